From an optimization exercise on the open Yosys and OpenROAD flow, aimed at small area; shortcuts taken in it are not production practice.
RTL that was checked went through simulation tests only; none was proved equivalent to the original.
Runs are listed by start time; runs that overlapped did not see each other's results, and the first one shown may already differ from the original design.
Some runs may be left out. An edit can pass the tests and still lose a function that they never use.
No functional check of the RTL was part of run 1.
Power is estimated from default activity; no workload was simulated. The flow treats the clock pin as an ideal source, which a real chip does not have.

--- flow/design.v ---
`timescale 1ns / 10ps
module uart_fifo
  #
  (
   parameter FIFO_WRITE_DEPTH = 16,
   parameter WRITE_DATA_WIDTH = 11
   )
  (
   input wire                                 clk,
   input wire                                 rst,    
   input wire                                 wr_en,
   input wire [WRITE_DATA_WIDTH-1:0]          din,
   output wire                                full,
   output wire [$clog2(FIFO_WRITE_DEPTH):0]   wr_data_count,
   input wire                                 rd_en,
   output wire [WRITE_DATA_WIDTH-1:0]         dout,
   output wire                                empty
   );
  localparam AW = $clog2(FIFO_WRITE_DEPTH);
  logic [WRITE_DATA_WIDTH-1:0] mem [0:FIFO_WRITE_DEPTH-1];
  logic [AW-1:0]               wr_ptr;
  logic [AW-1:0]               rd_ptr;
  logic [AW:0]                 count;
  wire do_wr = wr_en & ~full;
  wire do_rd = rd_en & ~empty;
  always @(posedge clk) begin
    if (do_wr) mem[wr_ptr] <= din;
    if (rst) begin
      wr_ptr <= '0;
      rd_ptr <= '0;
      count  <= '0;
    end else begin
      if (do_wr) wr_ptr <= wr_ptr + 1'b1;
      if (do_rd) rd_ptr <= rd_ptr + 1'b1;
      count <= count + {{AW{1'b0}}, do_wr} - {{AW{1'b0}}, do_rd};
    end
  end
  assign full          = count[AW];
  assign empty         = (count == '0);
  assign wr_data_count = count;
  assign dout          = empty ? '0 : mem[rd_ptr];
endmodule
`timescale 1ns / 10ps
module uart_cpu
  (
   input               sys_clk,  
   input               sys_rstn,  
   input               baud_en,  
   output logic        cpu_int,  
   input wire          reg_awvalid,
   output logic        reg_awready,
   input wire [2:0]    reg_awaddr,
   input wire          reg_wvalid,
   output logic        reg_wready,
   input wire [7:0]    reg_wdata,
   input wire          reg_bready,
   output logic        reg_bvalid,
   output logic [1:0]  reg_bresp,
   input wire          reg_arvalid,
   output logic        reg_arready,
   input wire [2:0]    reg_araddr,
   input wire          reg_rready,
   output logic        reg_rvalid,
   output logic [7:0]  reg_rdata,
   output logic [1:0]  reg_rresp,
   output logic [15:0] baud_terminal_count,  
   output logic [2:0]  parity,  
   output logic        force_rts,  
   output logic        autoflow,  
   output logic        loopback,  
   output logic        baud_reset,  
   input               rx_fifo_push,  
   input [7:0]         rx_fifo_din,  
   input               rx_break_det,  
   input               rx_parity_err,  
   input               rx_frame_err,  
   output              rx_fifo_full,  
   input               tx_fifo_pop,  
   input               tx_shift_empty,  
   output              tx_data_avail,  
   output [7:0]        tx_fifo_dout,  
   input               uart_cts  
   );
  typedef enum         bit [2:0]
                       {
                        REG_IDLE,
                        REG_W4ADDR,
                        REG_W4DATA,
                        REG_BRESP,
                        REG_W4RDREADY
                        } reg_cs_t;
  (* mark_debug = "true" *) reg_cs_t reg_cs;
  localparam
    RBR_THR    = 4'h0,  
    IER_IER    = 4'h1,  
    IIR_FCR0   = 4'h2,  
    LCR0       = 4'h3,  
    MCR0       = 4'h4,  
    LSR0       = 4'h5,  
    MSR0       = 4'h6,  
    SCR0       = 4'h7,  
    DLL        = 4'h8,  
    DLM        = 4'h9,  
    IIR_FCR1   = 4'hA,  
    LCR1       = 4'hB,  
    MCR1       = 4'hC,  
    LSR1       = 4'hD,  
    MSR1       = 4'hE,  
    SCR1       = 4'hF;  
  localparam AXI4_OKAY              = 2'b00;
  localparam AXI4_SLVERR            = 2'b10;
  logic [2:0]          reg_addr;
  logic                reg_we;
  logic [7:0]          reg_din;
  logic                dlab;                
  logic                break_en;            
  logic                fifo_enable;         
  logic                reset_rx_fifo;       
  logic                reset_tx_fifo;       
  logic [7:0]          scratch_reg;         
  logic                cts_change;          
  logic                cts_last;            
  (* mark_debug = "true" *) wire [7:0]           rx_fifo_out;         
  (* mark_debug = "true" *) logic                rx_fifo_pop;         
  (* mark_debug = "true" *) wire                 rx_fifo_empty;       
  (* mark_debug = "true" *) wire                 rx_data_avail;       
  logic [3:0]          rx_fifo_count;       
  logic [2:0]          rx_thresh;           
  logic                en_rx_data_avail;    
  logic                en_tx_fifo_empty;   
  logic                en_rx_status_change;
  logic                en_msr_change;
  wire                 tx_fifo_empty;
  logic                rx_status_change;
  logic                msr_change;
  logic                thr_empty, tx_shift_empty_d;
  logic [2:0]          int_status;     
  wire                 char_timeout = 0;  
  wire                 frame_err;      
  logic                tx_fifo_push;   
  logic [7:0]          tx_fifo_din;    
  wire                 break_det;      
  logic                overrun_error;  
  wire                 parity_err;
  wire                 rx_fifo_error;
  always @(posedge sys_clk) begin
    rx_fifo_pop   <= '0;
    reg_we        <= '0;
    reg_bvalid    <= '0;
    baud_reset    <= '0;
    reg_rresp     <= AXI4_OKAY;  
    cts_last <= uart_cts;
    if (baud_en & (cts_last ^ uart_cts)) cts_change <= 1'b1;
    case (reg_cs)
      REG_IDLE: begin
        reg_arready <= '1;
        reg_awready <= '1;
        reg_wready  <= '1;
        reg_rvalid  <= '0;
        if (reg_arvalid) begin
          reg_rvalid  <= '1;
          if (~reg_rready) begin
            reg_arready <= '0;
            reg_cs      <= REG_W4RDREADY;
          end
          case ({dlab, reg_araddr})
            RBR_THR: begin
              reg_rdata     <=  rx_fifo_out[7:0];
              rx_fifo_pop   <= ~rx_fifo_empty;
              if (~reg_rready) begin
                reg_arready <= '0;
                reg_cs      <= REG_W4RDREADY;
              end
            end
            IER_IER: begin
              reg_rdata <= {4'h0,  
                            en_rx_data_avail,
                            en_tx_fifo_empty,
                            en_rx_status_change,
                            en_msr_change};
            end
            IIR_FCR0, IIR_FCR1: begin
              reg_rdata[7:6] <= {2{fifo_enable}};
              reg_rdata[5:4] <= 2'b00;
              reg_rdata[3:0] <= {int_status, cpu_int};
            end
            LCR0, LCR1: begin
              reg_rdata <= {dlab,      
                            break_en,  
                            parity,   
                            1'b0,      
                            2'h0};     
            end  
            MCR0, MCR1: begin
              reg_rdata <= {2'b0,        
                            autoflow,    
                            loopback,    
                            2'b0,        
                            force_rts,   
                            1'b0};       
            end
            LSR0, LSR1: begin
              reg_rdata <= {rx_fifo_error & ~rx_fifo_empty,  
                            tx_shift_empty,   
                            tx_fifo_empty,  
                            break_det & ~rx_fifo_empty,  
                            frame_err & ~rx_fifo_empty,  
                            parity_err & ~rx_fifo_empty,  
                            overrun_error,  
                            ~rx_fifo_empty};    
            end
            MSR0, MSR1: begin
              cts_change <= '0;
              reg_rdata <= {3'h0,         
                            uart_cts,     
                            3'h0,
                            cts_change};  
            end
            SCR0, SCR1: reg_rdata <= scratch_reg;  
            DLL: begin
              reg_rdata  <= baud_terminal_count[7:0];
              baud_reset <= '1;
            end
            DLM: begin
              reg_rdata  <= baud_terminal_count[15:8];
              baud_reset <= '1;
            end
            default: begin
              reg_rdata <= '0;  
              reg_rresp <= AXI4_SLVERR;  
            end
          endcase  
        end else begin  
          case ({reg_awvalid, reg_wvalid})
            2'b11: begin
              reg_addr    <= reg_awaddr;
              reg_we      <= '1;
              reg_din     <= reg_wdata;
              if (reg_bready) begin
                reg_awready <= '1;
                reg_wready  <= '1;
                reg_bvalid  <= '1;
              end else begin
                reg_awready <= '0;
                reg_wready  <= '0;
                reg_cs      <= REG_BRESP;
              end
            end
            2'b10: begin
              reg_awready <= '0;
              reg_addr    <= reg_awaddr;
              reg_cs      <= REG_W4DATA;
            end
            2'b01: begin
              reg_wready <= '0;
              reg_din    <= reg_wdata;
              reg_cs     <= REG_W4ADDR;
            end
          endcase  
        end  
      end  
      REG_W4DATA: begin
        reg_we      <= '1;
        reg_din     <= reg_wdata;
        if (reg_bready) begin
          reg_awready <= '1;
          reg_wready  <= '1;
          reg_bvalid  <= '1;
          reg_cs      <= REG_IDLE;
        end else begin
          reg_awready <= '0;
          reg_wready  <= '0;
          reg_cs      <= REG_BRESP;
        end
      end
      REG_W4ADDR: begin
        reg_addr    <= reg_awaddr;
        reg_we      <= '1;
        if (reg_bready) begin
          reg_awready <= '1;
          reg_wready  <= '1;
          reg_bvalid  <= '1;
          reg_cs      <= REG_IDLE;
        end else begin
          reg_awready <= '0;
          reg_wready  <= '0;
          reg_cs      <= REG_BRESP;
        end
      end
      REG_BRESP: begin
        if (reg_bready) begin
          reg_awready <= '1;
          reg_wready  <= '1;
          reg_bvalid  <= '1;
          reg_cs      <= REG_IDLE;
        end else begin
          reg_awready <= '0;
          reg_wready  <= '0;
          reg_cs      <= REG_BRESP;
        end
      end
      REG_W4RDREADY: begin
        if (reg_rready) begin
          reg_arready <= '1;
          reg_cs      <= REG_IDLE;
        end
      end
    endcase  
    if (~sys_rstn) begin
      rx_fifo_pop         <= '0;
      reg_cs              <= REG_IDLE;
      cts_change          <= 1'b0;
      cts_last            <= 1'b0;
    end
  end  
  always @(posedge sys_clk) begin
    tx_fifo_push  <= '0;
    reset_rx_fifo <= '0;
    reset_tx_fifo <= '0;
    reg_bresp     <= AXI4_OKAY;  
    if (rx_fifo_push & ~rx_fifo_pop & rx_fifo_full) overrun_error <= 1'b1;
    else if (~rx_fifo_full) overrun_error <= 1'b0;
    if (en_rx_status_change && (overrun_error ||
                                parity_err & ~rx_fifo_empty ||
                                break_det & ~rx_fifo_empty ||
                                frame_err & ~rx_fifo_empty))
      {int_status, cpu_int} <= 4'b0110;
    else if (en_rx_data_avail && rx_data_avail)
      {int_status, cpu_int} <= 4'b0100;
    else if (char_timeout)
      {int_status, cpu_int} <= 4'b1100;
    else if (en_tx_fifo_empty && thr_empty)
      {int_status, cpu_int} <= 4'b0010;
    else if (en_msr_change && cts_change)
      {int_status, cpu_int} <= 4'b0000;
    else
      cpu_int <= 1'b1;
    tx_shift_empty_d <= tx_shift_empty;
    if (tx_shift_empty & ~tx_shift_empty_d && tx_fifo_empty) thr_empty <= 1'b1;
    if (reg_we) begin
      case ({dlab, reg_addr})
        RBR_THR: begin
          thr_empty <= 1'b0;
          tx_fifo_push      <= '1;
          tx_fifo_din[7:0]  <= reg_din;
        end
        IER_IER: begin
          {en_rx_data_avail,
           en_tx_fifo_empty,
           en_rx_status_change,
           en_msr_change} <= reg_din[3:0];
        end
        IIR_FCR0, IIR_FCR1: begin
          fifo_enable   <= reg_din[0];
          if (reg_din[1]) begin
            reset_rx_fifo <= '1;
          end
          if (reg_din[2]) begin
            reset_tx_fifo <= '1;
          end
          case (reg_din[7:6])
            2'h0: rx_thresh <= 4'h1;
            2'h1: rx_thresh <= 4'h2;
            2'h2: rx_thresh <= 4'h4;
            2'h3: rx_thresh <= 4'h7;
          endcase  
        end  
        LCR0, LCR1: begin
          dlab     <= reg_din[7];  
          break_en <= reg_din[6];  
          parity   <= reg_din[5:3];   
        end  
        MCR0, MCR1: begin
          autoflow  <= reg_din[5];  
          loopback  <= reg_din[4];  
          force_rts <= reg_din[1];  
        end
        SCR0, SCR1: scratch_reg <= reg_din;  
        DLL:        baud_terminal_count[7:0]  <= reg_din;
        DLM:        baud_terminal_count[15:8] <= reg_din;
        default:    reg_bresp  <= AXI4_SLVERR;  
      endcase  
    end  
    if (reg_cs == REG_IDLE && reg_arvalid &&
        ({dlab, reg_araddr} == IIR_FCR0 || {dlab, reg_araddr} == IIR_FCR1))
      thr_empty <= 1'b0;
    if (~sys_rstn) begin
      thr_empty           <= 1'b0;
      dlab                <= 1'b0;
      break_en            <= 1'b0;
      parity              <= 3'h0;
      autoflow            <= 1'b0;
      loopback            <= 1'b0;
      force_rts           <= 1'b0;
      fifo_enable         <= 1'b1;
      reset_rx_fifo       <= 1'b0;
      reset_tx_fifo       <= 1'b0;
      rx_thresh           <= '0;  
      en_rx_data_avail    <= 1'b0;
      en_tx_fifo_empty    <= 1'b0;
      en_rx_status_change <= 1'b0;
      en_msr_change       <= 1'b0;
      tx_fifo_push        <= 1'b0;
      overrun_error       <= 1'b0;
      baud_terminal_count <= 16'd247;  
      int_status          <= 3'h0;
      cpu_int             <= 1'b1;
      scratch_reg         <= 8'h0;
    end  
  end  
  logic [4:0] wr_data_count;
  wire        data_avail;
  wire        tx_fifo_full;
  assign data_avail = wr_data_count > rx_thresh;
  assign rx_data_avail = data_avail;
  uart_fifo
    #
    (
     .FIFO_WRITE_DEPTH (16),
     .WRITE_DATA_WIDTH (11)
     )
  u_rx
    (
     .rst              (reset_rx_fifo | ~sys_rstn),
     .clk              (sys_clk),
     .wr_en            (rx_fifo_push),
     .din              ({rx_break_det,
                         rx_parity_err,
                         rx_frame_err,
                         rx_fifo_din}),
     .full             (rx_fifo_full),
     .wr_data_count    (wr_data_count),
     .rd_en            (rx_fifo_pop),
     .dout             ({break_det,
                         parity_err,
                         frame_err,
                         rx_fifo_out}),
     .empty            (rx_fifo_empty)
     );
  assign rx_fifo_error = break_det | parity_err | frame_err;
  uart_fifo
    #
    (
     .FIFO_WRITE_DEPTH (16),
     .WRITE_DATA_WIDTH (11)
     )
  u_tx
    (
     .rst              (reset_tx_fifo | ~sys_rstn),
     .clk              (sys_clk),
     .wr_en            (tx_fifo_push),
     .din              (tx_fifo_din),
     .full             (tx_fifo_full),
     .rd_en            (tx_fifo_pop),
     .dout             (tx_fifo_dout),
     .empty            (tx_fifo_empty)
     );
  assign tx_data_avail = ~tx_fifo_empty;
endmodule  
`timescale 1ns / 10ps
module uart
  (
   input wire         sys_clk,  
   input wire         sys_rstn,  
   output logic       cpu_int,  
   input wire         reg_awvalid,
   output logic       reg_awready,
   input wire [2:0]   reg_awaddr,
   input wire         reg_wvalid,
   output logic       reg_wready,
   input wire [7:0]   reg_wdata,
   input wire         reg_bready,
   output logic       reg_bvalid,
   output logic [1:0] reg_bresp,
   input wire         reg_arvalid,
   output logic       reg_arready,
   input wire [2:0]   reg_araddr,
   input wire         reg_rready,
   output logic       reg_rvalid,
   output logic [7:0] reg_rdata,
   output logic [1:0] reg_rresp,
   input              uart_ctsn,  
   input              uart_rx,  
   output             uart_rtsn,  
   output             uart_tx    
   );
  typedef enum bit [1:0]
               {
                TX_IDLE       = 2'h0,
                TX_START      = 2'h1,
                TX_WAIT       = 2'h2,
                TX_TX         = 2'h3} tx_t;
  typedef enum bit [1:0]
               {
                RX_IDLE       = 2'h0,
                RX_START      = 2'h1,
                RX_SHIFT      = 2'h2,
                RX_PUSH       = 2'h3} rx_t;
  (* mark_debug = "true" *)rx_t                 rx_sm;
  tx_t                 tx_sm;
  logic [17:0]         tx_clken_count; 
  (* mark_debug = "true" *)logic [17:0]         rx_clken_count; 
  logic                tx_baudclk_en;  
  (* mark_debug = "true" *)logic                rx_baudclk_en;  
  logic [2:0]          tx_clk_cnt;     
  logic [3:0]          tx_data_cnt;    
  (* mark_debug = "true" *)logic [2:0]          rx_clk_cnt;     
  (* mark_debug = "true" *)logic [4:0]          rx_data_cnt;    
  (* mark_debug = "true" *)logic [6:0]          rx_data_shift;  
  wire                 tx_data_avail;  
  logic                tx_fifo_pop;    
  logic [10:0]         tx_shift;       
  (* mark_debug = "true" *)logic [10:0]         rx_shift;       
  wire [7:0]           tx_fifo_dout;   
  wire [2:0]           parity;         
  wire                 force_rts;     
  wire                 autoflow;       
  wire                 loopback;       
  logic                tx_rtsn;        
  logic [2:0]          din_shift;      
  wire                 rx_fifo_full;   
  (* mark_debug = "true" *) logic [6:0]          uart_rxd;       
  logic                rx_parity_err;  
  logic                rx_frame_err;   
  (* mark_debug = "true" *) logic                rx_fifo_push;   
  (* mark_debug = "true" *) logic [7:0]          rx_fifo_din;    
  logic                vote_bit;       
  logic                voted;          
  (* mark_debug = "true" *)wire [15:0]          baud_terminal_count;
  wire                 baud_reset;     
  logic                tx_shift_empty; 
  logic                enable_tx;      
  wire                 int_rx;
  (* mark_debug = "true" *)logic                rx_baud_reset;  
  wire                 tx_ctsn;        
  always @(posedge sys_clk) begin
    tx_baudclk_en <= '0;
    rx_baudclk_en <= '0;
    if (tx_clken_count == {1'b0, baud_terminal_count[15:1]}) begin
      tx_baudclk_en <= '1;
      tx_clken_count <= '0;
    end else
      tx_clken_count <= tx_clken_count + 1'b1;
    if (rx_clken_count == {2'b0,baud_terminal_count[15:2]}) begin
      rx_baudclk_en <= '1;
      rx_clken_count <= rx_clken_count + 1'b1;
    end else if (rx_clken_count == {1'b0, baud_terminal_count[15:1]}) begin
      rx_clken_count <= 16'h0;
    end else
      rx_clken_count <= rx_clken_count + 1'b1;
    if (~sys_rstn | baud_reset) begin
      tx_clken_count <= '0;
      tx_baudclk_en  <= '0;
    end
    if (~sys_rstn | baud_reset | rx_baud_reset) begin
      rx_clken_count <= '0;
      rx_baudclk_en  <= '0;
    end
  end  
  uart_cpu u_cpu
    (
     .sys_clk             (sys_clk),
     .sys_rstn            (sys_rstn),
     .baud_en             (tx_baudclk_en),
     .cpu_int             (cpu_int),
     .reg_awvalid         (reg_awvalid),
     .reg_awready         (reg_awready),
     .reg_awaddr          (reg_awaddr),
     .reg_wvalid          (reg_wvalid),
     .reg_wready          (reg_wready),
     .reg_wdata           (reg_wdata),
     .reg_bready          (reg_bready),
     .reg_bvalid          (reg_bvalid),
     .reg_bresp           (reg_bresp),
     .reg_arvalid         (reg_arvalid),
     .reg_arready         (reg_arready),
     .reg_araddr          (reg_araddr),
     .reg_rready          (reg_rready),
     .reg_rvalid          (reg_rvalid),
     .reg_rdata           (reg_rdata),
     .reg_rresp           (reg_rresp),
     .baud_terminal_count (baud_terminal_count),
     .baud_reset          (baud_reset),
     .rx_break_det        ('0),  
     .parity              (parity),
     .force_rts           (force_rts),
     .autoflow            (autoflow),
     .loopback            (loopback),
     .rx_fifo_push        (rx_fifo_push),
     .rx_fifo_din         (rx_fifo_din),
     .rx_parity_err       (rx_parity_err),
     .rx_frame_err        (rx_frame_err),
     .rx_fifo_full        (rx_fifo_full),
     .tx_fifo_pop         (tx_fifo_pop),
     .tx_shift_empty      (tx_shift_empty),
     .tx_data_avail       (tx_data_avail),
     .tx_fifo_dout        (tx_fifo_dout),
     .uart_cts            (uart_ctsn)  
     );
  assign uart_rtsn = autoflow ? rx_fifo_full : !force_rts;
  assign tx_ctsn = loopback ? uart_rtsn : uart_ctsn;  
  assign int_rx  = loopback ? uart_tx : uart_rx;
  assign uart_tx = enable_tx ? tx_shift[0] : '1;
  always @* begin
    case (rx_data_shift[4:2])
      3'b000: vote_bit = '0;
      3'b001: vote_bit = '0;
      3'b010: vote_bit = '0;
      3'b011: vote_bit = '1;
      3'b100: vote_bit = '0;
      3'b101: vote_bit = '1;
      3'b110: vote_bit = '1;
      3'b111: vote_bit = '1;
    endcase  
  end  
  always @(posedge sys_clk) begin
    enable_tx   <= '0;
    tx_fifo_pop <= '0;
    case (tx_sm)
      TX_IDLE: begin
        tx_shift_empty <= '1;
        tx_rtsn <= '1;  
        if (tx_data_avail) begin
          tx_sm       <= TX_START;
          tx_fifo_pop <= '1;
        end
      end
      TX_START: begin
        tx_shift_empty <= '0;
        casex (parity)
          3'bxx0: tx_shift <= {2'b11,tx_fifo_dout,1'b0};  
          3'b001: tx_shift <= {1'b1, ~^tx_fifo_dout,
                               tx_fifo_dout,1'b0};  
          3'b011: tx_shift <= {1'b1,  ^tx_fifo_dout,
                               tx_fifo_dout,1'b0};  
          3'b101: tx_shift <= {2'b11,tx_fifo_dout,1'b0};  
          3'b111: tx_shift <= {2'b10,tx_fifo_dout,1'b0};  
        endcase  
        tx_clk_cnt  <= '0;
        tx_data_cnt <= '0;
        tx_rtsn     <= '0;
        tx_sm       <= TX_WAIT;
      end  
      TX_WAIT: begin
        if (tx_baudclk_en && !tx_ctsn) begin
          enable_tx <= '1;
          tx_sm <= TX_TX;
        end
      end
      TX_TX: begin
        enable_tx <= '1;
        if (tx_baudclk_en) begin
          tx_clk_cnt <= tx_clk_cnt + 1'b1;  
          if (tx_clk_cnt == 6) begin
            tx_clk_cnt  <= 3'b0;
            if (( parity[0] && (tx_data_cnt != 10)) ||
                (~parity[0] && (tx_data_cnt != 9))) begin
              tx_data_cnt <= tx_data_cnt + 1'b1;
              tx_shift    <= tx_shift >> 1;
            end else begin
              tx_data_cnt <= 4'b0;
              tx_sm       <= TX_IDLE;
            end
          end  
        end  
      end  
    endcase  
    uart_rxd <= (uart_rxd << 1) | int_rx;  
    rx_fifo_push <= '0;
    rx_baud_reset <= '0;
    case (rx_sm)
      RX_IDLE: begin
        rx_clk_cnt  <= '0;
        rx_data_cnt <= '0;
        if (uart_rxd == 7'b1000000) begin
          rx_baud_reset <= '1;
          rx_data_shift <= (rx_data_shift << 1) | '0;
          rx_sm         <= RX_START;
        end
      end
      RX_START: begin
        if (rx_baudclk_en) begin
          rx_data_shift <= (rx_data_shift << 1) | uart_rxd[6];
          rx_clk_cnt    <= rx_clk_cnt + 1'b1;
          if (rx_clk_cnt == 4) begin
            voted <= ~(&rx_data_shift[4:2] | ~|rx_data_shift[4:2]);
            rx_shift[rx_data_cnt] <= vote_bit;
            if (~vote_bit) begin
              rx_data_cnt <= rx_data_cnt + 1'b1;
              rx_sm <= RX_SHIFT;
            end else begin
              rx_sm <= RX_IDLE;
            end
          end
        end
      end  
      RX_SHIFT: begin
        if (( parity[0] && (rx_data_cnt == 11)) ||
            (~parity[0] && (rx_data_cnt == 10))) begin
          rx_data_shift <= (rx_data_shift << 1) | uart_rxd[6];
          rx_clk_cnt    <= rx_clk_cnt + 1'b1;
          rx_data_cnt   <= 4'b0;
          rx_sm         <= RX_PUSH;
        end
        if (rx_baudclk_en) begin
          rx_data_shift <= (rx_data_shift << 1) | uart_rxd[6];
          rx_clk_cnt    <= rx_clk_cnt + 1'b1;
          if (rx_clk_cnt == 4) begin
            voted <= ~(&rx_data_shift[4:2] | ~|rx_data_shift[4:2]);
            rx_shift[rx_data_cnt] <= vote_bit;
            if (( parity[0] && (rx_data_cnt != 11)) ||
                (~parity[0] && (rx_data_cnt != 10))) begin
              rx_data_cnt <= rx_data_cnt + 1'b1;
            end else begin
              rx_data_cnt <= 4'b0;
              rx_sm       <= RX_PUSH;
            end
          end else if (rx_clk_cnt == 6) begin
            rx_clk_cnt  <= 3'b0;
          end  
        end
      end  
      RX_PUSH: begin
        rx_fifo_din <= rx_shift[8:1];
        if (~parity[0])
          rx_frame_err <= ~rx_shift[9];
        else
          rx_frame_err <= ~rx_shift[10];
        casex (parity)
          3'bxx0: rx_parity_err <= '0;  
          3'b001: rx_parity_err <= ~^rx_shift[9:1];  
          3'b011: rx_parity_err <=  ^rx_shift[9:1];  
          3'b101: rx_parity_err <= ~^rx_shift[9:1];  
          3'b111: rx_parity_err <= ~^rx_shift[9:1];  
          endcase  
        rx_fifo_push <= '1;
        rx_sm        <= RX_IDLE;
      end  
    endcase  
    if (~sys_rstn) begin
      tx_sm        <= TX_IDLE;
      rx_sm        <= RX_IDLE;
      tx_fifo_pop  <= '0;
      enable_tx    <= '0;
      rx_fifo_push <= '0;
      rx_baud_reset<= '0;
      rx_shift     <= '0;
    end
  end
endmodule  
--- flow/run.sh ---
#!/bin/bash
# synth_recipe.tcl (not shown) runs the flow's synth.tcl, then flattens the netlist and writes it again
# the make line also repeats each setting of config.mk as NAME=value (left out here)
make -C /OpenROAD-flow-scripts/flow DESIGN_CONFIG=/design/flow/config.mk WORK_HOME=/design/flow/orfs CLKGATE_MAP_FILE= SYNTH_SCRIPT=/design/flow/synth_recipe.tcl finish
--- flow/config.mk ---
export PLATFORM = sky130hd
export DESIGN_NAME = uart
export DESIGN_NICKNAME = uart
export VERILOG_FILES = /design/flow/design.v
export SDC_FILE = /design/flow/constraint.sdc
export NUM_CORES = 4
export LEC_CHECK = 0
export CAP_MARGIN = 20
export CORE_MARGIN = 2
export CORE_UTILIZATION = 40
export SLEW_MARGIN = 20
--- flow/constraint.sdc ---
create_clock -name core_clock -period 10.0 [get_ports {sys_clk}]
set_input_delay 2.0000 -clock core_clock [delete_from_list [all_inputs] [get_ports {sys_clk}]]
set_output_delay 2.0000 -clock core_clock [all_outputs]
set_load 0.01 [all_outputs]
==> results of run 1 <==
[path summary, 6_finish.rpt]
check                                    to  depth (start not counted)             from  slack, ns
worst max-delay path              uart_rtsn                          2  u_cpu.force_rts       5.90
worst min-delay path            uart_rxd[4]                          0      uart_rxd[3]       0.34
worst max register to register  tx_shift[9]                          9             flop       6.93
worst min register to register  uart_rxd[4]                          0      uart_rxd[3]       0.34
[metal layers]
layer  track usage  part of all wire  up-vias
li1              -                 -     5863
met3        0.0248             0.038       76
met4        0.0532             0.026        0
met5             0                 0        -
met1         0.230              0.46     6333
met2         0.280              0.48      241
[final cells by class]
class / instances / share of cell area
tap: 696 / 0.0351
clock inverter: 32 / 0.0131
timing repair buffer: 59 / 0.0216
inverter: 49 / 0.00741
clock buffer: 70 / 0.0594
sequential: 518 / 0.564
multi-input combinational: 939 / 0.300
[critical path: cells and delay by family (launching register included)]
kind,cells,cell delay (ns)
DFF,1,0.34
buffers and inverters,1,0.66
AOI/OAI and AO/OA,1,0.49
[placed cells by master, fill, tap and decap left out, types with 48 or more instances in the layout]
cell type and n:
ha_1 53, clkbuf_16 56, nor2_1 164, xor2_1 48, nand2_1 116, xnor2_1 70
mux4_2 73, inv_1 49, edfxtp_1 361, dfxtp_1 154
[cell usage after synthesis (20+ instances only)]
library cell	number
xnor2_1	70
ha_1	53
nor2b_1	45
xor2_1	48
o21ai_0	26
dfxtp_1	157
a22oi_1	28
nor2_1	171
nand3_1	28
mux2i_1	33
nand2_1	116
a21oi_1	36
mux4_2	73
and3_1	20
nand4_1	22
clkbuf_1	60
edfxtp_1	361
inv_1	49
[through the flow]
step	setup slack (ns)	total power [W]	instances	utilization
after floorplan	6.11	0.00304	1591	-
after global routing	5.88	0.00544	2363	0.459
final	5.90	0.00521	2363	0.459
after detailed placement	5.83	0.00325	2261	0.426
after CTS	5.89	0.00527	2363	0.459
after global placement	5.88	0.00324	2261	0.426
[logic make-up (layout without fill, tap and decap cells)]
logic type | Yosys count | after routing | synth area share
AO/OA/AOI/OAI | 155 | 155 | 0.0476
XOR/XNOR | 118 | 118 | 0.0470
adder cells (fa/ha/maj) | 56 | 56 | 0.0325
buffers and inverters | 134 | 210 | 0.0269
flip-flops | 518 | 518 | 0.636
multiplexers | 127 | 127 | 0.107
other | 1 | 3 | 0.000171
AND/OR/NAND/NOR | 480 | 480 | 0.103
[report_power, final]
group	internal (W)	total [W]	leakage, nW	switching, W
clock network	0.00117	0.00201	0.876	0.000833
logic	0.000308	0.000658	2.91	0.000350
registers	0.00242	0.00254	4.57	0.000122
==> flow_summary.ini, run 1 <==
[finish]
top_regs = u_cpu.u_rx.mem: 160 flops, u_cpu.u_tx.mem: 128 flops
fin_nets = 1700
ff_latch_area_um2 = 14000
areaGrowthSynthToFinish_pct = 12.9
final_cell_area_um2 = 24800
diodes = 0
nFillCells = 4777
drive_gt1_frac = 0.120
multi_input_area_um2 = 7430
largest_reg_flops = 160
top_register = u_cpu.u_rx.mem

[placed_design]
portBuffers = 39
hpwl_um = 31600
gp_congestion = 0.854
postPlaceCellArea_um2 = 23000

[floorplanning]
io_pins = 43
coreArea_um2 = 54000
die_area_um2 = 56800
fp.dieW_um = 238
start_util = 0.407
rows = 85
die_h_um = 238

[sta]
rsz0062_at_grt = no
hold_ws_ns = 0.344
worst_pin_slew_ns = 1.03
final_hold_viol_count = 0
maxSlewHeadroom = 0.311
maxSlewViolCount = 0
fmax_mhz = 244
fin_crit_sh = 0.410
setup_tns_ns = 0
finClkSkew_ns = 0.0192
setup_viol = 0
min_period_ns = 4.10

[worst_setup_path]
path_cells = o21ai_0 > clkdlybuf4s50_1
cpPeakStageDelay_ns = 0.66
end_kind = output port
arrival_ns = 2.10
cp_max_fo = 3
cp.required_ns = 8.00
crit_path_start_kind = flop
slowest_stage = clkdlybuf4s50_1
worstSetupPathType = flop to output port

[drt]
ant_nets = 0
wl_per_cell_um = 20.0
drt_wl_total_um = 47300
num_vias = 12500
first_iter_violations = 828
drtPass1Iterations = 5
post_drt_via_cell_ratio = 5.30
drc = 0

[power_and_ir_drop]
cellPowerDensity_nw_per_um2 = 210
ir_drop_mv = 0.158
power.leakage_nw = 8.35

[clocking]
cts.path.max_buffers = 3
clk_latency_ns = 0.61
numCtsBuffers = 55
cts_hold_buf = 0
tritoncts = built
cts_sinks = 518
ctsRootBufferMaster = clkbuf_16
cts_setup_buffers = 0
cts.clk_slew.worst_paths_ns = 0.06
htreeDepth = 2
ctsResizeCount = 0

[global_routing]
grtUsageTotal = 0.169
grt_pass1_wl_um = 73900
antenna_found_initial = 0
grt-ovfl-total = 0
grt_pass1_vias = 12600
grt_max_degree = 75

[yosys]
ys.flop_type = edfxtp_1
yosysWarnings = 5
ys_types = 59
synth_largest_area_cell = edfxtp_1
netlist_area_um2 = 22000
synth_seq_cells = 518
yosysSeqAreaShare = 0.636
synth_top_area_share = 0.493
synth_edf_count = 361
async_flop_share = 0
avgSynthCellArea_um2 = 13.8
synthCells = 1589
synth_area_leaders = edfxtp_1, dfxtp_1, mux4_2

[min_path]
min_path_type = flop to flop

[run_status]
status = no timing/DRC/antenna violations

[run]
cap_violations = 0
==> run 2, diff against run 1 <==
--- a/flow/design.v
+++ b/flow/design.v
@@ -2,43 +2,39 @@
 module uart_fifo
   #
   (
-   parameter FIFO_WRITE_DEPTH = 16,
    parameter WRITE_DATA_WIDTH = 11
    )
   (
-   input wire                                 clk,
-   input wire                                 rst,    
-   input wire                                 wr_en,
-   input wire [WRITE_DATA_WIDTH-1:0]          din,
-   output wire                                full,
-   output wire [$clog2(FIFO_WRITE_DEPTH):0]   wr_data_count,
-   input wire                                 rd_en,
-   output wire [WRITE_DATA_WIDTH-1:0]         dout,
-   output wire                                empty
+   input wire                         clk,
+   input wire                         rst,    
+   input wire                         wr_en,
+   input wire [WRITE_DATA_WIDTH-1:0]  din,
+   output wire                        full,
+   output wire [4:0]                  wr_data_count,
+   input wire                         rd_en,
+   output wire [WRITE_DATA_WIDTH-1:0] dout,
+   output wire                        empty
    );
-  localparam AW = $clog2(FIFO_WRITE_DEPTH);
-  logic [WRITE_DATA_WIDTH-1:0] mem [0:FIFO_WRITE_DEPTH-1];
-  logic [AW-1:0]               wr_ptr;
-  logic [AW-1:0]               rd_ptr;
-  logic [AW:0]                 count;
+  localparam W = WRITE_DATA_WIDTH;
+  logic [W-1:0] mem [0:15];
+  logic [4:0]   count;
   wire do_wr = wr_en & ~full;
   wire do_rd = rd_en & ~empty;
   always @(posedge clk) begin
-    if (do_wr) mem[wr_ptr] <= din;
-    if (rst) begin
-      wr_ptr <= '0;
-      rd_ptr <= '0;
-      count  <= '0;
-    end else begin
-      if (do_wr) wr_ptr <= wr_ptr + 1'b1;
-      if (do_rd) rd_ptr <= rd_ptr + 1'b1;
-      count <= count + {{AW{1'b0}}, do_wr} - {{AW{1'b0}}, do_rd};
+    if (do_wr) begin
+      mem[1] <= din;
+      for (int i = 2; i < 16; i++) mem[i] <= mem[i-1];
+      mem[0] <= mem[15];
     end
+    if (rst)
+      count <= '0;
+    else
+      count <= count + {4'b0, do_wr} - {4'b0, do_rd};
   end
-  assign full          = count[AW];
+  assign full          = count[4];
   assign empty         = (count == '0);
   assign wr_data_count = count;
-  assign dout          = empty ? '0 : mem[rd_ptr];
+  assign dout          = empty ? '0 : mem[count[3:0]];
 endmodule
 `timescale 1ns / 10ps
 module uart_cpu
@@ -416,33 +412,30 @@
   uart_fifo
     #
     (
-     .FIFO_WRITE_DEPTH (16),
-     .WRITE_DATA_WIDTH (11)
+     .WRITE_DATA_WIDTH (10)
      )
   u_rx
     (
      .rst              (reset_rx_fifo | ~sys_rstn),
      .clk              (sys_clk),
      .wr_en            (rx_fifo_push),
-     .din              ({rx_break_det,
-                         rx_parity_err,
+     .din              ({rx_parity_err,
                          rx_frame_err,
                          rx_fifo_din}),
      .full             (rx_fifo_full),
      .wr_data_count    (wr_data_count),
      .rd_en            (rx_fifo_pop),
-     .dout             ({break_det,
-                         parity_err,
+     .dout             ({parity_err,
                          frame_err,
                          rx_fifo_out}),
      .empty            (rx_fifo_empty)
      );
+  assign break_det = 1'b0;  
   assign rx_fifo_error = break_det | parity_err | frame_err;
   uart_fifo
     #
     (
-     .FIFO_WRITE_DEPTH (16),
-     .WRITE_DATA_WIDTH (11)
+     .WRITE_DATA_WIDTH (8)
      )
   u_tx
     (
==> run 2 against run 1 <==
Net effect: critical path depth did not move; total power fell by 0.96%; synthesized cell count rose by 5.9%; non-clock buffer count did not move; first-iteration DRC count rose by 67%; global-route usage rose by 0.48 points; critical endpoint unchanged.
==> flow_summary.ini, run 2 <==
[worst_setup_path]
end_kind = output port
arrival_ns = 1.94
r2r_cells = 10
r2r_start = u_cpu.u_tx.count[0]
r2r_end = tx_shift[9]
worstSetupPathType = flop to output port
cp.required_ns = 8.00
r2r_slack_ns = 6.18
crit_start = u_cpu.autoflow
cp-endpoint = uart_rtsn
cp_max_fo = 4
cpPeakStageDelay_ns = 0.62
slowest_stage = clkdlybuf4s50_1
path_cells = o21ai_0 > clkdlybuf4s50_1
crit_path_start_kind = flop

[finish]
top_regs = u_cpu.u_rx.mem: 160 flops, u_cpu.u_tx.mem: 128 flops
drive_gt1_frac = 0.0795
areaGrowthSynthToFinish_pct = 12.5
finalNonFillerCells = 2424
final_cell_mix = edfxtp_1, nor2_1, dfxtp_1
top_register = u_cpu.u_rx.mem
fin_nets = 1769
largest_reg_flops = 160
final_common_cell = edfxtp_1

[sta]
final_hold_viol_count = 0
rsz0062_at_grt = no
finClkSkew_ns = 0.0174
hold_ws_ns = 0.356
maxSlewViolCount = 0
fin_crit_sh = 0.394
fmax_mhz = 254
setup_viol = 0
min_period_ns = 3.94
worst_pin_slew_ns = 0.999
setup_tns_ns = 0
maxSlewHeadroom = 0.334

[drt]
wl_per_cell_um = 19.4
num_vias = 13300
first_iter_violations = 1386
drt_wl_total_um = 47100
drtPass1Iterations = 6
drc = 0
post_drt_via_cell_ratio = 5.50
ant_nets = 0

[floorplanning]
die_area_um2 = 54400
io_pins = 43
fp.dieW_um = 233
rows = 84
die_h_um = 233
coreArea_um2 = 52200
start_util = 0.402

[placed_design]
gp_congestion = 0.804
hpwl_um = 30700
place_inst = 2329
portBuffers = 39

[yosys]
yosysWarnings = 6
synthXorXnorAreaFrac = 0.0427
synth_fa_ha_area_frac = 0.0315
ys_types = 70
netlist_area_um2 = 21000
synth_area_leaders = edfxtp_1, dfxtp_1, ha_1
synth_largest_area_cell = edfxtp_1
async_flop_share = 0
synthCells = 1682
synthMostInstantiatedCell = edfxtp_1
synth_edf_count = 361
avgSynthCellArea_um2 = 12.5
synth_top_area_share = 0.516
muxShareOfSynthArea = 0.0423
yosysSeqAreaShare = 0.642
ys.flop_type = edfxtp_1
synth_compound_area_frac = 0.101
synth_top_family_by_area = simple AND/OR/NAND/NOR gates
ys_top_cells_by_count = edfxtp_1, nor2_1, dfxtp_1, nand2_1, clkbuf_1
synth_seq_cells = 494
synth_simple_gate_area_share = 0.109

[power_and_ir_drop]
power.leakage_nw = 8.06
ir_drop_mv = 0.148
cellPowerDensity_nw_per_um2 = 218

[global_routing]
antenna_found_initial = 1
grt_util_met1 = 0.252
grt_util_met2 = 0.264
grt_pass1_wl_um = 74200
grt.met3_usage = 0.0354
grt_max_degree = 82
grt-busiest-layer = met2
grt-ovfl-total = 0
grt_pass1_vias = 12900
grtUsageTotal = 0.174

[run_status]
status = no timing/DRC/antenna violations

[clocking]
htreeDepth = 2
cts_setup_buffers = 0
cts_hold_buf = 0
cts.path.max_buffers = 3
ctsResizeCount = 0
tritoncts = built
cts_sinks = 494
cts.clk_slew.worst_paths_ns = 0.06
numCtsBuffers = 52
clk_latency_ns = 0.59
ctsRootBufferMaster = clkbuf_16

[min_path]
min_path_type = flop to flop

[run]
cap_violations = 0
## run 2: cell count changes in the layout (fill, tap and decap cells not counted), sizes merged, moves of 16 or more
cell    previous run  this run
mux4              82         5
dfxtp            157       133
a21oi             36        65
nor2b             45        16
a222oi             0        16
a221oi             0        20
o21ai             26        61
nand3             28        61
mux2              12        28
## run 2: cells by family after synthesis
| kind of cell | Yosys count |
|---|---|
| fa+ha+maj | 52 |
| other cells | 1 |
| mux | 79 |
| flops | 494 |
| compound gates | 307 |
| buf+inv | 157 |
| simple gates | 492 |
| xor+xnor | 100 |
## run 2: power breakdown
group	switching [W]	internal (W)	total [W]
Clock	0.000780	0.00108	0.00186
Sequential	0.000107	0.00232	0.00242
Combinational	0.000513	0.000366	0.000879
## run 2: per-stage QoR
stage | setup slack, ns | cell area (um2) | utilization | total power (W)
detailed placement | 5.30 | 22000 | 0.421 | 0.00334
CTS | 5.92 | 23600 | 0.452 | 0.00521
global route | 5.93 | 23600 | 0.453 | 0.00539
floorplan | 5.92 | 21000 | - | 0.00307
finish | 6.06 | 23600 | 0.453 | 0.00516
global placement | 5.48 | 22000 | 0.421 | 0.00332
## run 2: cell type report
type / count / area [um2]
antenna: 1 / 2.50
multi-input combinational: 1033 / 6890
clock inverter: 16 / 133
sequential: 494 / 13500
timing repair buffer: 59 / 544
clock buffer: 78 / 1490
tap: 688 / 861
inverter: 55 / 214
fill: 4676 / 28600
## run 2: how the worst min path moves through the flow
stage	slack (ns)	cells after the start	startpoint	endpoint
3_3_place_gp	0.34	0	uart_rxd[5]	uart_rxd[6]
6_report	0.36	0	uart_rxd[1]	uart_rxd[2]
3_5_place_dp	0.34	0	uart_rxd[3]	uart_rxd[4]
5_1_grt	0.37	0	uart_rxd[5]	uart_rxd[6]
4_1_cts	0.35	0	uart_rxd[1]	uart_rxd[2]
2_1_floorplan	0.33	0	uart_rxd[3]	uart_rxd[4]
## run 2: worst max-delay path, delay by kind of cell, from the launching register on
family          cells  cell delay (ns)
compound gates      1             0.38
buf+inv             1             0.62
flops               1             0.35
## run 2: metal layers
metal | up-vias | routed length (um)
met5 | - | 0
met4 | 0 | 972
met3 | 62 | 3170
met2 | 422 | 21100
met1 | 6608 | 21800
li1 | 6239 | -
==> run 3, diff against run 2 <==
--- a/flow/design.v
+++ b/flow/design.v
@@ -34,7 +34,14 @@
   assign full          = count[4];
   assign empty         = (count == '0);
   assign wr_data_count = count;
-  assign dout          = empty ? '0 : mem[count[3:0]];
+  logic [15:0] sel;
+  logic [W-1:0] mm;
+  always @* begin
+    for (int i = 0; i < 16; i++) sel[i] = (count == 5'(i == 0 ? 16 : i));
+    mm = '0;
+    for (int i = 0; i < 16; i++) mm = mm | ({W{sel[i]}} & mem[i]);
+  end
+  assign dout = mm;
 endmodule
 `timescale 1ns / 10ps
 module uart_cpu
@@ -516,7 +523,7 @@
   logic                rx_parity_err;  
   logic                rx_frame_err;   
   (* mark_debug = "true" *) logic                rx_fifo_push;   
-  (* mark_debug = "true" *) logic [7:0]          rx_fifo_din;    
+  wire [7:0]           rx_fifo_din;    
   logic                vote_bit;       
   logic                voted;          
   (* mark_debug = "true" *)wire [15:0]          baud_terminal_count;
@@ -591,6 +598,7 @@
      .uart_cts            (uart_ctsn)  
      );
   assign uart_rtsn = autoflow ? rx_fifo_full : !force_rts;
+  assign rx_fifo_din = rx_shift[8:1];
   assign tx_ctsn = loopback ? uart_rtsn : uart_ctsn;  
   assign int_rx  = loopback ? uart_tx : uart_rx;
   assign uart_tx = enable_tx ? tx_shift[0] : '1;
@@ -714,22 +722,21 @@
         end
       end  
       RX_PUSH: begin
-        rx_fifo_din <= rx_shift[8:1];
-        if (~parity[0])
-          rx_frame_err <= ~rx_shift[9];
-        else
-          rx_frame_err <= ~rx_shift[10];
-        casex (parity)
-          3'bxx0: rx_parity_err <= '0;  
-          3'b001: rx_parity_err <= ~^rx_shift[9:1];  
-          3'b011: rx_parity_err <=  ^rx_shift[9:1];  
-          3'b101: rx_parity_err <= ~^rx_shift[9:1];  
-          3'b111: rx_parity_err <= ~^rx_shift[9:1];  
-          endcase  
         rx_fifo_push <= '1;
         rx_sm        <= RX_IDLE;
       end  
     endcase  
+    if (~parity[0])
+      rx_frame_err <= ~rx_shift[9];
+    else
+      rx_frame_err <= ~rx_shift[10];
+    casex (parity)
+      3'bxx0: rx_parity_err <= '0;  
+      3'b001: rx_parity_err <= ~^rx_shift[9:1];  
+      3'b011: rx_parity_err <=  ^rx_shift[9:1];  
+      3'b101: rx_parity_err <= ~^rx_shift[9:1];  
+      3'b111: rx_parity_err <= ~^rx_shift[9:1];  
+    endcase  
     if (~sys_rstn) begin
       tx_sm        <= TX_IDLE;
       rx_sm        <= RX_IDLE;
--- a/flow/config.mk
+++ b/flow/config.mk
@@ -8,4 +8,7 @@
 export CAP_MARGIN = 20
 export CORE_MARGIN = 2
 export CORE_UTILIZATION = 40
+export CTS_BUF_LIST = sky130_fd_sc_hd__clkbuf_16
+export CTS_CLUSTER_DIAMETER = 60
+export CTS_CLUSTER_SIZE = 35
 export SLEW_MARGIN = 20
==> run 3 against run 2 <==
Net effect: wire length rose by 0.66%; global-route usage grew 0.33 points; non-clock buffer count shrank 10; sequential power down 2%; critical path depth grew 1; combinational power down 5.3%; critical endpoint unchanged.
==> flow_summary.ini, run 3 <==
[power_and_ir_drop]
p_int_w = 0.00346
finalPower_w = 0.00489
clock_power_share = 0.344
pwr-share-seq = 0.486
cellPowerDensity_nw_per_um2 = 212
ir_drop_mv = 0.125
combPwrFrac = 0.170
p_switching_w = 0.00143
power.leakage_nw = 7.74
power.share.switching = 0.292

[sta]
final_hold_viol_count = 0
rsz0062_at_grt = no
setup_tns_ns = 0
finClkSkew_ns = 0.0368
setup_ws_ns = 5.72
maxSlewHeadroom = 0.208
fmax_mhz = 233
worst_pin_slew_ns = 1.19
hold_ws_ns = 0.356
fin_crit_sh = 0.428
setup_viol = 0
maxSlewViolCount = 0
min_period_ns = 4.28

[finish]
largest_reg_flops = 160
final_common_cell = edfxtp_1
top_regs = u_cpu.u_rx.mem: 160 flops, u_cpu.u_tx.mem: 128 flops
top_register = u_cpu.u_rx.mem
ff_latch_area_um2 = 13200
multi_input_area_um2 = 6880
fin_nets = 1718
areaGrowthSynthToFinish_pct = 11.5
final_cell_mix = edfxtp_1, dfxtp_1, nor2_1
drive_gt1_frac = 0.0741
nFillCells = 4604

[global_routing]
grtUsageTotal = 0.177
grt_pass1_wl_um = 73700
grt_pass1_vias = 12500
grt_max_degree = 87
antenna_found_initial = 2
grt-ovfl-total = 0

[floorplanning]
start_util = 0.404
rows = 83
die_h_um = 231
die_area_um2 = 53500
coreArea_um2 = 51200
fp.dieW_um = 231
io_pins = 43

[clocking]
tritoncts = built
ctsRootBufferMaster = clkbuf_16
numCtsBuffers = 39
ctsResizeCount = 0
cts_setup_buffers = 0
htreeDepth = 2
cts.path.max_buffers = 3
cts.clk_slew.worst_paths_ns = 0.08
clk_latency_ns = 0.58
cts_hold_buf = 0
cts_sinks = 486

[min_path]
holdPathStages = 0
min_from = uart_rxd[5]
min_to = uart_rxd[6]
min_path_type = flop to flop

[worst_setup_path]
cp_max_fo = 16
slowest_stage = dfxtp_1
worstSetupPathType = flop to output port
r2r_end = u_cpu.u_tx.count[4]
crit_path_start_kind = flop
cp.required_ns = 8.00
end_kind = output port
r2r_start = u_cpu.u_tx.count[2]
path_cells = nand2_1 > o21ai_0 > clkdlybuf4s50_1
arrival_ns = 2.28
r2r_slack_ns = 5.94
cpPeakStageDelay_ns = 0.75
r2r_cells = 15

[yosys]
synth_edf_count = 351
synthCells = 1633
yosysWarnings = 6
synth_top_area_share = 0.510
ys_top_cells_by_count = edfxtp_1, dfxtp_1, nor2_1, nand2_1
async_flop_share = 0
synth_largest_area_cell = edfxtp_1
synth_area_leaders = edfxtp_1, dfxtp_1, ha_1
ys_types = 78
ys.flop_type = edfxtp_1
synthMostInstantiatedCell = edfxtp_1
netlist_area_um2 = 20700
yosysSeqAreaShare = 0.640
synth_seq_cells = 486
avgSynthCellArea_um2 = 12.7

[drt]
drt_wl_total_um = 47400
wl_per_cell_um = 20.1
drc = 0
drtPass1Iterations = 8
ant_nets = 0
first_iter_violations = 1510
num_vias = 13000
post_drt_via_cell_ratio = 5.51

[run_status]
status = no timing/DRC/antenna violations

[placed_design]
post-place-ws_ns = 5.53
hpwl_um = 31400
portBuffers = 39
gp_congestion = 0.858

[run]
cap_violations = 0
## run 3: cell types whose count changed in the layout (fill, tap and decap cells not counted), sizes merged, moves of 13 or more
| cell | before | now |
|---|---|---|
| a22oi | 41 | 61 |
| clkbuf | 78 | 41 |
| inv | 56 | 78 |
| nand3 | 61 | 48 |
| nor2 | 161 | 133 |
| nor2b | 16 | 47 |
| o21ai | 61 | 37 |
## run 3: critical path: cells and delay by family, from the launching register on
kind	cells	cell delay (ns)
flip-flops	1	0.75
buffers and inverters	1	0.64
AND/OR/NAND/NOR	1	0.10
AO/OA/AOI/OAI	1	0.24
## run 3: logic make-up (layout without fill, tap and decap cells)
family | count (synthesis) | after routing | synth area share
AOI/OAI and AO/OA | 283 | 283 | 0.0960
xor gates and xnor gates | 100 | 100 | 0.0424
other | 1 | 4 | 0.000181
adders and majority gates | 52 | 52 | 0.0321
DFF | 486 | 486 | 0.640
muxes | 72 | 72 | 0.0391
and+or+nand+nor | 500 | 500 | 0.121
buffers and inverters | 139 | 177 | 0.0289
## run 3: per-stage QoR
stage                     instance area [um2]   util  std cells
after floorplan                         20700      -       1635
after global routing                    23100  0.450       2354
after CTS                               23100  0.450       2353
after detailed placement                21700  0.423       2283
after global placement                  21600  0.423       2283
final                                   23100  0.450       2354
## run 3: cell type report
class | instances | area share
Clock buffer | 41 | 0.0445
Multi-Input combinational cell | 1010 | 0.298
Timing Repair Buffer | 49 | 0.0200
Inverter | 58 | 0.00977
Tap cell | 680 | 0.0369
Clock inverter | 29 | 0.0162
Antenna cell | 1 | 0.000109
Sequential cell | 486 | 0.574
## run 3: worst max path at each step
stage	startpoint	cells past startpoint	endpoint	slack [ns]
final	u_cpu.u_rx.count[4]	3	uart_rtsn	5.72
after global routing	u_cpu.u_tx.count[2]	15	u_cpu.u_tx.count[4]	5.58
after CTS	u_cpu.u_rx.count[4]	3	uart_rtsn	5.65
after detailed placement	reg_araddr[1]	6	u_cpu.reg_rdata[3]	5.53
after global placement	reg_araddr[1]	6	u_cpu.reg_rdata[1]	5.66
after floorplan	u_cpu.u_rx.count[4]	4	u_cpu.u_rx.mem[0][0]	5.69
## run 3: power groups by stage
stage | sequential, W | combinational [W] | clock [W]
finish | 0.00238 | 0.000832 | 0.00168
global route | 0.00239 | 0.000919 | 0.00180
CTS | 0.00238 | 0.000836 | 0.00172
detailed placement | 0.00242 | 0.000830 | 0
global placement | 0.00242 | 0.000816 | 0
floorplan | 0.00237 | 0.000647 | 0
## run 3: metal layers
metal  GRT usage  vias up  wire (um)
met4      0.0702        2       1510
met1       0.252     6407      21500
met3      0.0292       87       2900
met2       0.270      418      21500
met5           0        -         16
li1            -     6063          -
==> run 4, diff against run 3 <==
--- a/flow/config.mk
+++ b/flow/config.mk
@@ -8,7 +8,7 @@
 export CAP_MARGIN = 20
 export CORE_MARGIN = 2
 export CORE_UTILIZATION = 40
-export CTS_BUF_LIST = sky130_fd_sc_hd__clkbuf_16
-export CTS_CLUSTER_DIAMETER = 60
-export CTS_CLUSTER_SIZE = 35
+export CTS_BUF_LIST = sky130_fd_sc_hd__clkbuf_8
+export CTS_CLUSTER_DIAMETER = 50
+export CTS_CLUSTER_SIZE = 16
 export SLEW_MARGIN = 20
==> run 4 against run 3 <==
Net effect: cell count rose by 1.1%; critical path depth did not move; utilization fell by 0.45 points; final area fell by 1.0%; clock power fell by 14%; non-clock buffer count did not move; first-iteration DRC count fell by 7.2%; clock skew rose by 0.017 ns; largest cell class unchanged; largest power group unchanged.
==> flow_summary.ini, run 4 <==
[yosys]
netlist_area_um2 = 20700
synth_top_area_share = 0.510
synth_area_leaders = edfxtp_1, dfxtp_1, ha_1
ys_types = 78
yosysSeqAreaShare = 0.640
avgSynthCellArea_um2 = 12.7
ys_top_cells_by_count = edfxtp_1, dfxtp_1, nor2_1, nand2_1
synthMostInstantiatedCell = edfxtp_1
ys.flop_type = edfxtp_1
synthCells = 1633
synth_edf_count = 351
yosysWarnings = 6
synth_largest_area_cell = edfxtp_1
synth_seq_cells = 486
async_flop_share = 0

[run]
cap_violations = 0

[clocking]
cts_setup_buffers = 0
ctsRootBufferMaster = clkbuf_8
cts_hold_buf = 0
numCtsBuffers = 52
cts.path.max_buffers = 3
htreeDepth = 2
ctsResizeCount = 0
tritoncts = built
cts.clk_slew.worst_paths_ns = 0.09
clk_latency_ns = 0.69
cts_sinks = 486

[sta]
fmax_mhz = 228
finClkSkew_ns = 0.0535
final_hold_viol_count = 0
min_period_ns = 4.39
worst_pin_slew_ns = 1.15
setup_tns_ns = 0
maxSlewHeadroom = 0.232
maxSlewViolCount = 0
rsz0062_at_grt = no
fin_crit_sh = 0.439
setup_viol = 0

[worst_setup_path]
path_cells = nand2_1 > o21ai_0 > clkdlybuf4s50_1
cp.required_ns = 8.00
end_kind = output port
crit_path_start_kind = flop
cp_max_fo = 16
cpPeakStageDelay_ns = 0.75
crit_buf_inv = 1
slowest_stage = dfxtp_1
critPathTopFamily = flip-flops
arrival_ns = 2.39
worstSetupPathType = flop to output port

[power_and_ir_drop]
p_int_w = 0.00325
power.share.switching = 0.301
combPwrFrac = 0.179
ir_drop_mv = 0.103
p_switching_w = 0.00140
power.leakage_nw = 7.67
cellPowerDensity_nw_per_um2 = 204
clock_power_share = 0.310
pwr-share-seq = 0.511
finalPower_w = 0.00465

[global_routing]
grt_max_degree = 87
antenna_found_initial = 2
grt-ovfl-total = 0
grtUsageTotal = 0.179
grt_pass1_vias = 12600
grt_pass1_wl_um = 74300

[drt]
drc = 0
drtPass1Iterations = 8
first_iter_violations = 1402
ant_nets = 0
post_drt_via_cell_ratio = 5.48
wl_per_cell_um = 20.2
num_vias = 13000
drt_wl_total_um = 48000

[finish]
drive_gt1_frac = 0.0848
top_register = u_cpu.u_rx.mem
final_common_cell = edfxtp_1
final_cell_mix = edfxtp_1, dfxtp_1, nor2_1
fin_util = 0.446
nFillCells = 4645
fin_nets = 1731
top_regs = u_cpu.u_rx.mem: 160 flops, u_cpu.u_tx.mem: 128 flops
largest_reg_flops = 160
areaGrowthSynthToFinish_pct = 10.4

[run_status]
status = no timing/DRC/antenna violations

[floorplanning]
rows = 83
fp.dieW_um = 231
io_pins = 43
start_util = 0.404
die_h_um = 231
die_area_um2 = 53500
coreArea_um2 = 51200

[placed_design]
gp_congestion = 0.858
portBuffers = 39
hpwl_um = 31400

[min_path]
min_path_type = flop to flop
## run 4: cell counts after synthesis
No cell type changed its count.
## run 4: area by class of cell
type,instances,area (um2),share of cell area
Antenna cell,1,2.50,0.000110
Timing Repair Buffer,49,460,0.0202
Clock buffer,54,743,0.0326
Inverter,58,225,0.00987
Clock inverter,42,423,0.0185
Tap cell,680,851,0.0373
Sequential cell,486,13200,0.580
Multi-Input combinational cell,1010,6880,0.301
## run 4: worst paths after layout
check | startpoint | endpoint | slack, ns | depth (start not counted)
worst max register to register | u_cpu.u_tx.count[2] | u_cpu.u_tx.count[4] | 5.92 | 15
worst max-delay path | u_cpu.u_rx.count[4] | uart_rtsn | 5.61 | 3
worst min register to register | uart_rxd[5] | uart_rxd[6] | 0.36 | 0
worst min-delay path | uart_rxd[5] | uart_rxd[6] | 0.36 | 0
## run 4: power groups by stage
| stage | clock (W) | sequential, W | combinational (W) |
|---|---|---|---|
| finish | 0.00144 | 0.00237 | 0.000832 |
| global route | 0.00156 | 0.00239 | 0.000919 |
| CTS | 0.00148 | 0.00238 | 0.000835 |
| detailed placement | 0 | 0.00242 | 0.000830 |
| global placement | 0 | 0.00242 | 0.000816 |
| floorplan | 0 | 0.00237 | 0.000647 |
## run 4: worst reg2reg max path, delay by kind of cell, from the launching register on
kind                     cells  cell delay (ns)
AO/OA/AOI/OAI                2             0.30
adder cells (fa/ha/maj)      4             1.39
buffers and inverters        4             0.29
AND/OR/NAND/NOR              5             1.70
flip-flops                   1             0.34
## run 4: metal layers
metal,vias up,routed length (um),global-route usage
li1,6084,-,-
met1,6444,21800,0.252
met2,422,21800,0.275
met3,90,3120,0.0360
met4,2,1260,0.0621
met5,-,16,0
## run 4: cell families after synthesis
group | after synthesis | synth area share
DFF | 486 | 0.640
adders and majority gates | 52 | 0.0321
and+or+nand+nor | 500 | 0.121
buffers and inverters | 139 | 0.0289
other | 1 | 0.000181
xor gates and xnor gates | 100 | 0.0424
muxes | 72 | 0.0391
AOI/OAI and AO/OA | 283 | 0.0960
## run 4: through the flow
stage	hold slack, ns	cells	worst slack [ns]	instance area, um2
after global placement	0.334	2283	5.66	21600
final	0.359	2380	5.61	22800
after detailed placement	0.343	2283	5.53	21700
after global routing	0.365	2380	5.49	22800
after CTS	0.358	2379	5.55	22800
after floorplan	0.332	1635	5.69	20700
==> run 5, diff against run 4 <==
==> flow/flow/run.sh (new file) <==
#!/bin/bash
# Own layout flow: the standard flow, with two changes.
#  1. After the standard synthesis, the combinational logic is mapped again for
#     area by flow/resynth.tcl (the flip-flops are kept: same instances, names
#     and cells). The new netlist replaces 1_2_yosys.v and the flow goes on.
#  2. The clock tree is built from fewer, larger clusters, without dummy loads.
set -euo pipefail
WORK=$(pwd)
R=$WORK/orfs/results/$FLOW_PLATFORM/uart/base
YOSYS=$(command -v yosys || echo "$FLOW_HOME/../tools/install/yosys/bin/yosys")
LIB=$FLOW_HOME/platforms/$FLOW_PLATFORM/lib/sky130_fd_sc_hd__tt_025C_1v80.lib

export CTS_ARGS="-sink_clustering_enable -repair_clock_nets -dont_use_dummy_load -buf_list sky130_fd_sc_hd__clkbuf_16 -sink_clustering_size 28 -sink_clustering_max_diameter 70"

bash standard.sh synth > standard_synth.log 2>&1

cp "$R/1_2_yosys.v" "$WORK/1_2_yosys_standard.v"
RS_LIB=$LIB RS_IN=$WORK/1_2_yosys_standard.v RS_TOP=$FLOW_TOP \
  RS_STAT_BEFORE=$WORK/resynth_stat_before.txt RS_STAT_AFTER=$WORK/resynth_stat_after.txt \
  RS_SCRIPT=$WORK/flow/area.script RS_OUT=$WORK/1_2_yosys_resynth.v \
  "$YOSYS" -c "$WORK/flow/resynth.tcl" > resynth.log 2>&1
cp "$WORK/1_2_yosys_resynth.v" "$R/1_2_yosys.v"
touch "$R/1_2_yosys.v"

bash standard.sh finish > standard_finish.log 2>&1
==> flow/flow/area.script (new file) <==
strash
&get -n
&deepsyn -T 60
&put
dch -f
amap
==> flow/flow/resynth.tcl (new file) <==
# Re-map the combinational logic of the standard synthesis netlist for area.
# The flip-flops are kept as they are (same instances, names and cells).
yosys -import
set lib $::env(RS_LIB)
read_liberty -ignore_miss_func $lib
blackbox sky130_fd_sc_hd__*df* sky130_fd_sc_hd__*dl* sky130_fd_sc_hd__conb*
read_verilog $::env(RS_IN)
hierarchy -top $::env(RS_TOP)
tee -o $::env(RS_STAT_BEFORE) stat -liberty $lib
flatten
opt_clean
abc -script $::env(RS_SCRIPT) -liberty $lib -dont_use sky130_fd_sc_hd__lpflow_* -dont_use sky130_fd_sc_hd__probe*
opt_clean -purge
hilomap -singleton -hicell sky130_fd_sc_hd__conb_1 HI -locell sky130_fd_sc_hd__conb_1 LO
splitnets
opt_clean -purge
tee -o $::env(RS_STAT_AFTER) stat -liberty $lib
write_verilog -noattr -noexpr -nohex -nodec $::env(RS_OUT)
==> flow/standard.sh (new file) <==
#!/bin/bash
# synth_recipe.tcl (not shown) runs the flow's synth.tcl, then flattens the netlist and writes it again
# the make line also repeats each setting of config.mk as NAME=value (left out here)
make -C /OpenROAD-flow-scripts/flow DESIGN_CONFIG=/design/flow/config.mk WORK_HOME=/design/flow/orfs CLKGATE_MAP_FILE= SYNTH_SCRIPT=/design/flow/synth_recipe.tcl "${@:-finish}"
--- a/flow/config.mk
+++ b/flow/config.mk
@@ -8,7 +8,4 @@
 export CAP_MARGIN = 20
 export CORE_MARGIN = 2
 export CORE_UTILIZATION = 40
-export CTS_BUF_LIST = sky130_fd_sc_hd__clkbuf_8
-export CTS_CLUSTER_DIAMETER = 50
-export CTS_CLUSTER_SIZE = 16
 export SLEW_MARGIN = 20
removed: flow/run.sh
==> run 5 against run 4 <==
Net effect: still clean; cell count shrank 9.0%; total power shrank 22%; first-iteration DRC count shrank 5.2%; register-to-register slack lost 0.16 ns; die area shrank 10%; sequential power shrank 3%; setup slack lost 0.099 ns; critical path depth grew 4; maximum frequency shrank 2.2%; via count shrank 4.8%; non-clock buffer count grew 12; largest cell class unchanged.
==> flow_summary.ini, run 5 <==
[run_status]
status = no timing/DRC/antenna violations

[min_path]
min_path_type = flop to flop
min_from = uart_rxd[0]

[sta]
fin_crit_sh = 0.449
worst_pin_slew_ns = 1.09
final_hold_viol_count = 0
min_period_ns = 4.49
finClkSkew_ns = 0.0921
maxSlewViolCount = 0
rsz0062_at_grt = no
setup_tns_ns = 0
setup_viol = 0
fmax_mhz = 223
maxSlewHeadroom = 0.272

[worst_setup_path]
r2r_start = u_cpu.u_tx.count[3]
worstSetupPathType = input port to flop
worst_path_most_repeated_cell = nor2_1
crit_buf_inv = 1
arrival_ns = 4.77
critPathTopFamily = simple AND/OR/NAND/NOR gates
end_kind = flop
crit_start = reg_araddr[2]
slowest_stage = nor2_1
cp.required_ns = 10.28
crit_path_start_kind = input port
cpPeakStageDelay_ns = 0.86
path_cells = clkdlybuf4s50_1 > nor2_1 > nand2_1 > nor2_1 > nand4_1 > a2111oi_0 > a31oi_1
cp_max_fo = 10

[power_and_ir_drop]
power.share.switching = 0.226
p_int_w = 0.00281
clock_power_share = 0.305
combPwrFrac = 0.064
pwr-share-seq = 0.631
p_switching_w = 0.000818
cellPowerDensity_nw_per_um2 = 176
power.leakage_nw = 6.36
finalPower_w = 0.00362
ir_drop_mv = 0.135

[floorplanning]
start_util = 0.407
io_pins = 43
rows = 78
die_area_um2 = 48100
die_h_um = 219
fp.dieW_um = 219
coreArea_um2 = 45600

[drt]
ant_nets = 0
drtPass1Iterations = 7
num_vias = 12400
post_drt_via_cell_ratio = 5.73
first_iter_violations = 1329
drc = 0
drt_wl_total_um = 44800
wl_per_cell_um = 20.7

[yosys]
synthCells = 1474
netlist_area_um2 = 18500
yosysWarnings = 6
avgSynthCellArea_um2 = 12.6

[clocking]
numCtsBuffers = 28
ctsResizeCount = 0
htreeDepth = 1
cts.path.max_buffers = 3
tritoncts = built
cts_sinks = 486
cts_setup_buffers = 0
cts_hold_buf = 0
cts.clk_slew.worst_paths_ns = 0.09
ctsRootBufferMaster = clkbuf_16
clk_latency_ns = 0.60

[finish]
diodes = 0
largest_reg_flops = 160
areaGrowthSynthToFinish_pct = 11.0
fin_nets = 1590
fin_util = 0.452
top_register = u_cpu.u_rx.mem
final_cell_mix = edfxtp_1, nor2_1, clkinv_1
drive_gt1_frac = 0.0345
top_regs = u_cpu.u_rx.mem: 160 flops, u_cpu.u_tx.mem: 128 flops
final_common_cell = edfxtp_1

[global_routing]
grtUsageTotal = 0.186
grt_max_degree = 96
grt_pass1_wl_um = 69400
grt-ovfl-total = 0
antenna_found_initial = 0
grt_pass1_vias = 12000

[placed_design]
hpwl_um = 30700
portBuffers = 39
gp_congestion = 0.934

[run]
cap_violations = 0
-- run 5: path summary, 6_finish.rpt --
kind	endpoint	slack (ns)	depth (start not counted)
max	u_cpu.reg_rdata[2]	5.51	7
min	uart_rxd[1]	0.33	0
max reg2reg	tx_shift[9]	5.76	16
min reg2reg	uart_rxd[1]	0.33	0
-- run 5: power groups by stage --
stage | clock [W] | sequential (W) | combinational (W)
after floorplan | 0 | 0.00232 | 0.000129
after global placement | 0 | 0.00233 | 0.000227
after detailed placement | 0 | 0.00233 | 0.000230
after CTS | 0.00113 | 0.00229 | 0.000231
after global routing | 0.00119 | 0.00230 | 0.000253
final | 0.00111 | 0.00229 | 0.000231
-- run 5: per-stage QoR --
stage,setup WS (ns),cell area (um2),hold slack [ns],std cells
3_3_place_gp,5.18,19900,0.328,2137
4_1_cts,5.62,20600,0.337,2165
3_5_place_dp,5.02,19900,0.334,2137
2_1_floorplan,5.01,18600,0.323,1476
5_1_grt,5.42,20600,0.330,2165
6_report,5.51,20600,0.330,2165
-- run 5: area by class of cell --
cell class              instances  area, um2
flip-flops and latches        486      13200
clock buffers                  28        701
multi-input cells             821       4690
inverters                     169        642
well taps                     600        751
repair buffers                 61        559
fillers                      4100      25000
-- run 5: per-layer routing --
| metal | GRT usage | up-vias | wire [um] |
|---|---|---|---|
| met5 | 0 | - | 0 |
| met1 | 0.259 | 6030 | 19300 |
| met2 | 0.301 | 474 | 20900 |
| met3 | 0.0286 | 84 | 3300 |
| li1 | - | 5822 | - |
| met4 | 0.0597 | 0 | 1260 |
==> run 6, diff against run 5 <==
--- a/flow/design.v
+++ b/flow/design.v
@@ -43,6 +43,55 @@
   end
   assign dout = mm;
 endmodule
+module uart_txfifo
+  #
+  (
+   parameter WRITE_DATA_WIDTH = 8
+   )
+  (
+   input wire                         clk,
+   input wire                         rst,    
+   input wire                         pre_wr,
+   input wire [WRITE_DATA_WIDTH-1:0]  din,
+   input wire                         wr_en,
+   output wire                        full,
+   input wire                         rd_en,
+   output wire [WRITE_DATA_WIDTH-1:0] dout,
+   output wire                        empty
+   );
+  localparam W = WRITE_DATA_WIDTH;
+  logic [W-1:0] mem [0:15];
+  logic [4:0]   count;
+  logic [4:0]   count_next;
+  wire do_wr = wr_en & ~full;
+  wire do_rd = rd_en & ~empty;
+  always @* begin
+    if (rst)
+      count_next = '0;
+    else
+      count_next = count + {4'b0, do_wr} - {4'b0, do_rd};
+  end
+  always @(posedge clk) begin
+    if (pre_wr & ~count_next[4]) begin
+      mem[1] <= din;
+      for (int i = 2; i < 16; i++) mem[i] <= mem[i-1];
+      mem[0] <= mem[15];
+    end
+    count <= count_next;
+  end
+  assign full  = count[4];
+  assign empty = (count == '0);
+  logic [15:0] sel;
+  logic [W-1:0] mm;
+  always @* begin
+    for (int i = 0; i < 16; i++)
+      sel[i] = ~empty & (do_wr ? (count == 5'(i == 0 ? 15 : i - 1))
+                               : (count == 5'(i == 0 ? 16 : i)));
+    mm = '0;
+    for (int i = 0; i < 16; i++) mm = mm | ({W{sel[i]}} & mem[i]);
+  end
+  assign dout = mm;
+endmodule
 `timescale 1ns / 10ps
 module uart_cpu
   (
@@ -141,7 +190,6 @@
   wire                 char_timeout = 0;  
   wire                 frame_err;      
   logic                tx_fifo_push;   
-  logic [7:0]          tx_fifo_din;    
   wire                 break_det;      
   logic                overrun_error;  
   wire                 parity_err;
@@ -345,7 +393,6 @@
         RBR_THR: begin
           thr_empty <= 1'b0;
           tx_fifo_push      <= '1;
-          tx_fifo_din[7:0]  <= reg_din;
         end
         IER_IER: begin
           {en_rx_data_avail,
@@ -439,17 +486,19 @@
      );
   assign break_det = 1'b0;  
   assign rx_fifo_error = break_det | parity_err | frame_err;
-  uart_fifo
+  wire        thr_we = reg_we & ({dlab, reg_addr} == RBR_THR);
+  uart_txfifo
     #
     (
      .WRITE_DATA_WIDTH (8)
      )
   u_tx
     (
-     .rst              (reset_tx_fifo | ~sys_rstn),
      .clk              (sys_clk),
+     .rst              (reset_tx_fifo | ~sys_rstn),
+     .pre_wr           (thr_we),
+     .din              (reg_din),
      .wr_en            (tx_fifo_push),
-     .din              (tx_fifo_din),
      .full             (tx_fifo_full),
      .rd_en            (tx_fifo_pop),
      .dout             (tx_fifo_dout),
--- a/flow/flow/run.sh
+++ b/flow/flow/run.sh
@@ -10,7 +10,7 @@
 YOSYS=$(command -v yosys || echo "$FLOW_HOME/../tools/install/yosys/bin/yosys")
 LIB=$FLOW_HOME/platforms/$FLOW_PLATFORM/lib/sky130_fd_sc_hd__tt_025C_1v80.lib
 
-export CTS_ARGS="-sink_clustering_enable -repair_clock_nets -dont_use_dummy_load -buf_list sky130_fd_sc_hd__clkbuf_16 -sink_clustering_size 28 -sink_clustering_max_diameter 70"
+export CTS_ARGS="-sink_clustering_enable -repair_clock_nets -dont_use_dummy_load -buf_list sky130_fd_sc_hd__clkbuf_16 -sink_clustering_size 32 -sink_clustering_max_diameter 80"
 
 bash standard.sh synth > standard_synth.log 2>&1
 
==> flow/flow/area.script (replaced) <==
strash
dc2
&get -n
&deepsyn -T 60
&put
dc2
dch -f
amap
strash
dch -f
amap
==> run 6 against run 5 <==
Net effect: sequential cell count is 8 lower; combinational power is 6% higher; maximum frequency is 5.2% lower; clock skew is 0.0014 ns higher; setup slack worse by 0.25 ns; clock power is 8% lower; global-route usage is 0.14 points higher; register-to-register slack worse by 0.09 ns; utilization is 0.48 points lower; clock-buffer cell count is 4 lower; highest routed layer unchanged.
==> flow_summary.ini, run 6 <==
[floorplanning]
io_pins = 43
fp.dieW_um = 217
die_h_um = 217
coreArea_um2 = 45200
die_area_um2 = 47200
start_util = 0.403
rows = 78

[finish]
fin_nets = 1551
diodes = 0
final_cell_mix = edfxtp_1, nor2_1, clkinv_1, dfxtp_1, nand2_1
areaGrowthSynthToFinish_pct = 11.0
drive_gt1_frac = 0.0380
top_regs = u_cpu.u_rx.mem: 160 flops, u_cpu.u_tx.mem: 128 flops
top_register = u_cpu.u_rx.mem
final_common_cell = edfxtp_1
largest_reg_flops = 160
finalNonFillerCells = 2126
final_cell_area_um2 = 20200

[drt]
first_iter_violations = 1453
drc = 0
drtPass1Iterations = 6
post_drt_via_cell_ratio = 5.79
wl_per_cell_um = 21.0
num_vias = 12300
ant_nets = 0
drt_wl_total_um = 44700

[global_routing]
grt-ovfl-total = 0
antenna_found_initial = 0
grt_pass1_vias = 11900
grt_pass1_wl_um = 68500
grt_max_degree = 103
grtUsageTotal = 0.188

[worst_setup_path]
cp.required_ns = 10.22
arrival_ns = 4.95
end_kind = flop
cp_max_fo = 78
slowest_stage = buf_4
cpPeakStageDelay_ns = 0.85
worst_path_most_repeated_cell = buf_4
crit_path_start_kind = input port
worstSetupPathType = input port to flop
path_cells = clkdlybuf4s50_1 > buf_4 > clkinv_1 > buf_4 > or2_0 > nor3_1 > nor2_4 > buf_4 > buf_4

[sta]
maxSlewHeadroom = 0.322
min_period_ns = 4.74
fmax_mhz = 211
final_hold_viol_count = 0
hold_ws_ns = 0.353
rsz0062_at_grt = no
finClkSkew_ns = 0.0935
setup_tns_ns = 0
worst_pin_slew_ns = 0.991
fin_crit_sh = 0.474
setup_viol = 0
maxSlewViolCount = 0

[placed_design]
postPlaceCellArea_um2 = 19600
portBuffers = 39
place_inst = 2102
hpwl_um = 29900
gp_congestion = 0.910

[clocking]
cts_setup_buffers = 0
ctsRootBufferMaster = clkbuf_16
tritoncts = built
clk_latency_ns = 0.60
cts.path.max_buffers = 3
numCtsBuffers = 24
cts.clk_slew.worst_paths_ns = 0.09
cts_hold_buf = 0
ctsResizeCount = 0
cts_sinks = 478
htreeDepth = 1

[power_and_ir_drop]
power.leakage_nw = 6.25
power.share.switching = 0.230
clock_power_share = 0.287
ir_drop_mv = 0.129
combPwrFrac = 0.069
pwr-share-seq = 0.643
p_int_w = 0.00273
p_switching_w = 0.000816
cellPowerDensity_nw_per_um2 = 176

[min_path]
min_path_type = flop to flop

[run_status]
status = no timing/DRC/antenna violations

[yosys]
netlist_area_um2 = 18200
yosysWarnings = 6
avgSynthCellArea_um2 = 12.7
synthCells = 1431

[run]
cap_violations = 0
-- run 6: cell count changes in the layout (fill, tap and decap cells not counted), moves of 10 or more --
cell	delta
a222oi_1	+18
nor2_1	-14
a21oi_1	+33
o22ai_1	-19
nand2_1	+10
clkinv_1	-32
o21ai_0	-11
-- run 6: routing by layer --
metal | GRT usage | share of wire | vias to the layer above
met5 | 0 | 0 | -
met3 | 0.0302 | 0.084 | 77
met1 | 0.260 | 0.43 | 6009
met4 | 0.0635 | 0.027 | 0
met2 | 0.303 | 0.46 | 497
li1 | - | - | 5718
-- run 6: power by group through the flow --
stage,clock network (W),registers (W),logic (W)
after floorplan,0,0.00232,0.000137
after global placement,0,0.00233,0.000241
after detailed placement,0,0.00233,0.000244
after CTS,0.00104,0.00228,0.000245
after global routing,0.00110,0.00229,0.000269
final,0.00102,0.00228,0.000246
-- run 6: cell type report --
cell class,count,area [um2]
Clock buffer,24,601
Fill cell,4081,25000
Inverter,136,515
Multi-Input combinational cell,819,4710
Sequential cell,478,13000
Tap cell,600,751
Timing Repair Buffer,69,616
-- run 6: worst paths after layout --
kind	startpoint	to	slack, ns	depth (start not counted)
setup reg to reg	u_cpu.u_rx.count[1]	u_cpu.reg_rdata[3]	5.67	12
hold reg to reg	uart_rxd[3]	uart_rxd[4]	0.35	0
hold / removal	uart_rxd[3]	uart_rxd[4]	0.35	0
setup / recovery	sys_rstn	u_cpu.u_tx.mem[10][1]	5.26	9
-- run 6: worst max-delay path, delay by kind of cell --
| family | cells | cell delay [ns] |
|---|---|---|
| buffers and inverters | 6 | 2.47 |
| AND/OR/NAND/NOR | 3 | 0.36 |
-- run 6: through the flow --
stage / util / setup WS, ns / total power, W
floorplan: - / 1.61 / 0.00245
global placement: 0.433 / 4.73 / 0.00257
detailed placement: 0.433 / 4.64 / 0.00257
CTS: 0.447 / 5.29 / 0.00357
global route: 0.447 / 5.06 / 0.00366
finish: 0.447 / 5.26 / 0.00355
==> run 7, diff against run 6 <==
==> flow/config.mk (replaced) <==
export PLATFORM = sky130hd
export DESIGN_NAME = uart
export DESIGN_NICKNAME = uart
export VERILOG_FILES = /design/flow/design.v
export SDC_FILE = /design/flow/constraint.sdc
export NUM_CORES = 4
export LEC_CHECK = 0
export CAP_MARGIN = 0
export CORE_MARGIN = 2
export CORE_UTILIZATION = 55
export SLEW_MARGIN = 0
==> run 7 against run 6 <==
Net effect: still clean on timing, DRC and antenna; die area is 27% lower; maximum frequency is 5.8% higher; synthesized cell count stayed put; register-to-register slack worse by 0.15 ns; critical endpoint is now tx_shift[9]; highest routed layer unchanged.
==> flow_summary.ini, run 7 <==
[run_status]
status = no timing/DRC/antenna violations

[global_routing]
antenna_found_initial = 1
grtUsageTotal = 0.263
grt_max_degree = 92
grt-ovfl-total = 0
grt_pass1_wl_um = 68300
grt_pass1_vias = 11800

[sta]
maxSlewHeadroom = 0.208
final_hold_viol_count = 0
fmax_mhz = 223
setup_ws_ns = 5.52
setup_viol = 0
worst_pin_slew_ns = 1.18
finClkSkew_ns = 0.0430
maxSlewViolCount = 0
rsz0062_at_grt = no
setup_tns_ns = 0
min_period_ns = 4.48
fin_crit_sh = 0.448

[drt]
num_vias = 12200
ant_nets = 0
drc = 0
post_drt_via_cell_ratio = 6.20
drt_wl_total_um = 45000
wl_per_cell_um = 22.9
first_iter_violations = 1195
drtPass1Iterations = 6

[floorplanning]
start_util = 0.559
die_h_um = 186
rows = 66
io_pins = 43
die_area_um2 = 34600
coreArea_um2 = 32500
fp.dieW_um = 186

[clocking]
tritoncts = built
htreeDepth = 1
cts_hold_buf = 0
cts.path.max_buffers = 3
numCtsBuffers = 21
cts.clk_slew.worst_paths_ns = 0.12
ctsRootBufferMaster = clkbuf_16
cts_setup_buffers = 0
ctsResizeCount = 0
cts_sinks = 478
clk_latency_ns = 0.56

[worst_setup_path]
path_cells = clkinv_1 > a32oi_1 > clkinv_1 > a222oi_1 > o2111ai_1 > a221oi_1 > nor2_1 > a21oi_1 > nand2_1 > o21ai_0 > o21ai_0 > a21oi_1 > o21ai_0 > nor2_1 > a21oi_1 > o32a_1
worstSetupPathType = flop to flop
cp_max_fo = 7
end_kind = flop
cpPeakStageDelay_ns = 0.80
arrival_ns = 4.81
crit_path_start_kind = flop
slowest_stage = a32oi_1
cp.required_ns = 10.33
crit_buf_inv = 2
critPathTopFamily = compound AO/OA/AOI/OAI gates

[finish]
top_register = u_cpu.u_rx.mem
drive_gt1_frac = 0.0335
final_common_cell = edfxtp_1
fin_nets = 1546
areaGrowthSynthToFinish_pct = 9.34
top_regs = u_cpu.u_rx.mem: 160 flops, u_cpu.u_tx.mem: 128 flops
largest_reg_flops = 160
final_cell_mix = edfxtp_1, nor2_1, clkinv_1, dfxtp_1, nand2_1
diodes = 0

[placed_design]
gp_congestion = 0.945
post-place-ws_ns = 5.18
portBuffers = 39
hpwl_um = 30600

[power_and_ir_drop]
power.leakage_nw = 6.20
cellPowerDensity_nw_per_um2 = 175
finalPower_w = 0.00348
ir_drop_mv = 0.143

[yosys]
yosysWarnings = 6
netlist_area_um2 = 18200
avgSynthCellArea_um2 = 12.7
synthCells = 1431

[run]
cap_violations = 0

[min_path]
min_path_type = flop to flop
[run 7: through the flow]
stage          hold slack [ns]  cells  area [um2]  utilization
5_1_grt                  0.361   1963       19900        0.611
3_5_place_dp             0.338   1942       19400        0.595
4_1_cts                  0.355   1963       19900        0.611
6_report                 0.352   1963       19900        0.611
3_3_place_gp             0.329   1942       19400        0.595
2_1_floorplan            0.323   1433       18200            -
[run 7: area by class of cell]
class | count | area, um2
Sequential cell | 478 | 13000
Fill cell | 2673 | 12600
Multi-Input combinational cell | 819 | 4700
Timing Repair Buffer | 67 | 601
Tap cell | 442 | 553
Clock buffer | 21 | 526
Inverter | 136 | 515
[run 7: worst paths after layout]
check,slack (ns),depth (start not counted),to,start
setup / recovery,5.52,16,tx_shift[9],u_cpu.u_tx.count[4]
hold / removal,0.35,0,uart_rxd[6],uart_rxd[5]
setup reg to reg,5.52,16,tx_shift[9],u_cpu.u_tx.count[4]
hold reg to reg,0.35,0,uart_rxd[6],uart_rxd[5]
[run 7: metal layers]
metal,global-route usage,vias to the layer above,share of wire
met1,0.370,5891,0.42
met5,0,-,0
met4,0.0658,0,0.023
li1,-,5716,-
met3,0.0473,70,0.087
met2,0.425,498,0.47
[run 7: power by group]
part	internal [W]	leakage, nW	switching (W)
logic	0.0000772	1.72	0.000165
clock network	0.000379	0.259	0.000579
registers	0.00222	4.22	0.0000584
==> run 8, diff against run 7 <==
==> flow/flow/run.sh (replaced) <==
#!/bin/bash
# Own layout flow: the standard flow, with these changes.
#  1. After the standard synthesis, the combinational logic is mapped again for
#     area by flow/resynth.tcl (the flip-flops are kept: same instances, names
#     and cells), with four ABC scripts that differ only in the random seed;
#     the smallest result replaces 1_2_yosys.v and the flow goes on.
#  2. The clock tree is built from fewer, larger clusters, without dummy loads.

set -euo pipefail
WORK=$(pwd)
R=$WORK/orfs/results/$FLOW_PLATFORM/uart/base
YOSYS=$(command -v yosys || echo "$FLOW_HOME/../tools/install/yosys/bin/yosys")
LIB=$FLOW_HOME/platforms/$FLOW_PLATFORM/lib/sky130_fd_sc_hd__tt_025C_1v80.lib

export CTS_ARGS="-sink_clustering_enable -repair_clock_nets -dont_use_dummy_load -buf_list sky130_fd_sc_hd__clkbuf_16 -sink_clustering_size 30 -sink_clustering_max_diameter 75"

bash standard.sh synth > standard_synth.log 2>&1

cp "$R/1_2_yosys.v" "$WORK/1_2_yosys_standard.v"
for S in 0 1 2 3; do
  RS_LIB=$LIB RS_IN=$WORK/1_2_yosys_standard.v RS_TOP=$FLOW_TOP \
    RS_STAT_BEFORE=$WORK/resynth_stat_before.txt RS_STAT_AFTER=$WORK/resynth_stat_after$S.txt \
    RS_SCRIPT=$WORK/flow/area$S.script RS_OUT=$WORK/1_2_yosys_resynth$S.v \
    "$YOSYS" -c "$WORK/flow/resynth.tcl" > resynth$S.log 2>&1 &
done
wait
BEST=""; BESTA=""
for S in 0 1 2 3; do
  A=$(awk '/Chip area for module/ {print $NF}' "$WORK/resynth_stat_after$S.txt" | tail -n 1)
  echo "seed script $S: area $A" >> resynth_choice.log
  if [[ -n "$A" && -s "$WORK/1_2_yosys_resynth$S.v" ]]; then
    if [[ -z "$BESTA" ]] || awk "BEGIN{exit !($A < $BESTA)}"; then BEST=$S; BESTA=$A; fi
  fi
done
echo "chosen: $BEST ($BESTA)" >> resynth_choice.log
cp "$WORK/1_2_yosys_resynth$BEST.v" "$R/1_2_yosys.v"
touch "$R/1_2_yosys.v"

bash standard.sh finish > standard_finish.log 2>&1
==> flow/flow/area0.script (new file) <==
strash
dc2
&get -n
&deepsyn -T 60 -S 1
&put
dc2
dch -f
amap
strash
dch -f
amap
==> flow/flow/area1.script (new file) <==
strash
dc2
&get -n
&deepsyn -T 60 -S 18
&put
dc2
dch -f
amap
strash
dch -f
amap
==> flow/flow/area2.script (new file) <==
strash
dc2
&get -n
&deepsyn -T 60 -S 35
&put
dc2
dch -f
amap
strash
dch -f
amap
==> flow/flow/area3.script (new file) <==
strash
dc2
&get -n
&deepsyn -T 60 -S 52
&put
dc2
dch -f
amap
strash
dch -f
amap
removed: flow/flow/area.script
==> run 8 against run 7 <==
Net effect: setup slack got worse by 0.67 ns; utilization up 0.16 points; first-iteration DRC count increased by 29%; final area about the same; still clean; sequential cell count unchanged; critical endpoint is now rx_clken_count[13].
==> flow_summary.ini, run 8 <==
[drt]
drtPass1Iterations = 6
wl_per_cell_um = 22.9
ant_nets = 0
num_vias = 12000
drc = 0
drt_wl_total_um = 44100
post_drt_via_cell_ratio = 6.26
first_iter_violations = 1545

[finish]
diodes = 0
fin_nets = 1507
final_cell_mix = edfxtp_1, nor2_1, dfxtp_1
top_register = u_cpu.u_rx.mem
largest_reg_flops = 160
drive_gt1_frac = 0.0364
finalNonFillerCells = 1924
areaGrowthSynthToFinish_pct = 10.2
top_regs = u_cpu.u_rx.mem: 160 flops, u_cpu.u_tx.mem: 128 flops
final_common_cell = edfxtp_1

[global_routing]
grt-ovfl-total = 0
antenna_found_initial = 0
grtUsageTotal = 0.258
grt_pass1_wl_um = 66500
grt_pass1_vias = 11200
grt_max_degree = 91

[clocking]
cts_sinks = 478
clk_latency_ns = 0.60
tritoncts = built
numCtsBuffers = 28
cts.clk_slew.worst_paths_ns = 0.09
ctsResizeCount = 0
ctsRootBufferMaster = clkbuf_16
cts.path.max_buffers = 3
cts_setup_buffers = 0
htreeDepth = 1
cts_hold_buf = 0

[sta]
min_period_ns = 5.15
finClkSkew_ns = 0.0863
worst_pin_slew_ns = 1.18
fmax_mhz = 194
setup_viol = 0
rsz0062_at_grt = no
maxSlewHeadroom = 0.194
fin_crit_sh = 0.515
setup_tns_ns = 0
final_hold_viol_count = 0
setup_ws_ns = 4.85
maxSlewViolCount = 0
hold_ws_ns = 0.350

[worst_setup_path]
crit_buf_inv = 3
worstSetupPathType = input port to flop
slowest_stage = clkinv_1
cpPeakStageDelay_ns = 0.65
crit_start = sys_rstn
path_cells = clkdlybuf4s50_1 > buf_4 > clkinv_1 > or3_1 > nor4b_1 > nand4b_1 > a2111oi_0 > nor2_1 > a211oi_1
critPathTopFamily = simple AND/OR/NAND/NOR gates
r2r_start = u_cpu.u_tx.count[4]
cp_max_fo = 28
end_kind = flop
arrival_ns = 5.59
cp.required_ns = 10.44
crit_path_start_kind = input port

[yosys]
avgSynthCellArea_um2 = 13.0
synthCells = 1391
netlist_area_um2 = 18100
yosysWarnings = 6

[placed_design]
post-place-ws_ns = 4.29
hpwl_um = 30200
portBuffers = 39
gp_congestion = 0.936
place_inst = 1896

[floorplanning]
coreArea_um2 = 32500
io_pins = 43
start_util = 0.556
die_h_um = 185
fp.dieW_um = 185
rows = 66
die_area_um2 = 34300

[run_status]
status = no timing/DRC/antenna violations

[min_path]
min_path_type = flop to flop
min_from = uart_rxd[4]

[power_and_ir_drop]
cellPowerDensity_nw_per_um2 = 178
ir_drop_mv = 0.132
power.leakage_nw = 6.29
finalPower_w = 0.00355

[run]
cap_violations = 0
-- run 8: cell type report --
type | instances | area [um2]
Clock buffer | 28 | 701
Fill cell | 2548 | 12600
Inverter | 131 | 497
Multi-Input combinational cell | 784 | 4590
Sequential cell | 478 | 13000
Tap cell | 442 | 553
Timing Repair Buffer | 61 | 556
-- run 8: through the flow --
stage          instance area [um2]   util
3_5_place_dp                 19200  0.591
5_1_grt                      19900  0.613
2_1_floorplan                18100      -
4_1_cts                      19900  0.613
6_report                     19900  0.613
3_3_place_gp                 19200  0.591
-- run 8: final timing paths --
path	end	slack, ns	depth (start not counted)
worst max-delay path	rx_clken_count[13]	4.85	9
worst min-delay path	uart_rxd[5]	0.35	0
worst max register to register	tx_shift[9]	5.49	15
worst min register to register	uart_rxd[5]	0.35	0
-- run 8: metal layers --
| layer | wire (um) | global-route usage | share of wire |
|---|---|---|---|
| met1 | 19400 | 0.384 | 0.44 |
| met2 | 19400 | 0.386 | 0.44 |
| met3 | 3780 | 0.0480 | 0.086 |
| met4 | 1520 | 0.0844 | 0.034 |
| met5 | 0 | 0 | 0 |
-- run 8: worst reg2reg max path: stages, from the launching register on --
cell and delay, ns:
dfxtp_1 0.43, clkinv_1 0.16, a32oi_1 0.47, nor2_1 0.34, and2_0 0.25, a2111oi_0 0.37
nand2_1 0.09, a2111oi_0 0.92, o21ai_0 0.28, nand2_1 0.11, o21ai_0 0.11, a21oi_1 0.14
o21ai_0 0.11, nor2_1 0.10, a21oi_1 0.05, o32a_1 0.28
-- run 8: report_power, final --
part	internal, W	leakage (nW)	switching, W
logic	0.0000711	1.71	0.000146
clock network	0.000495	0.345	0.000588
registers	0.00220	4.23	0.0000499
==> run 9, diff against run 8 <==
--- a/flow/flow/run.sh
+++ b/flow/flow/run.sh
@@ -5,7 +5,7 @@
 #     and cells), with four ABC scripts that differ only in the random seed;
 #     the smallest result replaces 1_2_yosys.v and the flow goes on.
 #  2. The clock tree is built from fewer, larger clusters, without dummy loads.
-
+#  3. The port buffers are the smallest buffer cell.
 set -euo pipefail
 WORK=$(pwd)
 R=$WORK/orfs/results/$FLOW_PLATFORM/uart/base
@@ -13,6 +13,7 @@
 LIB=$FLOW_HOME/platforms/$FLOW_PLATFORM/lib/sky130_fd_sc_hd__tt_025C_1v80.lib
 
 export CTS_ARGS="-sink_clustering_enable -repair_clock_nets -dont_use_dummy_load -buf_list sky130_fd_sc_hd__clkbuf_16 -sink_clustering_size 30 -sink_clustering_max_diameter 75"
+export BUFFER_PORTS_ARGS="-buffer_cell sky130_fd_sc_hd__buf_1"
 
 bash standard.sh synth > standard_synth.log 2>&1
 
==> run 9 against run 8 <==
Net effect: still clean on timing, DRC and antenna; clock skew shrank 0.031 ns; synthesized area is the same; sequential share of layout area grew 0.94 points; non-clock buffer count shrank 1; first-iteration DRC count shrank 8.7%; via count shrank 1.2%; global-route usage grew 0.089 points; register-to-register slack gained 0.14 ns; largest cell class unchanged; largest power group unchanged.
==> flow_summary.ini, run 9 <==
[placed_design]
post-place-ws_ns = 4.72
hpwl_um = 30700
portBuffers = 39
gp_congestion = 0.904

[worst_setup_path]
path_cells = buf_1 > buf_4 > clkinv_1 > or3_1 > nor4b_1 > nand4b_1 > a2111oi_0 > nor2_1 > a211oi_1
crit_path_start_kind = input port
arrival_ns = 5.20
end_kind = flop
cp.required_ns = 10.46
worstSetupPathDepth = 9
worstSetupPathType = input port to flop
critPathTopFamily = simple AND/OR/NAND/NOR gates
cpPeakStageDelay_ns = 0.63
cp_max_fo = 28
slowest_stage = clkinv_1
crit_buf_inv = 3
r2r_cells = 15

[power_and_ir_drop]
p_int_w = 0.00273
clock_power_share = 0.303
power.leakage_nw = 6.16
combPwrFrac = 0.057
ir_drop_mv = 0.127
p_switching_w = 0.000782
pwr-share-seq = 0.641
cellPowerDensity_nw_per_um2 = 179
power.share.switching = 0.223

[sta]
fin_crit_sh = 0.474
worst_pin_slew_ns = 1.21
finClkSkew_ns = 0.0548
fmax_mhz = 211
maxSlewHeadroom = 0.170
maxSlewViolCount = 0
hold_ws_ns = 0.356
rsz0062_at_grt = no
setup_viol = 0
setup_ws_ns = 5.26
setup_tns_ns = 0
min_period_ns = 4.74
final_hold_viol_count = 0

[yosys]
yosysWarnings = 6
synthCells = 1391
avgSynthCellArea_um2 = 13.0
netlist_area_um2 = 18100

[clocking]
tritoncts = built
cts.path.max_buffers = 3
ctsResizeCount = 0
htreeDepth = 1
cts_hold_buf = 0
cts_sinks = 478
clk_latency_ns = 0.58
ctsRootBufferMaster = clkbuf_16
cts_setup_buffers = 0
numCtsBuffers = 27
cts.clk_slew.worst_paths_ns = 0.07

[global_routing]
grt_pass1_wl_um = 66600
grt_max_degree = 88
grt_pass1_vias = 11200
grt-ovfl-total = 0
grtUsageTotal = 0.259
antenna_found_initial = 0

[finish]
areaGrowthSynthToFinish_pct = 8.64
top_register = u_cpu.u_rx.mem
largest_reg_flops = 160
fin_nets = 1505
final_common_cell = edfxtp_1
drive_gt1_frac = 0.0345
nFillCells = 2598
final_cell_mix = edfxtp_1, nor2_1, dfxtp_1
diodes = 0
top_regs = u_cpu.u_rx.mem: 160 flops, u_cpu.u_tx.mem: 128 flops

[min_path]
holdPathStages = 0
min_path_type = flop to flop

[drt]
drt_wl_total_um = 44100
drc = 0
drtPass1Iterations = 8
first_iter_violations = 1411
num_vias = 11900
ant_nets = 0
wl_per_cell_um = 23.0
post_drt_via_cell_ratio = 6.19

[floorplanning]
coreArea_um2 = 32500
die_h_um = 185
rows = 66
fp.dieW_um = 185
io_pins = 43
start_util = 0.556
die_area_um2 = 34300

[run_status]
status = no timing/DRC/antenna violations

[run]
cap_violations = 0
run 9: changes by cell type in the layout (fill, tap and decap cells not counted), sizes merged:
cell,delta
buf,+38
clkbuf,-1
clkdlybuf4s50,-39
run 9: final timing paths:
kind,slack [ns],endpoint,from
setup / recovery,5.26,rx_clken_count[9],sys_rstn
hold / removal,0.36,uart_rxd[1],uart_rxd[0]
setup reg to reg,5.63,tx_shift[9],u_cpu.u_tx.count[4]
hold reg to reg,0.36,uart_rxd[1],uart_rxd[0]
run 9: through the flow:
stage / util / std cells / total power, W / area, um2
after floorplan: - / 1393 / 0.00241 / 18100
after detailed placement: 0.584 / 1895 / 0.00249 / 18900
after global placement: 0.584 / 1895 / 0.00249 / 18900
after CTS: 0.604 / 1922 / 0.00353 / 19600
final: 0.604 / 1922 / 0.00351 / 19600
after global routing: 0.604 / 1922 / 0.00362 / 19600
run 9: metal layers:
metal  GRT usage  wire length (um)
met1       0.383             19600
met2       0.411             20200
met3      0.0362              3370
met4      0.0571               958
met5           0                 0
run 9: final cells by class:
class / count / area [um2] / share of cell area
clock buffers: 27 / 676 / 0.0344
inverters: 131 / 497 / 0.0253
multi-input cells: 784 / 4580 / 0.234
flip-flops and latches: 478 / 13000 / 0.663
well taps: 442 / 553 / 0.0282
repair buffers: 60 / 304 / 0.0155
run 9: power groups by stage:
stage	combinational (W)	clock [W]	sequential (W)
floorplan	0.000124	0	0.00229
global placement	0.000197	0	0.00229
detailed placement	0.000199	0	0.00230
CTS	0.000199	0.00108	0.00225
global route	0.000221	0.00114	0.00226
finish	0.000200	0.00106	0.00225
==> run 10, diff against run 9 <==
--- a/flow/flow/run.sh
+++ b/flow/flow/run.sh
@@ -12,7 +12,7 @@
 YOSYS=$(command -v yosys || echo "$FLOW_HOME/../tools/install/yosys/bin/yosys")
 LIB=$FLOW_HOME/platforms/$FLOW_PLATFORM/lib/sky130_fd_sc_hd__tt_025C_1v80.lib
 
-export CTS_ARGS="-sink_clustering_enable -repair_clock_nets -dont_use_dummy_load -buf_list sky130_fd_sc_hd__clkbuf_16 -sink_clustering_size 30 -sink_clustering_max_diameter 75"
+export CTS_ARGS="-sink_clustering_enable -repair_clock_nets -dont_use_dummy_load -buf_list sky130_fd_sc_hd__clkbuf_16 -sink_clustering_size 28 -sink_clustering_max_diameter 60"
 export BUFFER_PORTS_ARGS="-buffer_cell sky130_fd_sc_hd__buf_1"
 
 bash standard.sh synth > standard_synth.log 2>&1
--- a/flow/config.mk
+++ b/flow/config.mk
@@ -7,5 +7,5 @@
 export LEC_CHECK = 0
 export CAP_MARGIN = 0
 export CORE_MARGIN = 2
-export CORE_UTILIZATION = 55
+export CORE_UTILIZATION = 70
 export SLEW_MARGIN = 0
==> run 10 against run 9 <==
Net effect: now fails the layout checks on max-capacitance violations, max-slew violations; critical path depth down 1; non-clock buffer count down 3; register-to-register slack worse by 0.23 ns; highest routed layer unchanged; setup slack better by 0.046 ns; global-route usage up 8.4 points; total power up 2.3%; die area down 21%; maximum frequency up 0.98%.
==> flow_summary.ini, run 10 <==
[placed_design]
hpwl_um = 30300
gp_congestion = 0.958
post-place-ws_ns = 4.76
portBuffers = 39
postPlaceCellArea_um2 = 18800

[floorplanning]
io_pins = 43
start_util = 0.715
coreArea_um2 = 25300
die_area_um2 = 27100
fp.dieW_um = 165
die_h_um = 165
rows = 58

[clocking]
cts.path.max_buffers = 3
ctsRootBufferMaster = clkbuf_16
tritoncts = built
cts.clk_slew.worst_paths_ns = 0.09
htreeDepth = 1
clk_latency_ns = 0.60
cts_sinks = 478
numCtsBuffers = 30
ctsResizeCount = 0
cts_setup_buffers = 0
cts_hold_buf = 0

[finish]
top_regs = u_cpu.u_rx.mem: 160 flops, u_cpu.u_tx.mem: 128 flops
fin_nets = 1505
final_common_cell = edfxtp_1
drive_gt1_frac = 0.0345
diodes = 0
final_cell_mix = edfxtp_1, nor2_1, dfxtp_1
nFillCells = 1512
ff_latch_area_um2 = 13000
top_register = u_cpu.u_rx.mem
final_cell_area_um2 = 19500
largest_reg_flops = 160
multi_input_area_um2 = 4580
areaGrowthSynthToFinish_pct = 8.16

[worst_setup_path]
path_cells = buf_1 > buf_4 > clkinv_1 > or2_0 > nor3_1 > nor2_4 > buf_4 > buf_4
slowest_stage = clkinv_1
cp.required_ns = 10.19
cpPeakStageDelay_ns = 0.62
cp_max_fo = 77
crit_buf_inv = 5
worstSetupPathType = input port to flop
end_kind = flop
critPathTopFamily = buffers and inverters
worst_path_most_repeated_cell = buf_4
crit_path_start_kind = input port
arrival_ns = 4.88

[sta]
fmax_mhz = 213
setup_tns_ns = 0
rsz0062_at_grt = no
maxSlewHeadroom = -0.0156
final_hold_viol_count = 0
setup_viol = 0
setup_ws_ns = 5.31
hold_ws_ns = 0.352
worst_pin_slew_ns = 1.48
finClkSkew_ns = 0.0478
min_period_ns = 4.69
fin_crit_sh = 0.469
maxSlewViolCount = 1

[run_status]
status = finished with violations
failed_checks = max-capacitance violations, max-slew violations

[drt]
drc = 0
first_iter_violations = 2380
num_vias = 12700
wl_per_cell_um = 25.5
post_drt_via_cell_ratio = 7.02
drt_wl_total_um = 46200
drtPass1Iterations = 8
ant_nets = 0

[min_path]
min_path_type = flop to flop

[power_and_ir_drop]
power.leakage_nw = 6.18
ir_drop_mv = 0.167
finalPower_w = 0.00359
cellPowerDensity_nw_per_um2 = 184

[yosys]
yosysWarnings = 6
netlist_area_um2 = 18100
synthCells = 1391
avgSynthCellArea_um2 = 13.0

[global_routing]
grtUsageTotal = 0.343
grt-ovfl-total = 0
grt_pass1_wl_um = 69200
grt_max_degree = 88
grt_pass1_vias = 12000
antenna_found_initial = 0

[run]
cap_violations = 1
==> run 10: cell types whose count changed in the layout (fill, tap and decap cells not counted), sizes merged <==
cell / previous run / this run
clkbuf: 27 / 30
buf: 60 / 57
==> run 10: routing by layer <==
metal,share of wire,vias to the layer above,track usage
met3,0.13,148,0.0836
met5,0,-,0
li1,-,5624,-
met4,0.034,0,0.115
met1,0.37,5962,0.470
met2,0.47,968,0.548
==> run 10: path summary, 6_finish.rpt <==
| kind | from | endpoint | slack [ns] | cells after the start |
|---|---|---|---|---|
| min reg2reg | uart_rxd[0] | uart_rxd[1] | 0.35 | 0 |
| max | sys_rstn | u_cpu.u_tx.mem[1][5] | 5.31 | 8 |
| min | uart_rxd[0] | uart_rxd[1] | 0.35 | 0 |
| max reg2reg | u_cpu.u_tx.count[4] | tx_shift[9] | 5.40 | 15 |
==> run 10: where the power goes <==
part	total, W	internal, W	switching, W
Clock	0.00114	0.000529	0.000613
Combinational	0.000200	0.0000526	0.000147
Sequential	0.00225	0.00220	0.0000519
Total	0.00359	0.00278	0.000812
==> run 10: layout make-up <==
type                            count  share of cell area
Clock buffer                       30              0.0384
Sequential cell                   478               0.666
Timing Repair Buffer               57              0.0144
Multi-Input combinational cell    784               0.235
Tap cell                          330              0.0211
Inverter                          131              0.0254
==> run 10: metrics by stage <==
| stage | std cells | util |
|---|---|---|
| 4_1_cts | 1810 | 0.773 |
| 3_3_place_gp | 1780 | 0.743 |
| 5_1_grt | 1810 | 0.773 |
| 3_5_place_dp | 1780 | 0.743 |
| 6_report | 1810 | 0.773 |
| 2_1_floorplan | 1393 | - |
==> run 11, diff against run 10 <==
--- a/flow/flow/run.sh
+++ b/flow/flow/run.sh
@@ -12,7 +12,7 @@
 YOSYS=$(command -v yosys || echo "$FLOW_HOME/../tools/install/yosys/bin/yosys")
 LIB=$FLOW_HOME/platforms/$FLOW_PLATFORM/lib/sky130_fd_sc_hd__tt_025C_1v80.lib
 
-export CTS_ARGS="-sink_clustering_enable -repair_clock_nets -dont_use_dummy_load -buf_list sky130_fd_sc_hd__clkbuf_16 -sink_clustering_size 28 -sink_clustering_max_diameter 60"
+export CTS_ARGS="-sink_clustering_enable -repair_clock_nets -dont_use_dummy_load -buf_list sky130_fd_sc_hd__clkbuf_16 -sink_clustering_size 30 -sink_clustering_max_diameter 60"
 export BUFFER_PORTS_ARGS="-buffer_cell sky130_fd_sc_hd__buf_1"
 
 bash standard.sh synth > standard_synth.log 2>&1
--- a/flow/config.mk
+++ b/flow/config.mk
@@ -7,5 +7,5 @@
 export LEC_CHECK = 0
 export CAP_MARGIN = 0
 export CORE_MARGIN = 2
-export CORE_UTILIZATION = 70
+export CORE_UTILIZATION = 80
 export SLEW_MARGIN = 0
==> run 11 against run 10 <==
Net effect: now clean on timing, DRC and antenna; non-clock buffer count is 1 higher; synthesized cell count stayed put; clock power is essentially flat; sequential share of layout area grew 0.18 points; largest cell class unchanged; highest routed layer unchanged.
==> flow_summary.ini, run 11 <==
[run_status]
status = no timing/DRC/antenna violations

[power_and_ir_drop]
power.leakage_nw = 6.18
cellPowerDensity_nw_per_um2 = 186
ir_drop_mv = 0.157
finalPower_w = 0.00363

[sta]
fin_crit_sh = 0.507
min_period_ns = 5.07
setup_tns_ns = 0
setup_viol = 0
maxSlewViolCount = 0
finClkSkew_ns = 0.0535
final_hold_viol_count = 0
fmax_mhz = 197
worst_pin_slew_ns = 1.35
maxSlewHeadroom = 0.0987
rsz0062_at_grt = no

[finish]
largest_reg_flops = 160
top_register = u_cpu.u_rx.mem
areaGrowthSynthToFinish_pct = 7.87
fin_util = 0.887
fin_nets = 1506
diodes = 0
final_common_cell = edfxtp_1
nFillCells = 866
drive_gt1_frac = 0.0358
finalNonFillerCells = 1761
final_cell_mix = edfxtp_1, nor2_1, dfxtp_1
top_regs = u_cpu.u_rx.mem: 160 flops, u_cpu.u_tx.mem: 128 flops

[global_routing]
grt-ovfl-total = 0
grt_pass1_wl_um = 76800
grt_pass1_vias = 13400
grtUsageTotal = 0.429
antenna_found_initial = 1
grt_max_degree = 87

[placed_design]
hpwl_um = 31500
place_inst = 1730
portBuffers = 39
gp_congestion = 0.961

[worst_setup_path]
cp_max_fo = 7
critPathTopFamily = compound AO/OA/AOI/OAI gates
cpPeakStageDelay_ns = 1.01
cp.required_ns = 10.32
r2r_slack_ns = 4.93
slowest_stage = a2111oi_0
arrival_ns = 5.39
end_kind = flop
crit_path_start_kind = flop
worstSetupPathType = flop to flop
crit_buf_inv = 1
path_cells = clkinv_1 > a32oi_1 > nor2_1 > a222oi_1 > nand3_1 > a2111oi_0 > a21oi_1 > nand2_1 > o21ai_0 > nand2_1 > o21ai_0 > a21oi_1 > o21ai_0 > nor2_1 > a21oi_1 > o32a_1

[clocking]
ctsResizeCount = 0
cts_sinks = 478
tritoncts = built
clk_latency_ns = 0.60
ctsRootBufferMaster = clkbuf_16
cts_setup_buffers = 0
cts.clk_slew.worst_paths_ns = 0.08
htreeDepth = 1
cts_hold_buf = 0
numCtsBuffers = 30
cts.path.max_buffers = 3

[yosys]
netlist_area_um2 = 18100
synthCells = 1391
yosysWarnings = 6
avgSynthCellArea_um2 = 13.0

[drt]
ant_nets = 0
post_drt_via_cell_ratio = 7.76
drt_wl_total_um = 50900
wl_per_cell_um = 28.9
num_vias = 13700
drc = 0
drtPass1Iterations = 12
first_iter_violations = 2895

[min_path]
min_path_type = flop to flop

[run]
cap_violations = 0

[floorplanning]
rows = 54
io_pins = 43
start_util = 0.822
fp.dieW_um = 154
coreArea_um2 = 22000
die_area_um2 = 23800
die_h_um = 154
==> run 11: layer usage <==
| metal | global-route usage | wire (um) | vias up |
|---|---|---|---|
| li1 | - | - | 5629 |
| met1 | 0.534 | 16000 | 6192 |
| met2 | 0.681 | 23200 | 1482 |
| met3 | 0.131 | 8040 | 367 |
| met4 | 0.242 | 3710 | 0 |
| met5 | 0 | 0 | - |
==> run 11: power breakdown <==
group	switching [W]	internal [W]
Combinational	0.000155	0.0000527
Sequential	0.0000550	0.00220
Clock	0.000633	0.000530
Total	0.000842	0.00278
==> run 11: final cells by class <==
| cell class | count | area, um2 | area share |
|---|---|---|---|
| timing repair buffer | 58 | 287 | 0.0147 |
| inverter | 131 | 497 | 0.0255 |
| sequential | 478 | 13000 | 0.668 |
| tap | 280 | 350 | 0.0180 |
| clock buffer | 30 | 751 | 0.0385 |
| multi-input combinational | 784 | 4590 | 0.236 |
==> run 11: worst paths after layout <==
kind                                          start     endpoint  cells past startpoint
worst max-delay path            u_cpu.u_tx.count[4]  tx_shift[9]                     16
worst min-delay path                    uart_rxd[5]  uart_rxd[6]                      0
worst max register to register  u_cpu.u_tx.count[4]  tx_shift[9]                     16
worst min register to register          uart_rxd[5]  uart_rxd[6]                      0
==> run 11: metrics by stage <==
stage	hold slack [ns]	worst slack, ns	instance area [um2]
after floorplan	0.323	1.52	18100
after global placement	0.332	5.34	18700
after detailed placement	0.331	5.15	18700
after CTS	0.345	5.33	19500
after global routing	0.357	4.82	19500
final	0.343	4.93	19500
==> run 12, diff against run 11 <==
--- a/flow/flow/run.sh
+++ b/flow/flow/run.sh
@@ -12,7 +12,7 @@
 YOSYS=$(command -v yosys || echo "$FLOW_HOME/../tools/install/yosys/bin/yosys")
 LIB=$FLOW_HOME/platforms/$FLOW_PLATFORM/lib/sky130_fd_sc_hd__tt_025C_1v80.lib
 
-export CTS_ARGS="-sink_clustering_enable -repair_clock_nets -dont_use_dummy_load -buf_list sky130_fd_sc_hd__clkbuf_16 -sink_clustering_size 30 -sink_clustering_max_diameter 60"
+export CTS_ARGS="-sink_clustering_enable -repair_clock_nets -dont_use_dummy_load -buf_list sky130_fd_sc_hd__clkbuf_16 -sink_clustering_size 32 -sink_clustering_max_diameter 80"
 export BUFFER_PORTS_ARGS="-buffer_cell sky130_fd_sc_hd__buf_1"
 
 bash standard.sh synth > standard_synth.log 2>&1
--- a/flow/config.mk
+++ b/flow/config.mk
@@ -7,5 +7,5 @@
 export LEC_CHECK = 0
 export CAP_MARGIN = 0
 export CORE_MARGIN = 2
-export CORE_UTILIZATION = 80
+export CORE_UTILIZATION = 55
 export SLEW_MARGIN = 0
==> run 12 against run 11 <==
Net effect: maximum frequency is 5.0% higher; largest power group unchanged; sequential share of layout area hardly changed; critical path type is now input port to flop; highest routed layer unchanged; final area hardly changed; critical endpoint is now rx_clken_count[9]; critical path depth is 7 lower.
==> flow_summary.ini, run 12 <==
[drt]
drc = 0
post_drt_via_cell_ratio = 6.21
first_iter_violations = 1415
drtPass1Iterations = 6
num_vias = 11900
ant_nets = 0
wl_per_cell_um = 23.0
drt_wl_total_um = 44200

[power_and_ir_drop]
p_switching_w = 0.000766
ir_drop_mv = 0.139
combPwrFrac = 0.058
power.leakage_nw = 6.10
pwr-share-seq = 0.659
power.share.switching = 0.224
p_int_w = 0.00265
cellPowerDensity_nw_per_um2 = 175
clock_power_share = 0.282

[clocking]
cts_sinks = 478
cts.clk_slew.worst_paths_ns = 0.07
numCtsBuffers = 22
clk_latency_ns = 0.57
htreeDepth = 1
cts.path.max_buffers = 3
cts_hold_buf = 0
cts_setup_buffers = 0
tritoncts = built
ctsResizeCount = 0
ctsRootBufferMaster = clkbuf_16

[global_routing]
grt-ovfl-total = 0
grt_max_degree = 88
grt_pass1_wl_um = 66500
grt_pass1_vias = 11100
antenna_found_initial = 0
grtUsageTotal = 0.259

[worst_setup_path]
crit_path_start_kind = input port
cp_max_fo = 28
cp.required_ns = 10.43
cpPeakStageDelay_ns = 0.64
slowest_stage = clkinv_1
path_cells = buf_1 > buf_4 > clkinv_1 > or3_1 > nor4b_1 > nand4b_1 > a2111oi_0 > nor2_1 > a211oi_1
crit_start = sys_rstn
end_kind = flop
worstSetupPathType = input port to flop
arrival_ns = 5.26
r2r_start = u_cpu.u_tx.count[4]

[yosys]
yosysWarnings = 6
avgSynthCellArea_um2 = 13.0
synthCells = 1391
netlist_area_um2 = 18100

[sta]
setup_tns_ns = 0
fin_crit_sh = 0.483
setup_viol = 0
maxSlewViolCount = 0
min_period_ns = 4.83
finClkSkew_ns = 0.0632
fmax_mhz = 207
worst_pin_slew_ns = 1.21
rsz0062_at_grt = no
maxSlewHeadroom = 0.171
final_hold_viol_count = 0

[finish]
largest_reg_flops = 160
diodes = 0
fin_nets = 1500
top_register = u_cpu.u_rx.mem
final_cell_mix = edfxtp_1, nor2_1, dfxtp_1
finalNonFillerCells = 1917
final_common_cell = edfxtp_1
top_regs = u_cpu.u_rx.mem: 160 flops, u_cpu.u_tx.mem: 128 flops
areaGrowthSynthToFinish_pct = 7.95
drive_gt1_frac = 0.0312

[min_path]
min_from = uart_rxd[0]
min_path_type = flop to flop

[floorplanning]
die_h_um = 185
coreArea_um2 = 32500
rows = 66
fp.dieW_um = 185
start_util = 0.556
io_pins = 43
die_area_um2 = 34300

[placed_design]
gp_congestion = 0.904
portBuffers = 39
place_inst = 1895
hpwl_um = 30700

[run_status]
status = no timing/DRC/antenna violations

[run]
cap_violations = 0
run 12: changes by cell type in the layout (fill, tap and decap cells not counted):
| cell | delta |
|---|---|
| clkbuf_2 | -1 |
| clkbuf_16 | -8 |
| buf_4 | +3 |
| a2111oi_1 | -1 |
| nor3_1 | +1 |
| nor3_2 | -1 |
| a2111oi_0 | +1 |
run 12: power by group through the flow:
| stage | clock network (W) | logic (W) | registers (W) |
|---|---|---|---|
| after floorplan | 0 | 0.000124 | 0.00229 |
| after global placement | 0 | 0.000197 | 0.00229 |
| after detailed placement | 0 | 0.000199 | 0.00230 |
| after CTS | 0.000982 | 0.000199 | 0.00225 |
| after global routing | 0.00105 | 0.000221 | 0.00226 |
| final | 0.000964 | 0.000199 | 0.00225 |
run 12: metrics by stage:
| stage | utilization | total power (W) | hold WS, ns | setup WS [ns] | area (um2) |
|---|---|---|---|---|---|
| CTS | 0.601 | 0.00343 | 0.360 | 5.22 | 19500 |
| finish | 0.601 | 0.00341 | 0.356 | 5.17 | 19500 |
| global route | 0.601 | 0.00353 | 0.366 | 4.83 | 19500 |
| floorplan | - | 0.00241 | 0.323 | 1.52 | 18100 |
| global placement | 0.584 | 0.00249 | 0.333 | 4.86 | 18900 |
| detailed placement | 0.584 | 0.00249 | 0.342 | 4.72 | 18900 |
run 12: final timing paths:
kind | endpoint | slack [ns] | cells after the start
worst max register to register | tx_shift[9] | 5.61 | 15
worst min register to register | uart_rxd[1] | 0.36 | 0
worst min-delay path | uart_rxd[1] | 0.36 | 0
worst max-delay path | rx_clken_count[9] | 5.17 | 9
run 12: area by class of cell:
cell class              instances  area [um2]
flip-flops and latches        478       13000
fillers                      2603       13000
multi-input cells             784        4580
well taps                     442         553
clock buffers                  22         551
inverters                     131         497
repair buffers                 60         304
run 12: metal layers:
layer,track usage,share of wire
met1,0.385,0.44
met2,0.409,0.45
met3,0.0368,0.084
met4,0.0549,0.021
met5,0,0
run 12: worst max-delay path, delay by kind of cell:
kind                   cells  cell delay [ns]
AND/OR/NAND/NOR            4             1.46
buffers and inverters      3             1.00
AO/OA/AOI/OAI              2             0.79
==> run 13, diff against run 12 <==
--- a/flow/flow/run.sh
+++ b/flow/flow/run.sh
@@ -12,7 +12,7 @@
 YOSYS=$(command -v yosys || echo "$FLOW_HOME/../tools/install/yosys/bin/yosys")
 LIB=$FLOW_HOME/platforms/$FLOW_PLATFORM/lib/sky130_fd_sc_hd__tt_025C_1v80.lib
 
-export CTS_ARGS="-sink_clustering_enable -repair_clock_nets -dont_use_dummy_load -buf_list sky130_fd_sc_hd__clkbuf_16 -sink_clustering_size 32 -sink_clustering_max_diameter 80"
+export CTS_ARGS="-sink_clustering_enable -repair_clock_nets -dont_use_dummy_load -buf_list {sky130_fd_sc_hd__clkbuf_8 sky130_fd_sc_hd__clkbuf_16} -sink_clustering_size 32 -sink_clustering_max_diameter 80"
 export BUFFER_PORTS_ARGS="-buffer_cell sky130_fd_sc_hd__buf_1"
 
 bash standard.sh synth > standard_synth.log 2>&1
==> run 13 against run 12 <==
Net effect: non-clock buffer count did not move; combinational power barely moved; synthesized area did not move; via count did not move; sequential power barely moved; sequential share of layout area did not move; maximum frequency did not move; clock skew did not move; critical path depth did not move; total power did not move.
==> flow_summary.ini, run 13 <==
[run_status]
status = no timing/DRC/antenna violations

[floorplanning]
fp.dieW_um = 185
start_util = 0.556
rows = 66
coreArea_um2 = 32500
die_area_um2 = 34300
die_h_um = 185
io_pins = 43

[clocking]
cts_sinks = 478
clk_latency_ns = 0.57
cts.clk_slew.worst_paths_ns = 0.07
ctsRootBufferMaster = clkbuf_16
numCtsBuffers = 22
tritoncts = built
ctsResizeCount = 0
cts.path.max_buffers = 3
htreeDepth = 1
cts_setup_buffers = 0
cts_hold_buf = 0

[drt]
drt_wl_total_um = 44200
ant_nets = 0
post_drt_via_cell_ratio = 6.21
first_iter_violations = 1415
drtPass1Iterations = 6
wl_per_cell_um = 23.0
drc = 0
num_vias = 11900

[power_and_ir_drop]
ir_drop_mv = 0.139
power.leakage_nw = 6.10
cellPowerDensity_nw_per_um2 = 175

[sta]
worst_pin_slew_ns = 1.21
setup_viol = 0
maxSlewHeadroom = 0.171
setup_tns_ns = 0
fmax_mhz = 207
finClkSkew_ns = 0.0632
final_hold_viol_count = 0
maxSlewViolCount = 0
rsz0062_at_grt = no
hold_ws_ns = 0.356
min_period_ns = 4.83
fin_crit_sh = 0.483

[run]
cap_violations = 0

[worst_setup_path]
worstSetupPathType = input port to flop
arrival_ns = 5.26
crit_path_start_kind = input port
end_kind = flop
cp.required_ns = 10.43
cp_max_fo = 28

[finish]
final_common_cell = edfxtp_1
top_regs = u_cpu.u_rx.mem: 160 flops, u_cpu.u_tx.mem: 128 flops
diodes = 0
nFillCells = 2603
areaGrowthSynthToFinish_pct = 7.95
top_register = u_cpu.u_rx.mem
drive_gt1_frac = 0.0312
largest_reg_flops = 160
fin_nets = 1500
final_cell_mix = edfxtp_1, nor2_1, dfxtp_1

[yosys]
netlist_area_um2 = 18100
synthCells = 1391
avgSynthCellArea_um2 = 13.0
yosysWarnings = 6

[global_routing]
grt-ovfl-total = 0
antenna_found_initial = 0
grt_max_degree = 88
grtUsageTotal = 0.259
grt_pass1_vias = 11100
grt_pass1_wl_um = 66500

[min_path]
min_path_type = flop to flop

[placed_design]
hpwl_um = 30700
portBuffers = 39
gp_congestion = 0.904
-- run 13: power by group --
group / leakage [nW] / internal (W) / switching [W]
registers: 4.23 / 0.00220 / 0.0000503
logic: 1.60 / 0.0000526 / 0.000147
clock network: 0.271 / 0.000395 / 0.000569
-- run 13: worst max-delay path: stages --
cell and delay (ns):
buf_1 0.07, buf_4 0.29, clkinv_1 0.64, or3_1 0.60, nor4b_1 0.31, nand4b_1 0.13
a2111oi_0 0.48, nor2_1 0.42, a211oi_1 0.31
-- run 13: cell type report --
class	instances	area, um2	area share
Clock buffer	22	551	0.0282
Inverter	131	497	0.0255
Multi-Input combinational cell	784	4580	0.235
Sequential cell	478	13000	0.667
Tap cell	442	553	0.0284
Timing Repair Buffer	60	304	0.0156
-- run 13: final timing paths --
kind                       startpoint           endpoint  slack (ns)  cells after the start
setup / recovery             sys_rstn  rx_clken_count[9]        5.17                      9
hold / removal            uart_rxd[0]        uart_rxd[1]        0.36                      0
setup reg to reg  u_cpu.u_tx.count[4]        tx_shift[9]        5.61                     15
hold reg to reg           uart_rxd[0]        uart_rxd[1]        0.36                      0
-- run 13: layer usage --
layer	share of wire	track usage	vias up	wire [um]
li1	-	-	5618	-
met1	0.44	0.385	5711	19500
met2	0.45	0.409	523	20000
met3	0.084	0.0368	45	3720
met4	0.021	0.0549	0	926
met5	0	0	-	0
-- run 13: stage by stage --
stage               setup WS [ns]  instance area (um2)  cells   util  total power (W)
floorplan                    1.52                18100   1393      -          0.00241
global placement             4.86                18900   1895  0.584          0.00249
detailed placement           4.72                18900   1895  0.584          0.00249
CTS                          5.22                19500   1917  0.601          0.00343
global route                 4.83                19500   1917  0.601          0.00353
finish                       5.17                19500   1917  0.601          0.00341
==> run 14, diff against run 13 <==
--- a/flow/flow/run.sh
+++ b/flow/flow/run.sh
@@ -12,7 +12,7 @@
 YOSYS=$(command -v yosys || echo "$FLOW_HOME/../tools/install/yosys/bin/yosys")
 LIB=$FLOW_HOME/platforms/$FLOW_PLATFORM/lib/sky130_fd_sc_hd__tt_025C_1v80.lib
 
-export CTS_ARGS="-sink_clustering_enable -repair_clock_nets -dont_use_dummy_load -buf_list {sky130_fd_sc_hd__clkbuf_8 sky130_fd_sc_hd__clkbuf_16} -sink_clustering_size 32 -sink_clustering_max_diameter 80"
+export CTS_ARGS="-sink_clustering_enable -repair_clock_nets -dont_use_dummy_load -buf_list sky130_fd_sc_hd__clkbuf_16 -sink_clustering_size 32 -sink_clustering_max_diameter 80"
 export BUFFER_PORTS_ARGS="-buffer_cell sky130_fd_sc_hd__buf_1"
 
 bash standard.sh synth > standard_synth.log 2>&1
--- a/flow/config.mk
+++ b/flow/config.mk
@@ -7,5 +7,5 @@
 export LEC_CHECK = 0
 export CAP_MARGIN = 0
 export CORE_MARGIN = 2
-export CORE_UTILIZATION = 55
+export CORE_UTILIZATION = 62
 export SLEW_MARGIN = 0
==> run 14 against run 13 <==
Net effect: clock skew down 0.019 ns; clock power down 6.5%; worst hold slack better by 0.0011 ns; critical path type is now flop to flop; register-to-register slack better by 0.05 ns; total power down 1.9%; setup slack better by 0.49 ns; global-route usage up 2.4 points; largest power group unchanged; still clean; sequential share of layout area up 0.40 points; largest cell class unchanged; critical path depth up 9; via count up 2.7%; sequential power about the same.
==> flow_summary.ini, run 14 <==
[drt]
drt_wl_total_um = 43600
num_vias = 12200
first_iter_violations = 1843
post_drt_via_cell_ratio = 6.56
ant_nets = 0
drc = 0
wl_per_cell_um = 23.4
drtPass1Iterations = 8

[min_path]
holdPathStages = 0
min_path_type = flop to flop
min_from = uart_rxd[5]

[global_routing]
grt-ovfl-total = 0
grtUsageTotal = 0.283
grt_pass1_vias = 11400
grt_max_degree = 94
grt_pass1_wl_um = 65600
antenna_found_initial = 0

[floorplanning]
coreArea_um2 = 28700
io_pins = 43
rows = 62
die_area_um2 = 30500
die_h_um = 175
fp.dieW_um = 175
start_util = 0.629

[finish]
fin_nets = 1501
areaGrowthSynthToFinish_pct = 7.31
final_common_cell = edfxtp_1
top_regs = u_cpu.u_rx.mem: 160 flops, u_cpu.u_tx.mem: 128 flops
nFillCells = 2141
final_cell_mix = edfxtp_1, nor2_1, dfxtp_1
drive_gt1_frac = 0.0318
final_cell_area_um2 = 19400
top_register = u_cpu.u_rx.mem
largest_reg_flops = 160

[placed_design]
portBuffers = 39
gp_congestion = 0.978
post-place-ws_ns = 5.42
postPlaceCellArea_um2 = 18900
hpwl_um = 30000

[sta]
maxSlewViolCount = 0
setup_tns_ns = 0
worst_pin_slew_ns = 1.34
fin_crit_sh = 0.434
rsz0062_at_grt = no
min_period_ns = 4.34
final_hold_viol_count = 0
setup_viol = 0
fmax_mhz = 230
finClkSkew_ns = 0.0440
maxSlewHeadroom = 0.0964
setup_ws_ns = 5.66

[yosys]
synthCells = 1391
netlist_area_um2 = 18100
avgSynthCellArea_um2 = 13.0
yosysWarnings = 6

[power_and_ir_drop]
finalPower_w = 0.00335
cellPowerDensity_nw_per_um2 = 173
power.leakage_nw = 6.08
ir_drop_mv = 0.172

[clocking]
ctsResizeCount = 0
cts_hold_buf = 0
tritoncts = built
ctsRootBufferMaster = clkbuf_16
clk_latency_ns = 0.55
cts.path.max_buffers = 3
numCtsBuffers = 19
cts_setup_buffers = 0
htreeDepth = 1
cts_sinks = 478
cts.clk_slew.worst_paths_ns = 0.11

[worst_setup_path]
cp_max_fo = 8
worstSetupPathType = flop to flop
cp.required_ns = 10.29
r2r_start = u_cpu.u_tx.count[1]
crit_path_start_kind = flop
crit_start = u_cpu.u_tx.count[1]
r2r_cells = 18
end_kind = flop
arrival_ns = 4.63

[run_status]
status = no timing/DRC/antenna violations

[run]
cap_violations = 0
run 14: worst max-delay path: stages, from the launching register on:
cell      delay (ns)
dfxtp_1         0.42
clkinv_1        0.16
or4_1           0.61
nor2_1          0.79
a22o_1          0.27
a221oi_1        0.05
nand2_1         0.12
a221oi_1        0.06
nand4_1         0.31
nor2_1          0.08
a21oi_1         0.15
nor2_1          0.06
a21oi_1         0.15
o21ai_0         0.14
a21oi_1         0.14
o21ai_0         0.12
nor2_1          0.11
a21oi_1         0.05
o32a_1          0.29
run 14: area by class of cell:
type                            count  area (um2)  share of cell area
Antenna cell                        1        2.50            0.000129
Clock buffer                       19         475              0.0245
Inverter                          131         497              0.0256
Multi-Input combinational cell    784        4580               0.237
Sequential cell                   478       13000               0.671
Tap cell                          384         480              0.0248
Timing Repair Buffer               64         334              0.0172
run 14: stage by stage:
step,instances,hold WS (ns),utilization
after floorplan,1393,0.323,-
after detailed placement,1841,0.336,0.658
after global placement,1841,0.337,0.658
final,1861,0.357,0.675
after global routing,1860,0.367,0.675
after CTS,1860,0.359,0.675
run 14: path summary, 6_finish.rpt:
path	slack (ns)	to
min reg2reg	0.36	uart_rxd[6]
max	5.66	tx_shift[9]
min	0.36	uart_rxd[6]
max reg2reg	5.66	tx_shift[9]
run 14: power by group:
group          switching, W  internal (W)  total (W)
logic              0.000146     0.0000531   0.000199
registers         0.0000499       0.00220    0.00225
clock network      0.000556      0.000345   0.000901
run 14: per-layer routing:
layer | part of all wire | global-route usage | wire length (um)
met3 | 0.097 | 0.0498 | 4240
met1 | 0.42 | 0.415 | 18100
met4 | 0.030 | 0.0837 | 1320
met2 | 0.46 | 0.440 | 19900
met5 | 0 | 0 | 0

port drivers added, routing unchanged:
How much do the figures lean on ideal ports? The routed layouts below were timed once more, with nothing changed but the port constraints.
Step 1: set_driving_cell puts a clkbuf_16 on sys_clk and a buf_2 on each other input, an assumption about the parent block.
Step 2 adds t to the input delays and takes it off the output delays; t is the mean of the earliest and latest rising clock arrival at the registers after step 1. Input paths then give back, and output paths get back, about the clock's delay inside the block.
a / b / c = ideal ports / drivers / drivers and shift; a / b = the first two.
run	t, ns	slack for setup (ns)	worst setup path at the end	worst slew at a driven data input, ns
run 1	0.659	5.898 / 5.838 / 5.775	input to register	0.08
run 2	0.642	6.063 / 6.007 / 5.629	input to register	0.09
run 3	0.621	5.716 / 5.658 / 5.431	input to register	0.11
run 4	0.714	5.606 / 5.553 / 5.435	input to register	0.12
run 5	0.619	5.507 / 5.522 / 4.903	input to register	0.07
run 6	0.612	5.262 / 5.293 / 4.681	input to register	0.06
run 7	0.587	5.520 / 5.520 / 5.088	input to register	0.07
run 8	0.609	4.850 / 4.877 / 4.267	input to register	0.06
run 9	0.603	5.263 / 5.288 / 4.685	input to register	0.07
run 10	0.617	5.309 / 5.331 / 4.714	input to register	0.06
run 11	0.623	4.928 / 4.928 / 4.928	register to register	0.05
run 12	0.592	5.168 / 5.199 / 4.608	input to register	0.07
run 13	0.592	5.168 / 5.199 / 4.608	input to register	0.07
run 14	0.589	5.658 / 5.658 / 5.386	input to register	0.06
The setup slack of run 5, which loses most, moves by +0.015 ns with the drivers and by -0.604 ns with both steps.
